Source: an optimization exercise on an open RTL-to-GDS flow (aim: small area). Production flows keep margins and buffers that such runs may drop.
In this exercise RTL edits were held to simulation tests only and were not proved equivalent to the original.
Runs are listed by start time; runs that overlapped did not see each other's results, and the first one shown may already differ from the original design.
The series may have gaps, and a smaller design here may also do less where the tests do not look.
The clock cells of runs 4 to 14 come from the design's own scripts or RTL, not from TritonCTS.
No driver is modelled on the clock port, so clock power and skew are understated where the tree is cut down; a real chip needs a root buffer or a tree.

**design/flow/config.mk**
```make
export PLATFORM = sky130hd
export DESIGN_NAME = uart
export DESIGN_NICKNAME = uart
export VERILOG_FILES = /design/flow/design.v
export SDC_FILE = /design/flow/constraint.sdc
export NUM_CORES = 4
export LEC_CHECK = 0
export CAP_MARGIN = 20
export CORE_MARGIN = 2
export CORE_UTILIZATION = 40
export SLEW_MARGIN = 20
```
**design/flow/constraint.sdc**
```tcl
create_clock -name core_clock -period 10.0 [get_ports {clk}]
set_input_delay 2.0000 -clock core_clock [delete_from_list [all_inputs] [get_ports {clk}]]
set_output_delay 2.0000 -clock core_clock [all_outputs]
set_load 0.01 [all_outputs]
```
**design/flow/design.v**
```verilog
 `timescale 1ns/10ps
module rx #(
    parameter CLK_FRQ=100000000,  
    parameter BAUD_RATE=115200,   
    parameter BYTE=8
) (
    input logic clk,
    input logic areset,
    input logic data_in,
    output logic rx_open,
    output logic rx_valid,
    output logic [BYTE-1:0] rx_saved
);
    logic prev_data_in;
    logic data_in_val;
    always_ff @(posedge clk) begin
        prev_data_in <= data_in;
        data_in_val <= (!data_in && prev_data_in);
    end
    localparam int BAUD_DIV = CLK_FRQ / BAUD_RATE;
    logic baud_high; 
    int clk_counter;
    int half_counter;
    logic restart_baud;
    always_ff @(posedge clk or posedge areset) begin
        if (areset) begin
            clk_counter <= '0;
            baud_high <= 0;
        end else if (restart_baud) begin
            clk_counter <= '0;
            baud_high <= 1'b0;
        end else if (32'(clk_counter) == BAUD_DIV - 1) begin
            baud_high <= 1'b1;
            clk_counter <= '0;
        end else begin
            clk_counter <= clk_counter + 1;
            baud_high <= 1'b0;
        end
    end
    logic [1:0] state;
    logic [3:0] counter;
    localparam IDLE=2'd0, RECIEVING=2'd1, WAIT_HALF=2'd2, DONE=2'd3;
    localparam START_BIT=1'b0, STOP_BIT=1'b1;
    logic [BYTE-1:0] buffer;
    assign restart_baud = (state == WAIT_HALF) && (32'(half_counter) >= (BAUD_DIV >> 1));
    always_ff @(posedge clk or posedge areset) begin
        if (areset) begin
            counter <= 0;
            state <= IDLE;
            buffer <= '0; 
            rx_saved <= '0;
            half_counter <= 0;
            rx_open <= 1;
            rx_valid <= 0;
        end else begin
            case (state)
            IDLE : begin
                rx_open <= 1;
                rx_valid <= 0;
                if (data_in_val) begin
                    state <= WAIT_HALF;
                    counter <= 0;
                    half_counter <= 0;
                    buffer <= '0;
                end
            end
            WAIT_HALF : begin
                half_counter <= half_counter + 1;
                rx_open <= 1;
                rx_valid <= 0;
                if (32'(half_counter) >= (BAUD_DIV >> 1)) begin
                    half_counter <= 0;
                    state <= RECIEVING;
                end
            end
            RECIEVING : begin
                if (baud_high) begin
                    rx_open <= 0;
                    rx_valid <= 0;
                    if (counter == 8 && (data_in == STOP_BIT)) begin
                        counter <= 0;
                        state <= DONE;
                    end else if (counter >= 8 && (data_in != STOP_BIT)) begin
                        counter <= '0;
                        state <= IDLE;
                    end else begin
                        buffer[counter[2:0]] <= data_in;  
                        counter <= counter + 1;
                    end
                end
            end
            DONE : begin
                rx_saved <= buffer;
                rx_valid <= 1;
                rx_open <= 1;
                state <= IDLE;
            end
            default : begin
                state <= IDLE;
                counter <= '0;
                rx_open <= 1;
                buffer <= '0;
                rx_valid <= 0;
            end
            endcase
        end
    end
endmodule
 `timescale 1ns/10ps
module tx #(
    parameter CLK_FRQ=100000000,  
    parameter BAUD_RATE=115200,  
    parameter REG_WIDTH=10
) (
    input logic clk,
    input logic areset,
    input logic data_loaded,
    input logic [7:0] data_in,
    output logic data_out,
    output logic tx_done,
    output logic tx_busy
);
    logic prev_data_loaded;
    logic data_loaded_pos_edge;
    always_ff @(posedge clk) begin
        prev_data_loaded <= data_loaded;
        data_loaded_pos_edge <= (data_loaded && !prev_data_loaded);
    end
    logic load_pending;
    localparam int BAUD_DIV = CLK_FRQ / BAUD_RATE;
    logic baud_high; 
    logic [31:0] clk_counter; 
    always_ff @(posedge clk or posedge areset) begin
        if (areset) begin
            clk_counter <= '0;
            baud_high <= 0;
        end else if (32'(clk_counter) == 32'(BAUD_DIV - 1)) begin
            baud_high <= 1'b1;
            clk_counter <= '0;
        end else begin
            clk_counter <= clk_counter + 1;
            baud_high <= 1'b0;
        end
    end
    logic state;
    localparam START=1'd0, TRANSMIT=1'd1;
    localparam START_BIT=1'b0, STOP_BIT=1'b1;
    logic [REG_WIDTH-1:0] shift_reg;
    logic [$clog2(REG_WIDTH + 1) - 1:0] counter; 
    always_ff @(posedge clk or posedge areset) begin
        if (areset)
            load_pending <= 1'b0;
        else if (baud_high && state == START)
            load_pending <= 1'b0;
        else if (data_loaded_pos_edge)
            load_pending <= 1'b1;
    end
    always_ff @(posedge clk or posedge areset) begin
        if (areset) begin
            state <= START;
            tx_done <= 0;
            tx_busy <= 0;
            counter <= 0;
            data_out <= 1;
            shift_reg <= {REG_WIDTH{1'b0}};
        end else if (baud_high) begin
            case (state)
            START : begin
                tx_busy <= 0;
                if (load_pending || data_loaded_pos_edge) begin
                    tx_done <= 0;
                    shift_reg <= {STOP_BIT, data_in, START_BIT};
                    state <= TRANSMIT;
                end
            end
            TRANSMIT : begin
                if (counter == REG_WIDTH) begin
                    counter <= 0;
                    tx_done <= 1;
                    tx_busy <= 0;
                    state <= START;
                    data_out <= 1;
                end else begin
                    tx_busy <= 1;
                    data_out <= shift_reg[0];
                    shift_reg <= shift_reg >> 1;
                    counter <= counter + 1;
                end
            end
            default : begin
                tx_done <= 0;
                data_out <= 1;
                state <= START;
                tx_busy <= 0;
            end
            endcase
        end
    end
endmodule
 `timescale 1ns/10ps
module uart #(
    parameter BYTE=8,
    parameter CLK_FRQ=100000000,  
    parameter BAUD_RATE=115200    
) (
    input logic clk,
    input logic areset,
    input logic data_in_rx,
    output logic tx_done,
    output logic tx_busy, 
    output logic rx_open,
    output logic rx_valid,
    output logic [BYTE-1:0] rx_saved,
    output logic data_out
);
    tx #(.CLK_FRQ(CLK_FRQ), .BAUD_RATE(BAUD_RATE)) uart_tx(
        .clk(clk),
        .areset(areset),
        .data_loaded(rx_valid),
        .data_in(rx_saved),
        .data_out(data_out),
        .tx_done(tx_done),
        .tx_busy(tx_busy)
    );
    rx #(.CLK_FRQ(CLK_FRQ), .BAUD_RATE(BAUD_RATE), .BYTE(BYTE)) uart_rx (
        .clk(clk),
        .areset(areset),
        .data_in(data_in_rx),
        .rx_open(rx_open),
        .rx_valid(rx_valid),
        .rx_saved(rx_saved)
    );
endmodule
```
**design/flow/run.sh**
```bash
#!/bin/bash
# synth_recipe.tcl (not shown) runs the flow's synth.tcl, then flattens the netlist and writes it again
# the make line also repeats each setting of config.mk as NAME=value (left out here)
make -C /OpenROAD-flow-scripts/flow DESIGN_CONFIG=/design/flow/config.mk WORK_HOME=/design/flow/orfs CLKGATE_MAP_FILE= SYNTH_SCRIPT=/design/flow/synth_recipe.tcl finish
```
==> flow_summary.json, run 1 <==
{
  "drive_gt1_share_pct": 9.49,
  "die_y_um": 139,
  "rsz0062_at_grt": "no",
  "max_freq_mhz": 288,
  "fp.dieW_um": 139,
  "syn-num-nets": 741,
  "dpl.hpwl_mm": 9.39,
  "clkSlewWorstSetupHoldPaths_ns": 0.06,
  "cap_violations": 0,
  "yosysSeqAreaShare_pct": 49.7,
  "final_cell_mix": "139 x dfrtp_1, 87 x nor2_1, 61 x nand2_1",
  "ys_warn_count": 2,
  "synth-async-reset-ratio_pct": 97.2,
  "ios": 16,
  "cp.depth": 1,
  "vias": 5148,
  "root_buffer": "clkbuf_16",
  "startpoint": "uart_rx.rx_open$_DFFE_PP1P_",
  "fin_setup_tns_ns": 0,
  "ys_ff_latch": 145,
  "cts_max_level": 4,
  "dieArea_um2": 19300,
  "drc": 0,
  "fin_crit_ns": 3.47,
  "n_antenna_cell": 0,
  "ff2ff_setup_slack_ns": 7.25,
  "crit_path_start_kind": "flop",
  "synth_area_leaders": "dfrtp_1 48%, xnor2_1 6.0%, nor2_1 4.5%",
  "status": "timing/DRC/antenna clean",
  "ys.flop_type": "dfrtp_1",
  "worstPathArrival_ns": 1.47,
  "cp_top_family": "flip-flops",
  "clk_latency_ns": 0.42,
  "critical_path_class": "flop to output port",
  "grt_pass1_wl_mm": 23.9,
  "endpoint": "rx_open",
  "max_stage_delay_ns": 0.53,
  "postCtsResizedCells": 0,
  "first_iter_violations": 245,
  "tightest_slew_ns": 0.953,
  "grt-ovfl-total": 0,
  "cts.sinks": 145,
  "path_max_fanout": 2,
  "reg2regPathDepth": 6,
  "wire_per_inst_um": 14.3,
  "clock_path_buffers": 2,
  "syn_area_per_cell_um2": 10.0,
  "timing.final.crit_share_pct": 34.7,
  "io_buffers": 15,
  "synth_edf_count": 0,
  "cts_setup_buffers": 0,
  "synth_top_cell_by_area": "dfrtp_1",
  "slew_viol_final": 0,
  "grt_start_max_net_pins": 74,
  "num_rows": 49,
  "hp-class": "flop to flop",
  "synth_top_area_share_pct": 47.8,
  "worst-path-buf-inv": 1,
  "syn-cell-area_um2": 7270,
  "core-area_um2": 17900,
  "cts_tree": "yes",
  "setup_viol": 0,
  "grt_pass1_vias": 5079,
  "final_common_cell": "dfrtp_1",
  "cts_buffers": 17,
  "gp_congestion": 0.800,
  "routed_wl_mm": 13.9,
  "relSlewSlack_pct": 36.0,
  "crit_path_end_kind": "output port",
  "area_growth_pct": 12.3,
  "crit-reg2reg-launch": "uart_rx.state[0]$_DFFE_PP0P_",
  "holdBufCountCts": 0,
  "crit_chain": "clkdlybuf4s50_1",
  "vias_per_cell": 5.27,
  "track_usage_pct": 15.0,
  "ys_types": 59,
  "drt_pass1_iterations": 4,
  "r2r_end": "uart_rx.baud_high$_DFF_PP0_",
  "syn_inst": 726,
  "postRouteAntennaNets": 0,
  "antenna_found_initial": 0,
  "hold_viol": 0,
  "top_regs": "uart_rx.clk_counter x32, uart_rx.half_counter x32, uart_tx.clk_counter x32",
  "required_ns": 8.00,
  "layout.nets": 751,
  "start_util_pct": 40.6,
  "crit_path_top_delay_cell": "dfstp_2",
  "clock_skew_ns": 0.00823
}
-- cells by family after synthesis --
kind of cell,after synthesis,share of synthesized area (%)
simple gates,329,24.6
flops,145,49.7
compound gates,83,6.75
xor+xnor,82,9.88
buf+inv,48,3.15
mux,27,3.91
fa+ha+maj,12,2.07
-- cells in the mapped netlist, types with 16 or more instances --
library cell,count
a21oi_1,32
dfrtp_1,139
inv_1,21
mux2i_1,16
xnor2_1,50
nand3_1,34
nand2_1,61
nor2_1,87
nand4_1,33
xor2_1,32
nor4_1,20
o21ai_0,28
-- cell type report --
class | instances | area, µm²
multi-input combinational | 533 | 3440
clock inverter | 12 | 134
timing repair buffer | 17 | 165
inverter | 22 | 87.6
clock buffer | 19 | 443
fill | 1680 | 9740
tap | 229 | 287
sequential | 145 | 3610
-- through the flow --
stage	area [µm²]	hold WS, ns	std cells	setup WS, ns	util (%)
6_report	8160	0.377	977	6.53	45.6
5_1_grt	8160	0.401	977	6.32	45.6
4_1_cts	8160	0.383	977	6.51	45.6
3_5_place_dp	7580	0.379	946	6.07	42.3
3_3_place_gp	7580	0.371	946	6.12	42.3
2_1_floorplan	7270	0.367	726	4.22	-
-- per-layer routing --
layer	up-vias	GRT usage, %	share of wire [%]
met5	-	0	0
met4	0	5.74	1.7
met3	17	3.63	3.2
met2	77	24.5	47
met1	2499	19.3	48
li1	2555	-	-
-- worst min path at each step --
stage / start / to / slack (ns) / cells after the start
after floorplan: uart_tx.prev_data_loaded$_DFF_P_ / uart_tx.data_loaded_pos_edge$_DFF_P_ / 0.37 / 1
after global placement: uart_tx.prev_data_loaded$_DFF_P_ / uart_tx.data_loaded_pos_edge$_DFF_P_ / 0.37 / 1
final: uart_tx.prev_data_loaded$_DFF_P_ / uart_tx.data_loaded_pos_edge$_DFF_P_ / 0.38 / 1
after global routing: uart_tx.prev_data_loaded$_DFF_P_ / uart_tx.data_loaded_pos_edge$_DFF_P_ / 0.40 / 1
after CTS: uart_tx.prev_data_loaded$_DFF_P_ / uart_tx.data_loaded_pos_edge$_DFF_P_ / 0.38 / 1
after detailed placement: uart_tx.prev_data_loaded$_DFF_P_ / uart_tx.data_loaded_pos_edge$_DFF_P_ / 0.38 / 1
Power of run 1 is not shown: the default activity estimate is doubtful for this run.
==> inputs of run 2 (changes only) <==
==> design/flow/design.v (replaced) <==
 `timescale 1ns/10ps
module rx #(
    parameter CLK_FRQ=100000000,  
    parameter BAUD_RATE=115200,   
    parameter BYTE=8
) (
    input logic clk,
    input logic areset,
    input logic data_in,
    output logic rx_open,
    output logic rx_valid,
    output logic [BYTE-1:0] rx_saved
);
    logic prev_data_in;
    logic data_in_val;
    always_ff @(posedge clk) begin
        prev_data_in <= data_in;
        data_in_val <= (!data_in && prev_data_in);
    end
    logic [9:0] q;
    logic [9:0] q_step;
    assign q_step = {q[8], ~q[9],
                     q[6:5], ~(q[7] ^ q[6]),
                     q[3:0], ~(q[4] ^ q[2])};
    logic q_zero;
    assign q_zero = (q == 10'h000);
    logic b, o, v;
    logic [8:0] buf_q;
    logic armed, tick, full;
    assign armed = buf_q[8] | ~o;
    assign tick  = b & armed & q_zero;
    assign full  = buf_q[0];
    always_ff @(posedge clk) begin
        q <= b ? q_step : 10'h190;
        if (!b)
            buf_q <= {1'b0, buf_q[8:1]};
        else if (!armed)
            buf_q <= {q_zero, buf_q[8:1]};
        else if (tick && !full)
            buf_q <= {data_in, buf_q[8:1]};
    end
    always_ff @(posedge clk or posedge areset) begin
        if (areset) begin
            b <= 1'b0;
            o <= 1'b1;
            v <= 1'b0;
            rx_saved <= '0;
        end else begin
            if (!b) begin
                b <= data_in_val;
                o <= 1'b1;
                v <= 1'b0;
            end else begin
                b <= !(v || (tick && full && !data_in));
                o <= v || (o && !tick);
                v <= v || (tick && full && data_in);
            end
            if (b && v)
                rx_saved <= buf_q[8:1];
        end
    end
    assign rx_open  = o;
    assign rx_valid = v & ~b;
endmodule
 `timescale 1ns/10ps
module tx #(
    parameter CLK_FRQ=100000000,  
    parameter BAUD_RATE=115200  
) (
    input logic clk,
    input logic areset,
    input logic data_loaded,
    input logic [7:0] data_in,
    output logic data_out,
    output logic tx_done,
    output logic tx_busy
);
    logic [9:0] q;
    logic tick;
    assign tick = (q == 10'h000);
    always_ff @(posedge clk or posedge areset) begin
        if (areset)
            q <= '0;
        else
            q <= {q[8], ~q[9],
                  q[6:5], ~(q[7] ^ q[6]),
                  q[3:0], ~(q[4] ^ q[2])};
    end
    logic req;
    logic [8:0] sr;
    logic empty;
    assign empty = (sr == 9'd0);
    logic idle;
    assign idle = ~tx_busy & empty;
    always_ff @(posedge clk or posedge areset) begin
        if (areset) begin
            req <= 1'b0;
            sr <= '0;
            tx_busy <= 1'b0;
            tx_done <= 1'b0;
            data_out <= 1'b1;
        end else begin
            req <= data_loaded || (req && !(tick && idle));
            if (tick) begin
                tx_busy <= !empty;
                data_out <= empty || (tx_busy && sr[0]);
                if (idle && req) begin
                    sr <= {1'b1, data_in};
                    tx_done <= 1'b0;
                end else if (tx_busy && !empty) begin
                    sr <= {1'b0, sr[8:1]};
                end else if (tx_busy && empty) begin
                    tx_done <= 1'b1;
                end
            end
        end
    end
endmodule
 `timescale 1ns/10ps
module uart #(
    parameter BYTE=8,
    parameter CLK_FRQ=100000000,  
    parameter BAUD_RATE=115200    
) (
    input logic clk,
    input logic areset,
    input logic data_in_rx,
    output logic tx_done,
    output logic tx_busy, 
    output logic rx_open,
    output logic rx_valid,
    output logic [BYTE-1:0] rx_saved,
    output logic data_out
);
    tx #(.CLK_FRQ(CLK_FRQ), .BAUD_RATE(BAUD_RATE)) uart_tx(
        .clk(clk),
        .areset(areset),
        .data_loaded(rx_valid),
        .data_in(rx_saved),
        .data_out(data_out),
        .tx_done(tx_done),
        .tx_busy(tx_busy)
    );
    rx #(.CLK_FRQ(CLK_FRQ), .BAUD_RATE(BAUD_RATE), .BYTE(BYTE)) uart_rx (
        .clk(clk),
        .areset(areset),
        .data_in(data_in_rx),
        .rx_open(rx_open),
        .rx_valid(rx_valid),
        .rx_saved(rx_saved)
    );
endmodule
==> flow_summary.json, run 2 <==
{
  "holdBufCountCts": 0,
  "die_y_um": 75.6,
  "status": "timing/DRC/antenna clean",
  "first_iter_violations": 86,
  "synth_area_leaders": "dfrtp_1 39%, dfxtp_1 13%, edfxtp_1 12%",
  "ys_warn_count": 2,
  "top_regs": "uart_rx.q x10, uart_tx.q x10",
  "hold_start": "uart_tx.q[5]$_DFF_PP0_",
  "drt_pass1_iterations": 4,
  "whs_ns": 0.391,
  "fin_setup_tns_ns": 0,
  "ios": 16,
  "grt_pass1_vias": 1207,
  "startpoint": "uart_rx.b$_DFF_PP0_",
  "antenna_found_initial": 0,
  "path_max_fanout": 17,
  "num_rows": 26,
  "ys_types": 34,
  "synth-async-reset-ratio_pct": 61.8,
  "nFillCells": 453,
  "crit_path_top_delay_cell": "clkdlybuf4s50_1",
  "yosysSeqAreaShare_pct": 66.0,
  "vias": 1174,
  "crit_chain": "nor2b_1, clkdlybuf4s50_1",
  "clock_skew_ns": 0.00982,
  "dieArea_um2": 5720,
  "root_buffer": "clkbuf_8",
  "track_usage_pct": 13.0,
  "fin_crit_ns": 3.67,
  "crit_path_end_kind": "output port",
  "n_antenna_cell": 0,
  "final_common_cell": "dfrtp_1",
  "hp-class": "flop to flop",
  "wire_per_inst_um": 12.7,
  "syn_area_per_cell_um2": 12.7,
  "worst-path-buf-inv": 1,
  "io_buffers": 15,
  "required_ns": 8.00,
  "synth_edf_count": 8,
  "drive_gt1_share_pct": 11.5,
  "max_freq_mhz": 272,
  "critical_path_class": "flop to output port",
  "synth_top_area_share_pct": 39.0,
  "clk_latency_ns": 0.30,
  "area_growth_pct": 14.8,
  "setup_viol": 0,
  "ys_ff_latch": 55,
  "cts.sinks": 55,
  "synth_top_cell_by_area": "dfrtp_1",
  "ys.flop_type": "dfrtp_1",
  "grt_pass1_wl_mm": 5.54,
  "start_util_pct": 40.7,
  "stdcell_area_um2": 2350,
  "dpl.hpwl_mm": 2.32,
  "cts_tree": "yes",
  "core-area_um2": 5040,
  "hold_viol": 0,
  "synthMostInstantiatedCell": "dfrtp_1",
  "fp.dieW_um": 75.6,
  "place_area_um2": 2260,
  "worstPathArrival_ns": 1.67,
  "slew_viol_final": 0,
  "drc": 0,
  "cap_violations": 0,
  "yosys-top-cells-count": "32 x dfrtp_1, 19 x inv_1, 13 x dfxtp_1",
  "grt_start_max_net_pins": 35,
  "routed_wl_mm": 3.21,
  "timing.final.crit_share_pct": 36.7,
  "syn_inst": 162,
  "rsz0062_at_grt": "no",
  "cts_max_level": 2,
  "syn-num-nets": 167,
  "crit-reg2reg-launch": "uart_tx.sr[5]$_DFFE_PP0P_",
  "layout.nets": 186,
  "crit_path_start_kind": "flop",
  "postCtsResizedCells": 0,
  "clkSlewWorstSetupHoldPaths_ns": 0.09,
  "cts_buffers": 5,
  "grt-ovfl-total": 0,
  "final_cell_mix": "32 x dfrtp_1, 19 x inv_1, 15 x clkdlybuf4s50_1",
  "tightest_slew_ns": 0.786,
  "max_stage_delay_ns": 0.57,
  "syn-cell-area_um2": 2050,
  "ff2ff_setup_slack_ns": 8.02,
  "postRouteAntennaNets": 0,
  "vias_per_cell": 4.66,
  "cp_top_family": "buffers and inverters",
  "clock_path_buffers": 2,
  "cts_setup_buffers": 0,
  "relSlewSlack_pct": 47.4,
  "gp_congestion": 0.814
}
[run 2: changes by cell type after synthesis, sizes merged, moves of 17 or more]
cell,change
dfrtp,-107
nor2,-83
nand2,-56
xnor2,-48
nand3,-33
nand4,-33
xor2,-32
o21ai,-24
a21oi,-22
nor4,-20
nor3,-17
[run 2: logic make-up after synthesis]
family | synth area share, %
and+or+nand+nor | 11.8
adders and majority gates | 1.22
AOI/OAI and AO/OA | 6.83
xor gates and xnor gates | 0.854
muxes | 8.30
DFF | 66.0
buffers and inverters | 5.00
[run 2: metrics by stage]
step / instances / utilization (%) / setup WS, ns
2_1_floorplan: 162 / - / 7.26
3_3_place_gp: 244 / 44.9 / 6.67
3_5_place_dp: 244 / 44.9 / 6.62
4_1_cts: 252 / 46.7 / 6.28
5_1_grt: 252 / 46.7 / 6.19
6_report: 252 / 46.7 / 6.33
[run 2: layout make-up]
class	instances	area [µm²]	area share, %
clock buffers	5	68.8	2.92
clock inverters	3	20.0	0.851
inverters	19	71.3	3.03
multi-input cells	84	594	25.3
flip-flops and latches	55	1350	57.5
well taps	70	87.6	3.72
repair buffers	16	158	6.70
[run 2: final timing paths]
path | depth (start not counted) | end
setup reg to reg | 4 | uart_tx.sr[1]$_DFFE_PP0P_
max in group asynchronous | 3 | uart_rx.o$_DFF_PP1_
hold / removal | 0 | uart_tx.q[6]$_DFF_PP0_
setup / recovery | 2 | rx_valid
min in group asynchronous | 3 | uart_tx.sr[1]$_DFFE_PP0P_
hold reg to reg | 0 | uart_tx.q[6]$_DFF_PP0_
[run 2: per-layer routing]
metal | wire length, µm | track usage (%) | vias up
met4 | 55 | 6.63 | 0
met5 | 0 | 0 | -
li1 | - | - | 581
met3 | 98 | 2.78 | 5
met2 | 1540 | 19.5 | 17
met1 | 1510 | 17.7 | 571
Power of run 2 is not shown: the default activity estimate is doubtful for this run.
==> inputs of run 3 (changes only) <==
==> design/flow/flow/run.sh (new file) <==
#!/bin/bash
# The standard layout, with two changes: the port buffers are buf_1 cells (the
# smallest buffer) instead of the default, and CTS adds no dummy loads.
set -euo pipefail
export BUFFER_PORTS_ARGS="-buffer_cell sky130_fd_sc_hd__buf_1"
export CTS_ARGS="-sink_clustering_enable -repair_clock_nets -dont_use_dummy_load"
bash standard.sh > standard.log 2>&1
==> design/flow/standard.sh (new file) <==
#!/bin/bash
# synth_recipe.tcl (not shown) runs the flow's synth.tcl, then flattens the netlist and writes it again
# the make line also repeats each setting of config.mk as NAME=value (left out here)
make -C /OpenROAD-flow-scripts/flow DESIGN_CONFIG=/design/flow/config.mk WORK_HOME=/design/flow/orfs CLKGATE_MAP_FILE= SYNTH_SCRIPT=/design/flow/synth_recipe.tcl "${@:-finish}"
removed: design/flow/run.sh
==> flow_summary.json, run 3 <==
{
  "status": "timing/DRC/antenna clean",
  "rsz0062_at_grt": "no",
  "hp-class": "flop to flop",
  "nFillCells": 467,
  "hold_viol": 0,
  "dpl.hpwl_mm": 2.45,
  "cts_buffers": 5,
  "root_buffer": "clkbuf_8",
  "setup_viol": 0,
  "clock_skew_ns": 0.0193,
  "grt_start_max_net_pins": 35,
  "timing.final.crit_share_pct": 32.5,
  "clkSlewWorstSetupHoldPaths_ns": 0.09,
  "crit_path_top_delay_cell": "dfrtp_1",
  "final_common_cell": "dfrtp_1",
  "postCtsResizedCells": 0,
  "n_antenna_cell": 0,
  "clock_path_buffers": 2,
  "cp_top_family": "flip-flops",
  "track_usage_pct": 13.5,
  "postRouteAntennaNets": 0,
  "cts_setup_buffers": 0,
  "crit_path_end_kind": "output port",
  "yosys-top-cells-count": "32 x dfrtp_1, 19 x inv_1, 13 x dfxtp_1",
  "gp_congestion": 0.784,
  "final_cells": 249,
  "synth_area_leaders": "dfrtp_1 39%, dfxtp_1 13%, edfxtp_1 12%",
  "cts.sinks": 55,
  "worstPathArrival_ns": 1.25,
  "tightest_slew_ns": 0.745,
  "cap_violations": 0,
  "dieArea_um2": 5720,
  "critical_path_class": "flop to output port",
  "grt_pass1_wl_mm": 5.59,
  "io_buffers": 15,
  "syn_inst": 162,
  "ios": 16,
  "holdBufCountCts": 0,
  "yosysSeqAreaShare_pct": 66.0,
  "routed_wl_mm": 3.42,
  "slew_viol_final": 0,
  "relSlewSlack_pct": 50.1,
  "synth_edf_count": 8,
  "crit_path_start_kind": "flop",
  "vias": 1210,
  "antenna_found_initial": 0,
  "layout.nets": 186,
  "path_max_fanout": 17,
  "fin_crit_ns": 3.25,
  "fin_ws_ns": 6.75,
  "first_iter_violations": 68,
  "fin_setup_tns_ns": 0,
  "worst-path-buf-inv": 1,
  "required_ns": 8.00,
  "start_util_pct": 40.7,
  "die_y_um": 75.6,
  "drt_pass1_iterations": 4,
  "syn-cell-area_um2": 2050,
  "grt-ovfl-total": 0,
  "placed_cells": 244,
  "fp.dieW_um": 75.6,
  "max_stage_delay_ns": 0.55,
  "synth-async-reset-ratio_pct": 61.8,
  "wire_per_inst_um": 13.7,
  "ys_types": 34,
  "drc": 0,
  "cts_tree": "yes",
  "crit_chain": "nor2b_1, buf_1",
  "core-area_um2": 5040,
  "clk_latency_ns": 0.30,
  "syn_area_per_cell_um2": 12.7,
  "ys_warn_count": 2,
  "max_freq_mhz": 308,
  "syn-num-nets": 167,
  "ys.flop_type": "dfrtp_1",
  "grt_pass1_vias": 1184,
  "num_rows": 26,
  "synth_top_cell_by_area": "dfrtp_1",
  "drive_gt1_share_pct": 10.6,
  "vias_per_cell": 4.86,
  "synth_top_area_share_pct": 39.0,
  "ff2ff_setup_slack_ns": 7.91,
  "final_cell_mix": "32 x dfrtp_1, 19 x inv_1, 15 x buf_1",
  "area_growth_pct": 9.21,
  "synthMostInstantiatedCell": "dfrtp_1",
  "cts_max_level": 2,
  "top_regs": "uart_rx.q x10, uart_tx.q x10",
  "pre_cts_ws_ns": 7.05,
  "ys_ff_latch": 55
}
==> run 3: cell types whose count changed in the layout (fill, tap and decap cells not counted) <==
cell             previous run  this run
buf_1                       0        15
clkdlybuf4s50_1            15         0
clkinv_1                    1         0
clkinv_4                    1         0
clkinvlp_4                  1         0
==> run 3: cell type report <==
class	count	area, µm²	share of cell area [%]
sequential	55	1350	60.4
inverter	19	71.3	3.18
timing repair buffer	16	63.8	2.85
clock buffer	5	68.8	3.07
tap	70	87.6	3.91
multi-input combinational	84	594	26.5
==> run 3: stage by stage <==
stage | utilization (%) | instance area (µm²) | hold slack (ns)
finish | 44.4 | 2240 | 0.384
global route | 44.4 | 2240 | 0.405
CTS | 44.4 | 2240 | 0.386
detailed placement | 43.1 | 2170 | 0.366
global placement | 43.1 | 2170 | 0.363
floorplan | - | 2050 | 0.354
==> run 3: per-layer routing <==
| layer | vias up | wire, µm | global-route usage [%] |
|---|---|---|---|
| li1 | 583 | - | - |
| met1 | 597 | 1610 | 17.5 |
| met2 | 28 | 1630 | 20.8 |
| met3 | 2 | 154 | 5.16 |
| met4 | 0 | 22 | 4.68 |
| met5 | - | 0 | 0 |
==> run 3: final timing paths <==
path | startpoint | endpoint | cells after the start
min reg2reg | uart_tx.q[1]$_DFF_PP0_ | uart_tx.q[2]$_DFF_PP0_ | 0
min | uart_tx.q[1]$_DFF_PP0_ | uart_tx.q[2]$_DFF_PP0_ | 0
max reg2reg | uart_tx.sr[5]$_DFFE_PP0P_ | uart_tx.sr[5]$_DFFE_PP0P_ | 4
min in group asynchronous | areset | uart_tx.q[5]$_DFF_PP0_ | 3
max in group asynchronous | areset | uart_rx.o$_DFF_PP1_ | 3
max | uart_rx.b$_DFF_PP0_ | rx_valid | 2
==> run 3: worst reg2reg max path: cells and delay by family, from the launching register on <==
family             cells  cell delay, ns
DFF                    1            0.43
and+or+nand+nor        2            0.84
muxes                  1            0.27
AOI/OAI and AO/OA      1            0.47
==> run 3: cells by family after synthesis <==
group	Yosys count	synth area share, %
XOR/XNOR	2	0.854
AND/OR/NAND/NOR	40	11.8
buffers and inverters	23	5.00
multiplexers	16	8.30
AO/OA/AOI/OAI	24	6.83
flip-flops	55	66.0
adder cells (fa/ha/maj)	2	1.22
Power of run 3 is not shown: the default activity estimate is doubtful for this run.
==> inputs of run 4 (changes only) <==
==> design/flow/flow/run.sh (replaced) <==
#!/bin/bash
# The standard layout (standard.sh), with these changes:
#  - synthesis: the standard synthesis script, with abc given an area-oriented
#    script (abc.script) in place of ORFS's speed script; registers untouched;
#  - the port buffers are buf_1 cells (the smallest buffer);
#  - clock tree: cts.tcl drives the registers from three clkbuf_8 cells, each
#    at the centre of a third of the registers (split along x).
# Each step's full log is under orfs/logs; make's output is in standard.log.
set -euo pipefail
F=$PWD/flow
printf 'proc abc {args} {\n  set i [lsearch $args -script]\n  if {$i >= 0} { set args [lreplace $args [expr {$i+1}] [expr {$i+1}] %s] }\n  yosys abc {*}$args\n}\nsource %s\n' \
  "$F/abc.script" "$PWD/synth_recipe.tcl" > my_synth.tcl
sed "s#SYNTH_SCRIPT=[^ ]*#SYNTH_SCRIPT=$PWD/my_synth.tcl#" standard.sh > my_standard.sh
grep -q "SYNTH_SCRIPT=$PWD/my_synth.tcl" my_standard.sh
export BUFFER_PORTS_ARGS="-buffer_cell sky130_fd_sc_hd__buf_1"
export PRE_CTS_TCL=$F/cts.tcl
export ONE_CLK_BUF=sky130_fd_sc_hd__clkbuf_8 ONE_CLK_N=3 ONE_CLK_AXIS=0
bash my_standard.sh > standard.log 2>&1
==> design/flow/flow/abc.script (new file) <==
strash
rewrite
refactor
balance
rewrite -z
refactor -z
rewrite -z
balance
dch -f
map -a
==> design/flow/flow/cts.tcl (new file) <==
# Replace TritonCTS: split the registers into ONE_CLK_N groups by position
# (along x, then y) and drive each group from one clock buffer at its centre.
proc clock_tree_synthesis {args} {
  set block [ord::get_db_block]
  set dbu [$block getDbUnitsPerMicron]
  set net [$block findNet clk]
  set sinks {}
  foreach it [$net getITerms] {
    set bb [[$it getInst] getBBox]
    set x [expr {([$bb xMin] + [$bb xMax]) / 2.0 / $dbu}]
    set y [expr {([$bb yMin] + [$bb yMax]) / 2.0 / $dbu}]
    lappend sinks [list $x $y "[[$it getInst] getName]/[[$it getMTerm] getName]"]
  }
  set n [llength $sinks]
  set k $::env(ONE_CLK_N)
  if {$k == 4} {
    # 2 x 2: split by x, then each half by y
    set sx [lsort -real -index 0 $sinks]
    set h [expr {$n / 2}]
    set groups {}
    foreach half [list [lrange $sx 0 [expr {$h-1}]] [lrange $sx $h end]] {
      set sy [lsort -real -index 1 $half]
      set m [expr {[llength $sy] / 2}]
      lappend groups [lrange $sy 0 [expr {$m-1}]] [lrange $sy $m end]
    }
  } else {
    set sx [lsort -real -index $::env(ONE_CLK_AXIS) $sinks]
    set groups {}
    for {set g 0} {$g < $k} {incr g} {
      lappend groups [lrange $sx [expr {$g * $n / $k}] [expr {($g + 1) * $n / $k - 1}]]
    }
  }
  foreach grp $groups {
    set sx 0.0; set sy 0.0; set pins {}
    foreach s $grp {
      set sx [expr {$sx + [lindex $s 0]}]
      set sy [expr {$sy + [lindex $s 1]}]
      lappend pins [get_pins [lindex $s 2]]
    }
    set m [llength $grp]
    set r [insert_buffer -buffer_cell $::env(ONE_CLK_BUF) -net clk -load_pins $pins \
             -location [list [expr {$sx / $m}] [expr {$sy / $m}]] -buffer_name clkbuf_leaf -net_name clknet_leaf]
    set bi [$block findInst [get_full_name $r]]
    [[$bi findITerm X] getNet] setSigType CLOCK
    puts "clock buffer [$bi getName] drives $m sinks"
  }
  set_propagated_clock [all_clocks]
}
==> flow_summary.json, run 4 <==
{
  "max_freq_mhz": 340,
  "synth_top_area_share_pct": 41.3,
  "synth_area_leaders": "dfrtp_1 41%, dfxtp_1 13%, edfxtp_1 12%",
  "yosys-top-cells-count": "32 x dfrtp_1, 25 x clkinv_1, 24 x nor2_1",
  "hp-class": "flop to flop",
  "ys_warn_count": 2,
  "clkSlewWorstSetupHoldPaths_ns": 0.11,
  "timing.final.crit_share_pct": 29.4,
  "syn-num-nets": 178,
  "setup_viol": 0,
  "ios": 16,
  "area_growth_pct": 9.11,
  "drc": 0,
  "cts_setup_buffers": 0,
  "required_ns": 8.00,
  "first_iter_violations": 59,
  "ys_types": 19,
  "final_cell_mix": "32 x dfrtp_1, 25 x clkinv_1, 24 x nor2_1",
  "grt_pass1_vias": 1084,
  "top_regs": "uart_rx.q x10, uart_tx.q x10",
  "cap_violations": 0,
  "rsz0062_at_grt": "no",
  "critical_path_class": "flop to output port",
  "synth_top_cell_by_area": "dfrtp_1",
  "slew_viol_final": 0,
  "dpl.hpwl_mm": 2.14,
  "crit_path_end_kind": "output port",
  "status": "timing/DRC/antenna clean",
  "io_buffers": 15,
  "n_antenna_cell": 0,
  "grt_start_max_net_pins": 35,
  "track_usage_pct": 11.8,
  "grt_pass1_wl_mm": 5.22,
  "ys_ff_latch": 55,
  "num_rows": 25,
  "postRouteAntennaNets": 0,
  "fin_crit_ns": 2.94,
  "vias_per_cell": 4.89,
  "synth-async-reset-ratio_pct": 61.8,
  "die_y_um": 73.6,
  "syn-cell-area_um2": 1940,
  "holdBufCountCts": 0,
  "crit_path_top_delay_cell": "dfrtp_1",
  "yosysSeqAreaShare_pct": 69.9,
  "gp_congestion": 0.735,
  "synth_edf_count": 8,
  "drive_gt1_share_pct": 7.81,
  "syn_area_per_cell_um2": 11.2,
  "drt_pass1_iterations": 4,
  "dieArea_um2": 5410,
  "relSlewSlack_pct": 40.6,
  "clk_latency_ns": 0.16,
  "crit_chain": "nor2_1, buf_1",
  "final_common_cell": "dfrtp_1",
  "fin_setup_tns_ns": 0,
  "worstPathArrival_ns": 0.94,
  "crit_path_start_kind": "flop",
  "syn_inst": 173,
  "ys.flop_type": "dfrtp_1",
  "nFillCells": 435,
  "grt-ovfl-total": 0,
  "routed_wl_mm": 2.99,
  "postCtsResizedCells": 0,
  "antenna_found_initial": 0,
  "vias": 1202,
  "clock_skew_ns": 0.00609,
  "wire_per_inst_um": 12.1,
  "max_stage_delay_ns": 0.47,
  "tightest_slew_ns": 0.884,
  "path_max_fanout": 8,
  "synthMostInstantiatedCell": "dfrtp_1",
  "fp.dieW_um": 73.6,
  "start_util_pct": 41.3,
  "layout.nets": 199,
  "core-area_um2": 4690,
  "hold_viol": 0
}
-- run 4: cell types whose count changed in the layout (fill, tap and decap cells not counted), moves of 4 or more --
cell / before / now
a21oi_1: 10 / 21
and2_1: 6 / 0
clkinv_1: 0 / 25
inv_1: 19 / 0
mux2i_1: 8 / 0
nand2_1: 5 / 16
nand2b_1: 5 / 0
nor2_1: 6 / 24
nor2b_1: 4 / 0
-- run 4: critical path: cells and delay by family (launching register included) --
family | cells | cell delay, ns
DFF | 1 | 0.47
and+or+nand+nor | 1 | 0.15
buffers and inverters | 1 | 0.16
-- run 4: metrics by stage --
step           cell area (µm²)  hold slack, ns  setup WS [ns]  util [%]  instances
6_report                  2110           0.385           7.06      45.0        246
5_1_grt                   2110           0.407           6.96      45.0        246
4_1_cts                   2110           0.391           7.02      45.0        246
3_5_place_dp              2070           0.367           7.10      44.1        243
3_3_place_gp              2070           0.359           7.21      44.1        243
2_1_floorplan             1940           0.354           7.38         -        173
-- run 4: kinds of logic after synthesis --
logic type      Yosys count  synth area share, %
fa+ha+maj                 2                 1.29
simple gates             52                 11.3
compound gates           31                 8.14
flops                    55                 69.9
buf+inv                  25                 4.84
xor+xnor                  1                0.452
mux                       7                 4.07
-- run 4: final timing paths --
| check | slack [ns] | endpoint | startpoint | depth (start not counted) |
|---|---|---|---|---|
| max in group asynchronous | 7.78 | uart_rx.o$_DFF_PP1_ | areset | 3 |
| max | 7.06 | rx_valid | uart_rx.b$_DFF_PP0_ | 2 |
| min in group asynchronous | 1.88 | uart_tx.q[7]$_DFF_PP0_ | areset | 3 |
| max reg2reg | 7.35 | uart_tx.sr[0]$_DFFE_PP0P_ | uart_tx.sr[8]$_DFFE_PP0P_ | 7 |
| min | 0.38 | uart_tx.q[2]$_DFF_PP0_ | uart_tx.q[1]$_DFF_PP0_ | 0 |
| min reg2reg | 0.38 | uart_tx.q[2]$_DFF_PP0_ | uart_tx.q[1]$_DFF_PP0_ | 0 |
-- run 4: cell type report, clock buffers not listed --
class | instances | area, µm² | share of cell area, %
flip-flops and latches | 55 | 1350 | 64.1
well taps | 54 | 67.6 | 3.20
multi-input cells | 93 | 493 | 23.3
repair buffers | 16 | 63.8 | 3.02
inverters | 25 | 93.8 | 4.44
-- run 4: layer usage --
layer,share of wire (%),routed length (µm),global-route usage [%],vias to the layer above
met5,0,0,0,-
met4,1.0,31,1.21,0
met3,3.0,91,1.10,3
met2,45,1340,18.9,16
met1,51,1520,18.0,571
li1,-,-,-,612
Power of run 4 is not shown: the default activity estimate is doubtful for this run.
==> inputs of run 5 (changes only) <==
--- a/design/flow/design.v
+++ b/design/flow/design.v
@@ -17,8 +17,11 @@
         prev_data_in <= data_in;
         data_in_val <= (!data_in && prev_data_in);
     end
+    localparam logic [9:0] QPOL = 10'h0b5;
+    logic [9:0] qs;
     logic [9:0] q;
     logic [9:0] q_step;
+    assign q = qs ^ QPOL;
     assign q_step = {q[8], ~q[9],
                      q[6:5], ~(q[7] ^ q[6]),
                      q[3:0], ~(q[4] ^ q[2])};
@@ -31,7 +34,7 @@
     assign tick  = b & armed & q_zero;
     assign full  = buf_q[0];
     always_ff @(posedge clk) begin
-        q <= b ? q_step : 10'h190;
+        qs <= (b ? q_step : 10'h190) ^ QPOL;
         if (!b)
             buf_q <= {1'b0, buf_q[8:1]};
         else if (!armed)
@@ -75,45 +78,55 @@
     output logic tx_done,
     output logic tx_busy
 );
+    localparam logic [9:0] QPOL = 10'h0b5;
+    logic [9:0] qs;
     logic [9:0] q;
+    assign q = qs ^ QPOL;
     logic tick;
     assign tick = (q == 10'h000);
-    always_ff @(posedge clk or posedge areset) begin
+    always_ff @(posedge clk) begin
         if (areset)
-            q <= '0;
+            qs <= QPOL;
         else
-            q <= {q[8], ~q[9],
-                  q[6:5], ~(q[7] ^ q[6]),
-                  q[3:0], ~(q[4] ^ q[2])};
+            qs <= {q[8], ~q[9],
+                   q[6:5], ~(q[7] ^ q[6]),
+                   q[3:0], ~(q[4] ^ q[2])} ^ QPOL;
     end
     logic req;
+    logic       mk;          
+    logic [7:0] sd;          
     logic [8:0] sr;
+    assign sr = {mk, sd};
     logic empty;
     assign empty = (sr == 9'd0);
     logic idle;
-    assign idle = ~tx_busy & empty;
+    assign idle = ~tx_busy & ~sr[8];
     always_ff @(posedge clk or posedge areset) begin
         if (areset) begin
             req <= 1'b0;
-            sr <= '0;
+            mk <= 1'b0;
             tx_busy <= 1'b0;
             tx_done <= 1'b0;
             data_out <= 1'b1;
         end else begin
             req <= data_loaded || (req && !(tick && idle));
             if (tick) begin
-                tx_busy <= !empty;
-                data_out <= empty || (tx_busy && sr[0]);
+                tx_busy <= tx_busy ? !empty : sr[8];
+                data_out <= tx_busy ? (empty || sr[0]) : !sr[8];
                 if (idle && req) begin
-                    sr <= {1'b1, data_in};
+                    mk <= 1'b1;
                     tx_done <= 1'b0;
                 end else if (tx_busy && !empty) begin
-                    sr <= {1'b0, sr[8:1]};
+                    mk <= 1'b0;
                 end else if (tx_busy && empty) begin
                     tx_done <= 1'b1;
                 end
             end
         end
+    end
+    always_ff @(posedge clk) begin
+        if (tick && !(!tx_busy && mk))
+            sd <= sr[8:1] | ({8{req && idle}} & data_in);
     end
 endmodule
  `timescale 1ns/10ps
==> flow_summary.json, run 5 <==
{
  "yosys-top-cells-count": "28 x nor2_1, 25 x clkinv_1, 23 x dfxtp_1",
  "tightest_slew_ns": 0.957,
  "startpoint": "areset",
  "setup_viol": 0,
  "drc": 0,
  "required_ns": 10.09,
  "final_cell_mix": "28 x nor2_1, 25 x clkinv_1, 23 x dfxtp_1",
  "critical_path_class": "input port to flop",
  "final_common_cell": "nor2_1",
  "postRouteAntennaNets": 0,
  "whs_ns": 0.393,
  "first_iter_violations": 72,
  "grt_pass1_wl_mm": 5.38,
  "syn-num-nets": 181,
  "postCtsResizedCells": 0,
  "crit-reg2reg-launch": "uart_tx.qs[6]$_SDFF_PP0_",
  "synth_top_area_share_pct": 25.2,
  "wire_per_inst_um": 12.1,
  "max_freq_mhz": 335,
  "ys.flop_type": "dfxtp_1",
  "gp_congestion": 0.705,
  "synth_area_leaders": "edfxtp_1 25%, dfxtp_1 24%, dfrtp_1 18%",
  "rsz0062_at_grt": "no",
  "fin_crit_ns": 2.99,
  "clkSlewWorstSetupHoldPaths_ns": 0.11,
  "grtUsageMet2_pct": 20.4,
  "cts_setup_buffers": 0,
  "utilization_pct": 44.5,
  "vias": 1202,
  "grt-ovfl-total": 0,
  "routed_wl_mm": 3.01,
  "vias_per_cell": 4.85,
  "num_rows": 25,
  "dieArea_um2": 5340,
  "fin_setup_tns_ns": 0,
  "clock_skew_ns": 0.0107,
  "ys_types": 20,
  "synth_top_cell_by_area": "edfxtp_1",
  "drt_pass1_iterations": 4,
  "holdBufCountCts": 0,
  "layout.nets": 201,
  "core-area_um2": 4660,
  "crit_path_start_kind": "input port",
  "grt_start_max_net_pins": 21,
  "syn_area_per_cell_um2": 10.8,
  "slew_viol_final": 0,
  "path_max_fanout": 20,
  "relSlewSlack_pct": 36.2,
  "antenna_found_initial": 0,
  "track_usage_pct": 12.4,
  "ios": 16,
  "synthMostInstantiatedCell": "nor2_1",
  "hold_start": "uart_tx.qs[3]$_SDFF_PP0_",
  "syn_inst": 176,
  "clk_latency_ns": 0.16,
  "timing.final.crit_share_pct": 29.9,
  "hold_viol": 0,
  "grt_pass1_vias": 1115,
  "hp-class": "flop to flop",
  "area_growth_pct": 8.66,
  "io_buffers": 15,
  "worstPathArrival_ns": 3.08,
  "grtUsageMet3_pct": 1.24,
  "ys_ff_latch": 55,
  "drive_gt1_share_pct": 4.64,
  "fp.dieW_um": 73.1,
  "yosysSeqAreaShare_pct": 70.4,
  "n_antenna_cell": 0,
  "ys_warn_count": 2,
  "crit_path_end_kind": "flop",
  "synth_edf_count": 16,
  "dpl.hpwl_mm": 2.19,
  "grtUsageMet1_pct": 18.4,
  "synth-async-reset-ratio_pct": 29.1,
  "grt-busiest-layer": "met2",
  "top_regs": "uart_rx.qs x10, uart_tx.qs x10, uart_rx.buf_q x9",
  "syn-cell-area_um2": 1910,
  "cap_violations": 0,
  "die_y_um": 73.1,
  "start_util_pct": 40.9,
  "status": "timing/DRC/antenna clean"
}
==> run 5: changes by cell type after synthesis, moves of 6 or more <==
cell,change
edfxtp_1,+8
dfrtp_1,-18
a21oi_1,-10
dfxtp_1,+10
mux2_2,-7
o21bai_1,+6
==> run 5: worst max-delay path, stage by stage <==
cell and delay [ns]:
buf_1 0.22, clkinv_1 0.62, o21ai_0 0.23
==> run 5: final cells by class, clock buffers not listed <==
class	count	area [µm²]
multi-input cells	96	470
inverters	25	93.8
repair buffers	15	56.3
fillers	440	2590
flip-flops and latches	55	1340
well taps	54	67.6
==> run 5: final timing paths <==
path,to,slack (ns),cells after the start
max in group asynchronous,uart_rx.o$_DFF_PP1_,7.71,2
setup reg to reg,uart_tx.sd[5]$_DFFE_PP_,8.00,6
hold / removal,uart_tx.qs[4]$_SDFF_PP1_,0.39,1
min in group asynchronous,uart_tx.tx_busy$_DFFE_PP0P_,1.93,2
setup / recovery,uart_tx.qs[0]$_SDFF_PP1_,7.01,3
hold reg to reg,uart_tx.qs[4]$_SDFF_PP1_,0.39,1
==> run 5: cells by family (layout without fill, tap and decap cells) <==
group	count (synthesis)	in the layout	synth area share, %
AND/OR/NAND/NOR	61	61	13.2
flip-flops	55	55	70.4
AO/OA/AOI/OAI	33	33	10.2
buffers and inverters	25	43	4.92
adder cells (fa/ha/maj)	2	2	1.31
==> run 5: metal layers <==
layer / wire length (µm) / vias up
met5: 0 / -
met4: 31 / 0
met3: 143 / 3
met2: 1360 / 21
met1: 1480 / 558
li1: - / 620
==> run 5: stage by stage <==
step,instances,instance area [µm²],setup WS (ns)
4_1_cts,248,2070,6.93
3_3_place_gp,245,2030,6.82
3_5_place_dp,245,2030,6.75
5_1_grt,248,2070,6.78
2_1_floorplan,176,1910,7.34
6_report,248,2070,7.01
Power of run 5 is not shown: the default activity estimate is doubtful for this run.
==> inputs of run 6 (changes only) <==
--- a/design/flow/design.v
+++ b/design/flow/design.v
@@ -42,19 +42,24 @@
         else if (tick && !full)
             buf_q <= {data_in, buf_q[8:1]};
     end
+    always_ff @(posedge clk) begin
+        if (areset)
+            b <= 1'b0;
+        else if (!b)
+            b <= data_in_val;
+        else
+            b <= !(v || (tick && full && !data_in));
+    end
     always_ff @(posedge clk or posedge areset) begin
         if (areset) begin
-            b <= 1'b0;
             o <= 1'b1;
             v <= 1'b0;
             rx_saved <= '0;
         end else begin
             if (!b) begin
-                b <= data_in_val;
                 o <= 1'b1;
                 v <= 1'b0;
             end else begin
-                b <= !(v || (tick && full && !data_in));
                 o <= v || (o && !tick);
                 v <= v || (tick && full && data_in);
             end
@@ -101,23 +106,31 @@
     assign empty = (sr == 9'd0);
     logic idle;
     assign idle = ~tx_busy & ~sr[8];
-    always_ff @(posedge clk or posedge areset) begin
+    always_ff @(posedge clk) begin
         if (areset) begin
             req <= 1'b0;
             mk <= 1'b0;
+        end else begin
+            req <= data_loaded || (req && !(tick && idle));
+            if (tick) begin
+                if (idle && req)
+                    mk <= 1'b1;
+                else if (tx_busy && !empty)
+                    mk <= 1'b0;
+            end
+        end
+    end
+    always_ff @(posedge clk or posedge areset) begin
+        if (areset) begin
             tx_busy <= 1'b0;
             tx_done <= 1'b0;
             data_out <= 1'b1;
         end else begin
-            req <= data_loaded || (req && !(tick && idle));
             if (tick) begin
                 tx_busy <= tx_busy ? !empty : sr[8];
                 data_out <= tx_busy ? (empty || sr[0]) : !sr[8];
                 if (idle && req) begin
-                    mk <= 1'b1;
                     tx_done <= 1'b0;
-                end else if (tx_busy && !empty) begin
-                    mk <= 1'b0;
                 end else if (tx_busy && empty) begin
                     tx_done <= 1'b1;
                 end
==> design/flow/flow/run.sh (replaced) <==
#!/bin/bash
# The standard layout (standard.sh), with these changes:
#  - synthesis: the standard synthesis script, but abc maps the logic with
#    each of the area-oriented scripts abc_*.script and keeps the smallest
#    result (synth_wrap.tcl); registers are untouched;
#  - the port buffers are buf_1 cells (the smallest buffer);
#  - clock tree: cts.tcl drives the registers from three clkbuf_8 cells, each
#    at the centre of a third of the registers (split along x).
# Each step's full log is under orfs/logs; make's output is in standard.log.
set -euo pipefail
F=$PWD/flow
mkdir -p abc_stats
export ABC_STAT_DIR=$PWD/abc_stats
export ABC_SCRIPTS="$(ls $F/abc_*.script | tr '\n' ' ')"
printf 'source %s\nsource %s\n' "$F/synth_wrap.tcl" "$PWD/synth_recipe.tcl" > my_synth.tcl
sed "s#SYNTH_SCRIPT=[^ ]*#SYNTH_SCRIPT=$PWD/my_synth.tcl#" standard.sh > my_standard.sh
grep -q "SYNTH_SCRIPT=$PWD/my_synth.tcl" my_standard.sh
export BUFFER_PORTS_ARGS="-buffer_cell sky130_fd_sc_hd__buf_1"
export PRE_CTS_TCL=$F/cts.tcl
export ONE_CLK_BUF=sky130_fd_sc_hd__clkbuf_8 ONE_CLK_N=3 ONE_CLK_AXIS=0
bash my_standard.sh > standard.log 2>&1
==> design/flow/flow/abc_a1.script (new file) <==
strash
dch -f
map -a
==> design/flow/flow/abc_a8.script (new file) <==
strash
rewrite
refactor
balance
rewrite -z
refactor -z
rewrite -z
balance
dch -f
map -a
==> design/flow/flow/abc_b1.script (new file) <==
strash
dch -f
map -a
strash
dch -f
map -a
strash
dch -f
map -a
strash
dch -f
map -a
==> design/flow/flow/abc_b2.script (new file) <==
strash
&get -n
&deepsyn -T 20
&put
dch -f
map -a
==> design/flow/flow/abc_c2.script (new file) <==
strash
&get -n
&st
&dch -f
&nf -R 1000
&put
==> design/flow/flow/abc_c3.script (new file) <==
strash
&get -n
&deepsyn -T 30
&put
strash
rewrite
refactor
balance
rewrite -z
refactor -z
rewrite -z
balance
dch -f
map -a
==> design/flow/flow/synth_wrap.tcl (new file) <==
# Sourced by my_synth.tcl (written by run.sh) before the standard
# synthesis script. It replaces abc's script: abc maps the combinational logic
# once per script in ABC_SCRIPTS and keeps the smallest result (standard-cell
# area by yosys stat). Registers are mapped before abc and are not touched.
proc abc {args} {
  set i [lsearch $args -script]
  set j [lsearch $args -liberty]
  set lib [lindex $args [expr {$j + 1}]]
  yosys design -save pre_abc
  set best -1
  set k 0
  foreach s $::env(ABC_SCRIPTS) {
    yosys design -load pre_abc
    set a [lreplace $args [expr {$i + 1}] [expr {$i + 1}] $s]
    yosys abc {*}$a
    set f $::env(ABC_STAT_DIR)/abc_area_$k.txt
    yosys tee -q -o $f stat -liberty $lib
    set area -1
    set fh [open $f]
    foreach line [split [read $fh] "\n"] {
      if {[regexp {Chip area[^:]*:\s*([0-9.eE+-]+)} $line -> x]} { set area $x }
    }
    close $fh
    puts "abc script $s: area $area"
    if {$area >= 0 && ($best < 0 || $area < $best)} {
      set best $area
      yosys design -save best_abc
      puts "abc: best so far"
    }
    incr k
  }
  yosys design -load best_abc
}
removed: design/flow/flow/abc.script
==> flow_summary.json, run 6 <==
{
  "status": "timing/DRC/antenna clean",
  "worst-path-buf-inv": 3,
  "start_util_pct": 40.9,
  "ios": 16,
  "crit_path_start_kind": "flop",
  "synth_adder_area_share_pct": 1.32,
  "hp-class": "flop to flop",
  "syn_area_per_cell_um2": 10.6,
  "cpMostUsedCell": "clkinv_1",
  "slew_viol_final": 0,
  "synth_top_family_by_area": "simple AND/OR/NAND/NOR gates",
  "max_stage_delay_ns": 0.43,
  "timing.final.crit_share_pct": 32.8,
  "synth_top_area_share_pct": 27.5,
  "synth-async-reset-ratio_pct": 23.6,
  "cp_top_family": "buffers and inverters",
  "synth_compound_area_share_pct": 9.11,
  "synth-xor-area-share_pct": 0,
  "holdPathStages": 1,
  "synthMostInstantiatedCell": "nor2_1",
  "final_common_cell": "nor2_1",
  "grt_pass1_wl_mm": 4.81,
  "critical_path_class": "flop to output port",
  "drc": 0,
  "synthSimpleGateAreaFrac_pct": 14.9,
  "postCtsResizedCells": 0,
  "die_y_um": 72.8,
  "track_usage_pct": 10.9,
  "worstPathArrival_ns": 1.28,
  "ys.flop_type": "dfxtp_1",
  "gp_congestion": 0.803,
  "r2r_end": "uart_rx.buf_q[4]$_DFFE_PP_",
  "area_growth_pct": 8.72,
  "fin_crit_ns": 3.28,
  "fp.dieW_um": 72.8,
  "yosysSeqAreaShare_pct": 70.1,
  "wire_per_inst_um": 11.4,
  "crit-reg2reg-launch": "uart_rx.b$_SDFF_PP0_",
  "vias_per_cell": 4.71,
  "syn-num-nets": 184,
  "hold_viol": 0,
  "path_max_fanout": 12,
  "syn_inst": 179,
  "fin_setup_tns_ns": 0,
  "cts_setup_buffers": 0,
  "place_area_um2": 2020,
  "core-area_um2": 4630,
  "dpl.hpwl_mm": 2.11,
  "grt-ovfl-total": 0,
  "utilization_pct": 44.5,
  "max_freq_mhz": 305,
  "n_antenna_cell": 0,
  "synth_mux_area_share_pct": 0,
  "synth_edf_count": 16,
  "setup_viol": 0,
  "holdBufCountCts": 0,
  "layout.nets": 204,
  "clkSlewWorstSetupHoldPaths_ns": 0.10,
  "syn-cell-area_um2": 1890,
  "vias": 1183,
  "crit_path_end_kind": "output port",
  "nFillCells": 442,
  "synth_top_cell_by_area": "dfxtp_1",
  "top_regs": "uart_rx.qs x10, uart_tx.qs x10, uart_rx.buf_q x9",
  "postRouteAntennaNets": 0,
  "dieArea_um2": 5300,
  "stdcell_area_um2": 2060,
  "final_cell_mix": "28 x nor2_1, 26 x nand2_1, 26 x dfxtp_1",
  "first_iter_violations": 25,
  "grt_pass1_vias": 1043,
  "rsz0062_at_grt": "no",
  "clk_latency_ns": 0.16,
  "ys_ff_latch": 55,
  "yosys-top-cells-count": "28 x nor2_1, 26 x dfxtp_1, 26 x nand2_1",
  "clock_skew_ns": 0.00545,
  "grt_start_max_net_pins": 20,
  "drt_pass1_iterations": 4,
  "hold_start": "uart_tx.qs[6]$_SDFF_PP0_",
  "reg2regPathDepth": 4,
  "cap_violations": 0,
  "drive_gt1_share_pct": 4.06,
  "ys_types": 18,
  "synth_area_leaders": "dfxtp_1 27%, edfxtp_1 25%, dfrtp_1 15%",
  "crit_path_top_delay_cell": "dfxtp_1",
  "min_to": "uart_tx.qs[7]$_SDFF_PP1_",
  "num_rows": 25,
  "routed_wl_mm": 2.87,
  "crit_chain": "clkinv_1, nand2_1, clkinv_1, buf_1",
  "ff2ff_setup_slack_ns": 7.74,
  "tightest_slew_ns": 1.01,
  "io_buffers": 15,
  "relSlewSlack_pct": 32.2,
  "required_ns": 8.00,
  "ys_warn_count": 2,
  "antenna_found_initial": 0
}
## run 6: cell count changes after synthesis, sizes merged, moves of 2 or more
cell / change
clkinv: -2
dfrtp: -3
dfxtp: +3
nand2: +6
nand3: -2
## run 6: kinds of logic (layout without fill, tap and decap cells)
family                   count (synthesis)  in the layout
AO/OA/AOI/OAI                           31             31
AND/OR/NAND/NOR                         68             68
buffers and inverters                   23             41
adder cells (fa/ha/maj)                  2              2
flip-flops                              55             55
## run 6: per-stage QoR
stage,instances,hold slack [ns],setup WS [ns]
6_report,251,0.397,6.72
3_3_place_gp,248,0.371,6.78
5_1_grt,251,0.414,6.58
4_1_cts,251,0.401,6.70
2_1_floorplan,179,0.366,7.17
3_5_place_dp,248,0.376,6.69
## run 6: per-layer routing
metal	track usage (%)	wire, µm
met1	16.8	1530
met2	17.2	1200
met3	1.24	97
met4	1.23	37
met5	0	0
## run 6: area by class of cell, clock buffers not listed
cell class / instances / area [µm²] / share of cell area [%]
repair buffers: 15 / 56.3 / 2.73
inverters: 23 / 86.3 / 4.19
well taps: 54 / 67.6 / 3.28
flip-flops and latches: 55 / 1330 / 64.5
multi-input cells: 101 / 479 / 23.3
## run 6: worst max path at each step
| stage | end | cells past startpoint | start |
|---|---|---|---|
| floorplan | rx_valid | 3 | uart_rx.b$_SDFF_PP0_ |
| CTS | rx_valid | 4 | uart_rx.b$_SDFF_PP0_ |
| global placement | uart_tx.qs[0]$_SDFF_PP1_ | 3 | areset |
| detailed placement | uart_tx.qs[0]$_SDFF_PP1_ | 3 | areset |
| global route | rx_valid | 4 | uart_rx.b$_SDFF_PP0_ |
| finish | rx_valid | 4 | uart_rx.b$_SDFF_PP0_ |
## run 6: worst register-to-register path, stage by stage, from the launching register on
cell and delay, ns:
dfxtp_1 0.43, clkinv_1 0.32, nor2_1 0.22, nand2_1 0.10, o21ai_0 0.81
Power of run 6 is not shown: the default activity estimate is doubtful for this run.
==> inputs of run 7 (changes only) <==
--- a/design/flow/design.v
+++ b/design/flow/design.v
@@ -17,7 +17,7 @@
         prev_data_in <= data_in;
         data_in_val <= (!data_in && prev_data_in);
     end
-    localparam logic [9:0] QPOL = 10'h0b5;
+    localparam logic [9:0] QPOL = 10'h04a;
     logic [9:0] qs;
     logic [9:0] q;
     logic [9:0] q_step;
==> flow_summary.json, run 7 <==
{
  "vias": 1184,
  "grt-ovfl-total": 0,
  "grt_pass1_wl_mm": 5.69,
  "yosys-top-cells-count": "32 x nand2_1, 26 x dfxtp_1, 23 x clkinv_1, 23 x nor2_1, 16 x edfxtp_1",
  "cap_violations": 0,
  "final_cell_mix": "32 x nand2_1, 26 x dfxtp_1, 23 x clkinv_1, 23 x nor2_1, 16 x edfxtp_1",
  "top_regs": "uart_rx.qs x10, uart_tx.qs x10, uart_rx.buf_q x9",
  "io_buffers": 15,
  "routed_wl_mm": 3.07,
  "ios": 16,
  "antenna_found_initial": 0,
  "first_iter_violations": 81,
  "area_growth_pct": 8.62,
  "ys_types": 23,
  "hp-class": "flop to flop",
  "crit_path_start_kind": "input port",
  "holdBufCountCts": 0,
  "dpl.hpwl_mm": 2.37,
  "ys_warn_count": 2,
  "fin_ws_ns": 6.88,
  "synthMostInstantiatedCell": "nand2_1",
  "fp.dieW_um": 72.7,
  "path_max_fanout": 18,
  "clk_latency_ns": 0.16,
  "crit_chain": "buf_1, clkinv_1, o211ai_1, a21oi_1",
  "synth_top_cell_by_area": "dfxtp_1",
  "cp_top_family": "buffers and inverters",
  "num_rows": 24,
  "drt_pass1_iterations": 4,
  "syn_area_per_cell_um2": 11.0,
  "synth_edf_count": 16,
  "grt_start_max_net_pins": 20,
  "cts_setup_buffers": 0,
  "yosysSeqAreaShare_pct": 70.4,
  "worstPathArrival_ns": 3.17,
  "utilization_pct": 46.1,
  "setup_viol": 0,
  "syn_inst": 172,
  "gp_congestion": 0.769,
  "die_y_um": 72.7,
  "grt_pass1_vias": 1222,
  "synth_top_area_share_pct": 27.6,
  "multi_input_area_um2": 472,
  "core-area_um2": 4440,
  "final_common_cell": "nand2_1",
  "slew_viol_final": 0,
  "wire_per_inst_um": 12.7,
  "critical_path_class": "input port to flop",
  "postRouteAntennaNets": 0,
  "hold_viol": 0,
  "n_antenna_cell": 0,
  "max_freq_mhz": 321,
  "ys.flop_type": "dfxtp_1",
  "timing.final.crit_share_pct": 31.2,
  "synth_area_leaders": "dfxtp_1 28%, edfxtp_1 25%, dfrtp_1 15%",
  "postCtsResizedCells": 0,
  "layout.area.seq_um2": 1330,
  "crit_path_top_delay_cell": "clkinv_1",
  "syn-num-nets": 177,
  "max_stage_delay_ns": 0.58,
  "pre_cts_ws_ns": 6.66,
  "required_ns": 10.05,
  "ys_ff_latch": 55,
  "worst-path-buf-inv": 2,
  "relSlewSlack_pct": 60.4,
  "start_util_pct": 42.5,
  "synth-async-reset-ratio_pct": 23.6,
  "dieArea_um2": 5280,
  "fin_crit_ns": 3.12,
  "clkSlewWorstSetupHoldPaths_ns": 0.10,
  "nFillCells": 422,
  "crit_path_end_kind": "flop",
  "vias_per_cell": 4.89,
  "layout.nets": 197,
  "status": "timing/DRC/antenna clean",
  "track_usage_pct": 12.9,
  "fin_setup_tns_ns": 0,
  "clock_skew_ns": 0.00614,
  "tightest_slew_ns": 0.591,
  "drc": 0,
  "drive_gt1_share_pct": 6.84,
  "rsz0062_at_grt": "no",
  "syn-cell-area_um2": 1890
}
run 7: cell types whose count changed after synthesis, moves of 2 or more:
| cell | before | now |
|---|---|---|
| nand3_1 | 5 | 3 |
| a21oi_1 | 13 | 8 |
| o21bai_1 | 6 | 3 |
| mux2_2 | 0 | 4 |
| nor2_1 | 28 | 23 |
| a21o_2 | 0 | 2 |
| o21ai_0 | 11 | 4 |
| nand2_1 | 26 | 32 |
run 7: final timing paths:
path / from / to / slack [ns] / cells after the start
max in group asynchronous: areset / uart_rx.o$_DFF_PP1_ / 7.72 / 2
min in group asynchronous: areset / uart_tx.tx_done$_DFFE_PP0P_ / 1.94 / 2
worst min-delay path: uart_tx.qs[6]$_SDFF_PP0_ / uart_tx.qs[7]$_SDFF_PP1_ / 0.40 / 1
worst min register to register: uart_tx.qs[6]$_SDFF_PP0_ / uart_tx.qs[7]$_SDFF_PP1_ / 0.40 / 1
worst max-delay path: areset / uart_rx.b$_SDFF_PP0_ / 6.88 / 4
worst max register to register: uart_tx.qs[6]$_SDFF_PP0_ / uart_tx.sd[4]$_DFFE_PP_ / 8.21 / 10
run 7: through the flow:
step / area (µm²) / cells / hold slack (ns)
2_1_floorplan: 1890 / 172 / 0.366
3_5_place_dp: 2010 / 239 / 0.376
5_1_grt: 2050 / 242 / 0.412
3_3_place_gp: 2010 / 239 / 0.369
6_report: 2050 / 242 / 0.396
4_1_cts: 2050 / 242 / 0.401
run 7: worst reg2reg max path: cells and delay by family (launching register included):
family                     cells  cell delay [ns]
adders and majority gates      1             0.19
DFF                            1             0.34
buffers and inverters          3             0.43
and+or+nand+nor                6             0.53
run 7: layout make-up, clock buffers not listed:
cell class                      count  area share, %
Multi-Input combinational cell     94           23.0
Inverter                           23           4.21
Tap cell                           52           3.17
Timing Repair Buffer               15           2.75
Sequential cell                    55           64.8
run 7: cell families after synthesis:
family                   synth area share (%)
buffers and inverters                    4.58
adder cells (fa/ha/maj)                  1.33
flip-flops                               70.4
multiplexers                             2.39
AO/OA/AOI/OAI                            6.37
AND/OR/NAND/NOR                          14.9
run 7: metal layers:
metal	global-route usage (%)	vias to the layer above	part of all wire, %
li1	-	596	-
met5	0	-	0
met3	0.967	4	3.2
met1	18.2	564	48
met2	22.6	20	47
met4	1.65	0	1.3
Power of run 7 is not shown: the default activity estimate is doubtful for this run.
==> inputs of run 8 (changes only) <==
--- a/design/flow/flow/run.sh
+++ b/design/flow/flow/run.sh
@@ -4,8 +4,9 @@
 #    each of the area-oriented scripts abc_*.script and keeps the smallest
 #    result (synth_wrap.tcl); registers are untouched;
 #  - the port buffers are buf_1 cells (the smallest buffer);
-#  - clock tree: cts.tcl drives the registers from three clkbuf_8 cells, each
-#    at the centre of a third of the registers (split along x).
+#  - clock tree: cts.tcl drives the registers from three inv_6 cells, each at
+#    the centre of a third of the registers (split along x), fed by one inv_2
+#    root inverter on clk, so each register sees clk through two inverters.
 # Each step's full log is under orfs/logs; make's output is in standard.log.
 set -euo pipefail
 F=$PWD/flow
@@ -17,5 +18,5 @@
 grep -q "SYNTH_SCRIPT=$PWD/my_synth.tcl" my_standard.sh
 export BUFFER_PORTS_ARGS="-buffer_cell sky130_fd_sc_hd__buf_1"
 export PRE_CTS_TCL=$F/cts.tcl
-export ONE_CLK_BUF=sky130_fd_sc_hd__clkbuf_8 ONE_CLK_N=3 ONE_CLK_AXIS=0
+export ROOT_INV=sky130_fd_sc_hd__inv_2 LEAF_INV=sky130_fd_sc_hd__inv_6 ONE_CLK_N=3
 bash my_standard.sh > standard.log 2>&1
==> design/flow/flow/cts.tcl (replaced) <==
# Replace TritonCTS: clk -> one root inverter -> ONE_CLK_N leaf inverters,
# each driving the registers of one group (split along x), so every register
# sees clk through two inversions.
proc mk_inst {block master name x y} {
  set m [[ord::get_db] findMaster $master]
  set inst [odb::dbInst_create $block $m $name]
  set dbu [$block getDbUnitsPerMicron]
  $inst setLocation [expr {int($x * $dbu)}] [expr {int($y * $dbu)}]
  $inst setPlacementStatus PLACED
  return $inst
}
proc clock_tree_synthesis {args} {
  set block [ord::get_db_block]
  set dbu [$block getDbUnitsPerMicron]
  set net [$block findNet clk]
  set sinks {}
  set ax 0.0; set ay 0.0
  foreach it [$net getITerms] {
    set bb [[$it getInst] getBBox]
    set x [expr {([$bb xMin] + [$bb xMax]) / 2.0 / $dbu}]
    set y [expr {([$bb yMin] + [$bb yMax]) / 2.0 / $dbu}]
    set ax [expr {$ax + $x}]; set ay [expr {$ay + $y}]
    lappend sinks [list $x $y $it]
  }
  set n [llength $sinks]
  set k $::env(ONE_CLK_N)
  set root [mk_inst $block $::env(ROOT_INV) clkinv_root [expr {$ax / $n}] [expr {$ay / $n}]]
  set rnet [odb::dbNet_create $block clknet_root]
  $rnet setSigType CLOCK
  [$root findITerm A] connect $net
  [$root findITerm Y] connect $rnet
  set sx [lsort -real -index 0 $sinks]
  for {set g 0} {$g < $k} {incr g} {
    set grp [lrange $sx [expr {$g * $n / $k}] [expr {($g + 1) * $n / $k - 1}]]
    set gx 0.0; set gy 0.0
    foreach s $grp { set gx [expr {$gx + [lindex $s 0]}]; set gy [expr {$gy + [lindex $s 1]}] }
    set m [llength $grp]
    set leaf [mk_inst $block $::env(LEAF_INV) clkinv_leaf_$g [expr {$gx / $m}] [expr {$gy / $m}]]
    set lnet [odb::dbNet_create $block clknet_leaf_$g]
    $lnet setSigType CLOCK
    [$leaf findITerm A] connect $rnet
    [$leaf findITerm Y] connect $lnet
    foreach s $grp {
      set it [lindex $s 2]
      $it disconnect
      $it connect $lnet
    }
    puts "clock inverter clkinv_leaf_$g drives $m sinks"
  }
  set_propagated_clock [all_clocks]
}
==> flow_summary.json, run 8 <==
{
  "tightest_slew_ns": 0.591,
  "grt_start_max_net_pins": 20,
  "io_buffers": 15,
  "postRouteAntennaNets": 0,
  "dpl.hpwl_mm": 2.37,
  "die_y_um": 72.7,
  "max_freq_mhz": 327,
  "synth_edf_count": 16,
  "synth_top_area_share_pct": 27.6,
  "fp.dieW_um": 72.7,
  "hold_viol": 0,
  "grt_pass1_wl_mm": 5.73,
  "final_common_cell": "nand2_1",
  "ios": 16,
  "syn_inst": 172,
  "drc": 0,
  "fin_crit_ns": 3.06,
  "track_usage_pct": 13.1,
  "clock_skew_ns": 0.00946,
  "clk_latency_ns": 0.22,
  "path_max_fanout": 18,
  "drive_gt1_share_pct": 7.33,
  "top_regs": "uart_rx.qs x10, uart_tx.qs x10, uart_rx.buf_q x9",
  "clkSlewWorstSetupHoldPaths_ns": 0.11,
  "ys_warn_count": 2,
  "num_rows": 24,
  "syn-cell-area_um2": 1890,
  "worstPathArrival_ns": 3.17,
  "ff2ff_setup_slack_ns": 8.21,
  "grt_pass1_vias": 1228,
  "syn_area_per_cell_um2": 11.0,
  "synth-async-reset-ratio_pct": 23.6,
  "crit_path_start_kind": "input port",
  "cap_violations": 0,
  "hp-class": "flop to flop",
  "ys_types": 23,
  "cp_top_family": "buffers and inverters",
  "crit-reg2reg-launch": "uart_tx.qs[6]$_SDFF_PP0_",
  "ys_ff_latch": 55,
  "gp_congestion": 0.769,
  "wire_per_inst_um": 12.7,
  "ys.flop_type": "dfxtp_1",
  "vias": 1179,
  "setup_viol": 0,
  "synthMostInstantiatedCell": "nand2_1",
  "final_cell_mix": "32 x nand2_1, 26 x dfxtp_1, 23 x clkinv_1, 23 x nor2_1, 16 x edfxtp_1",
  "drt_pass1_iterations": 6,
  "layout.nets": 198,
  "vias_per_cell": 4.85,
  "fin_setup_tns_ns": 0,
  "holdBufCountCts": 0,
  "area_growth_pct": 8.02,
  "worst-path-buf-inv": 2,
  "required_ns": 10.10,
  "start_util_pct": 42.5,
  "holdPathStages": 1,
  "yosysSeqAreaShare_pct": 70.4,
  "nFillCells": 425,
  "n_antenna_cell": 0,
  "relSlewSlack_pct": 60.4,
  "min_to": "uart_tx.qs[7]$_SDFF_PP1_",
  "core-area_um2": 4440,
  "crit_path_top_delay_cell": "clkinv_1",
  "max_stage_delay_ns": 0.58,
  "cts_setup_buffers": 0,
  "syn-num-nets": 177,
  "reg2regPathDepth": 10,
  "synth_top_cell_by_area": "dfxtp_1",
  "timing.final.crit_share_pct": 30.6,
  "yosys-top-cells-count": "32 x nand2_1, 26 x dfxtp_1, 23 x clkinv_1, 23 x nor2_1, 16 x edfxtp_1",
  "grt-ovfl-total": 0,
  "routed_wl_mm": 3.08,
  "status": "timing/DRC/antenna clean",
  "crit_chain": "buf_1, clkinv_1, o211ai_1, a21oi_1",
  "first_iter_violations": 80,
  "slew_viol_final": 0,
  "postCtsResizedCells": 0,
  "r2r_end": "uart_tx.sd[0]$_DFFE_PP_",
  "rsz0062_at_grt": "no",
  "critical_path_class": "input port to flop",
  "crit_path_end_kind": "flop",
  "synth_area_leaders": "dfxtp_1 28%, edfxtp_1 25%, dfrtp_1 15%",
  "antenna_found_initial": 0,
  "hold_start": "uart_tx.qs[6]$_SDFF_PP0_",
  "dieArea_um2": 5280
}
==> run 8: worst register-to-register path: stages, from the launching register on <==
cell,delay (ns)
dfxtp_1,0.35
clkinv_1,0.07
ha_1,0.19
nand2_1,0.06
nor2_1,0.04
nand3_1,0.14
clkinv_1,0.11
nand2_1,0.11
nand2_1,0.08
nand2_1,0.09
clkinv_1,0.25
==> run 8: how the worst max path moves through the flow <==
stage | start | cells past startpoint | slack [ns] | endpoint
2_1_floorplan | areset | 3 | 7.28 | uart_rx.b$_SDFF_PP0_
3_3_place_gp | areset | 4 | 6.72 | uart_rx.b$_SDFF_PP0_
3_5_place_dp | areset | 4 | 6.66 | uart_rx.b$_SDFF_PP0_
6_report | areset | 4 | 6.94 | uart_rx.b$_SDFF_PP0_
4_1_cts | areset | 4 | 6.90 | uart_rx.b$_SDFF_PP0_
5_1_grt | areset | 4 | 6.77 | uart_rx.b$_SDFF_PP0_
==> run 8: logic make-up (layout without fill, tap and decap cells) <==
group	Yosys count	count (layout)	synth area share (%)
compound gates	20	20	6.37
fa+ha+maj	2	2	1.33
mux	4	4	2.39
buf+inv	23	42	4.58
flops	55	55	70.4
simple gates	68	68	14.9
==> run 8: layout make-up <==
class,instances,area (µm²),share of cell area [%]
inverters,27,116,5.71
well taps,52,65.1,3.19
flip-flops and latches,55,1330,65.2
multi-input cells,94,472,23.1
repair buffers,15,56.3,2.76
==> run 8: per-layer routing <==
metal / global-route usage, % / wire length, µm / vias up
li1: - / - / 600
met1: 18.2 / 1470 / 557
met2: 22.8 / 1460 / 18
met3: 1.38 / 106 / 4
met4: 1.65 / 39 / 0
met5: 0 / 0 / -
==> run 8: through the flow <==
stage               setup WS (ns)  hold WS, ns  instances  area [µm²]  util, %
floorplan                    7.28        0.366        172        1890        -
global placement             6.72        0.369        239        2010     45.2
CTS                          6.90        0.403        243        2040     45.9
finish                       6.94        0.396        243        2040     45.9
global route                 6.77        0.414        243        2040     45.9
detailed placement           6.66        0.376        239        2010     45.2
Power of run 8 is not shown: the default activity estimate is doubtful for this run.
==> inputs of run 9 (changes only) <==
--- a/design/flow/design.v
+++ b/design/flow/design.v
@@ -29,18 +29,14 @@
     assign q_zero = (q == 10'h000);
     logic b, o, v;
     logic [8:0] buf_q;
-    logic armed, tick, full;
-    assign armed = buf_q[8] | ~o;
-    assign tick  = b & armed & q_zero;
-    assign full  = buf_q[0];
+    logic a, tick, full;
+    assign a    = b & (buf_q[8] | ~o);
+    assign tick = a & q_zero;
+    assign full = buf_q[0];
     always_ff @(posedge clk) begin
         qs <= (b ? q_step : 10'h190) ^ QPOL;
-        if (!b)
-            buf_q <= {1'b0, buf_q[8:1]};
-        else if (!armed)
-            buf_q <= {q_zero, buf_q[8:1]};
-        else if (tick && !full)
-            buf_q <= {data_in, buf_q[8:1]};
+        if (!a || (q_zero && !full))
+            buf_q <= {a ? data_in : q_zero, buf_q[8:1]};
     end
     always_ff @(posedge clk) begin
         if (areset)
==> flow_summary.json, run 9 <==
{
  "holdPathStages": 1,
  "n_antenna_cell": 0,
  "antenna_found_initial": 0,
  "hp-class": "flop to flop",
  "syn_inst": 168,
  "drc": 0,
  "worst-path-buf-inv": 2,
  "dpl.hpwl_mm": 2.23,
  "cts_setup_buffers": 0,
  "yosysSeqAreaShare_pct": 71.7,
  "grt-busiest-layer": "met2",
  "vias_per_cell": 5.00,
  "fin_setup_tns_ns": 0,
  "setup_viol": 0,
  "grtUsageMet3_pct": 1.39,
  "ys_warn_count": 2,
  "pre_cts_ws_ns": 6.58,
  "vias": 1199,
  "cp_top_family": "buffers and inverters",
  "crit-reg2reg-launch": "uart_tx.qs[6]$_SDFF_PP0_",
  "final_common_cell": "nor2_1",
  "ys_types": 19,
  "drt_pass1_iterations": 4,
  "layout.nets": 195,
  "num_rows": 24,
  "io_buffers": 15,
  "grtUsageMet2_pct": 21.5,
  "clkSlewWorstSetupHoldPaths_ns": 0.12,
  "ys.flop_type": "dfxtp_1",
  "yosys-top-cells-count": "28 x nor2_1, 25 x dfxtp_1, 20 x clkinv_1, 20 x nand2_1, 17 x edfxtp_1",
  "gp_congestion": 0.811,
  "fp.dieW_um": 72.3,
  "critical_path_class": "input port to flop",
  "max_stage_delay_ns": 0.59,
  "relSlewSlack_pct": 46.3,
  "syn-num-nets": 173,
  "drive_gt1_share_pct": 5.32,
  "area_growth_pct": 8.51,
  "crit_path_start_kind": "input port",
  "routed_wl_mm": 3.02,
  "final_cell_mix": "28 x nor2_1, 25 x dfxtp_1, 20 x clkinv_1, 20 x nand2_1, 17 x edfxtp_1",
  "grt_start_max_net_pins": 20,
  "start_util_pct": 42.3,
  "cap_violations": 0,
  "hold_start": "uart_tx.qs[3]$_SDFF_PP0_",
  "required_ns": 10.12,
  "synth_area_leaders": "edfxtp_1 27%, dfxtp_1 27%, dfrtp_1 15%",
  "synth_top_area_share_pct": 27.3,
  "wire_per_inst_um": 12.6,
  "grt_pass1_wl_mm": 5.16,
  "syn_area_per_cell_um2": 11.1,
  "path_max_fanout": 18,
  "startpoint": "areset",
  "status": "timing/DRC/antenna clean",
  "ys_ff_latch": 55,
  "holdBufCountCts": 0,
  "tightest_slew_ns": 0.805,
  "worstPathArrival_ns": 3.21,
  "first_iter_violations": 35,
  "postCtsResizedCells": 0,
  "clk_latency_ns": 0.22,
  "clock_skew_ns": 0.00737,
  "ios": 16,
  "synthMostInstantiatedCell": "nor2_1",
  "synth-async-reset-ratio_pct": 23.6,
  "synth_top_cell_by_area": "edfxtp_1",
  "syn-cell-area_um2": 1870,
  "cp.depth": 4,
  "reg2regPathDepth": 6,
  "grtUsageMet1_pct": 15.7,
  "die_y_um": 72.3,
  "nFillCells": 410,
  "max_freq_mhz": 323,
  "grt_pass1_vias": 1199,
  "crit_path_end_kind": "flop",
  "crit_chain": "buf_1, clkinv_1, o211ai_1, nor2_1",
  "dieArea_um2": 5230,
  "fin_crit_ns": 3.10,
  "timing.final.crit_share_pct": 31.0,
  "postRouteAntennaNets": 0,
  "fin_ws_ns": 6.90,
  "grt-ovfl-total": 0,
  "hold_viol": 0,
  "slew_viol_final": 0,
  "rsz0062_at_grt": "no",
  "core-area_um2": 4410,
  "track_usage_pct": 11.8,
  "top_regs": "uart_rx.qs x10, uart_tx.qs x10, uart_rx.buf_q x9",
  "crit_path_top_delay_cell": "clkinv_1",
  "synth_edf_count": 17
}
[run 9: cell count changes after synthesis, moves of 3 or more]
cell and delta:
a21oi_1 +7, nand2_1 -12, mux2_2 -4, o21bai_1 +4, clkinv_1 -3, nor2_1 +5
[run 9: layout make-up]
| cell class | count | area (µm²) | area share [%] |
|---|---|---|---|
| Sequential cell | 55 | 1340 | 66.0 |
| Inverter | 24 | 105 | 5.19 |
| Multi-Input combinational cell | 93 | 454 | 22.4 |
| Timing Repair Buffer | 16 | 63.8 | 3.15 |
| Tap cell | 52 | 65.1 | 3.21 |
[run 9: per-stage QoR]
| stage | instance area (µm²) | instances | util [%] | hold WS [ns] |
|---|---|---|---|---|
| 4_1_cts | 2030 | 240 | 45.9 | 0.400 |
| 3_3_place_gp | 2000 | 236 | 45.2 | 0.369 |
| 5_1_grt | 2030 | 240 | 45.9 | 0.426 |
| 3_5_place_dp | 2000 | 236 | 45.2 | 0.378 |
| 6_report | 2030 | 240 | 45.9 | 0.397 |
| 2_1_floorplan | 1870 | 168 | - | 0.358 |
[run 9: logic make-up (layout without fill, tap and decap cells)]
| logic type | count (synthesis) | count (layout) | share of synthesized area [%] |
|---|---|---|---|
| compound gates | 30 | 30 | 9.31 |
| fa+ha+maj | 2 | 2 | 1.34 |
| simple gates | 61 | 61 | 13.7 |
| buf+inv | 20 | 40 | 4.02 |
| flops | 55 | 55 | 71.7 |
[run 9: path summary, 6_finish.rpt]
check | endpoint | slack, ns
setup / recovery | uart_rx.b$_SDFF_PP0_ | 6.90
hold / removal | uart_tx.qs[4]$_SDFF_PP1_ | 0.40
setup reg to reg | uart_tx.sd[7]$_DFFE_PP_ | 8.05
hold reg to reg | uart_tx.qs[4]$_SDFF_PP1_ | 0.40
max in group asynchronous | uart_rx.o$_DFF_PP1_ | 7.77
min in group asynchronous | uart_tx.tx_done$_DFFE_PP0P_ | 1.89
[run 9: routing by layer]
layer | up-vias | routed length, µm
met5 | - | 0
met4 | 0 | 12
met2 | 21 | 1450
met1 | 577 | 1430
met3 | 2 | 125
li1 | 599 | -
Power of run 9 is not shown: the default activity estimate is doubtful for this run.
==> inputs of run 10 (changes only) <==
--- a/design/flow/design.v
+++ b/design/flow/design.v
@@ -108,12 +108,8 @@
             mk <= 1'b0;
         end else begin
             req <= data_loaded || (req && !(tick && idle));
-            if (tick) begin
-                if (idle && req)
-                    mk <= 1'b1;
-                else if (tx_busy && !empty)
-                    mk <= 1'b0;
-            end
+            if (tick)
+                mk <= !tx_busy && (mk || req);
         end
     end
     always_ff @(posedge clk or posedge areset) begin
@@ -121,21 +117,18 @@
             tx_busy <= 1'b0;
             tx_done <= 1'b0;
             data_out <= 1'b1;
-        end else begin
-            if (tick) begin
-                tx_busy <= tx_busy ? !empty : sr[8];
-                data_out <= tx_busy ? (empty || sr[0]) : !sr[8];
-                if (idle && req) begin
-                    tx_done <= 1'b0;
-                end else if (tx_busy && empty) begin
-                    tx_done <= 1'b1;
-                end
-            end
+        end else if (tick) begin
+            tx_busy <= tx_busy ? !empty : mk;
+            data_out <= tx_busy ? (empty || sd[0]) : !mk;
+            if (tx_busy && empty)
+                tx_done <= 1'b1;
+            else if (idle && req)
+                tx_done <= 1'b0;
         end
     end
     always_ff @(posedge clk) begin
-        if (tick && !(!tx_busy && mk))
-            sd <= sr[8:1] | ({8{req && idle}} & data_in);
+        if (tick && (tx_busy || !mk))
+            sd <= sr[8:1] | ({8{req && !tx_busy}} & data_in);
     end
 endmodule
  `timescale 1ns/10ps
==> flow_summary.json, run 10 <==
{
  "grt_pass1_vias": 1033,
  "syn-num-nets": 176,
  "start_util_pct": 42.1,
  "cts_setup_buffers": 0,
  "clkSlewWorstSetupHoldPaths_ns": 0.11,
  "crit_path_start_kind": "input port",
  "dieArea_um2": 5240,
  "gp_congestion": 0.789,
  "cap_violations": 0,
  "clk_latency_ns": 0.22,
  "ios": 16,
  "top_regs": "uart_rx.qs x10, uart_tx.qs x10, uart_rx.buf_q x9",
  "rsz0062_at_grt": "no",
  "drc": 0,
  "hp-class": "flop to flop",
  "clock_skew_ns": 0.00643,
  "worstPathArrival_ns": 3.14,
  "antenna_found_initial": 0,
  "holdBufCountCts": 0,
  "vias_per_cell": 4.76,
  "ys_ff_latch": 55,
  "io_buffers": 15,
  "area_growth_pct": 8.09,
  "critical_path_class": "input port to flop",
  "dpl.hpwl_mm": 2.17,
  "ys_warn_count": 2,
  "final_common_cell": "nor2_1",
  "die_y_um": 72.4,
  "required_ns": 10.11,
  "routed_wl_mm": 2.88,
  "timing.final.crit_share_pct": 30.3,
  "slew_viol_final": 0,
  "syn_area_per_cell_um2": 10.9,
  "ys.flop_type": "dfxtp_1",
  "tightest_slew_ns": 0.745,
  "relSlewSlack_pct": 50.0,
  "postRouteAntennaNets": 0,
  "hold_viol": 0,
  "syn_inst": 171,
  "num_rows": 24,
  "postCtsResizedCells": 0,
  "core-area_um2": 4440,
  "setup_viol": 0,
  "synth_top_area_share_pct": 27.3,
  "synth-async-reset-ratio_pct": 23.6,
  "syn-cell-area_um2": 1870,
  "wire_per_inst_um": 11.9,
  "crit_path_end_kind": "flop",
  "yosys-top-cells-count": "28 x nor2_1, 25 x dfxtp_1, 24 x clkinv_1",
  "synth_area_leaders": "edfxtp_1 27%, dfxtp_1 27%, dfrtp_1 15%",
  "track_usage_pct": 11.1,
  "fin_crit_ns": 3.03,
  "grt_pass1_wl_mm": 4.76,
  "vias": 1153,
  "final_cell_mix": "28 x nor2_1, 25 x dfxtp_1, 24 x clkinv_1",
  "path_max_fanout": 18,
  "grt-ovfl-total": 0,
  "ys_types": 19,
  "max_freq_mhz": 330,
  "layout.nets": 197,
  "status": "timing/DRC/antenna clean",
  "n_antenna_cell": 0,
  "fp.dieW_um": 72.4,
  "grt_start_max_net_pins": 20,
  "yosysSeqAreaShare_pct": 71.5,
  "first_iter_violations": 92,
  "drt_pass1_iterations": 4,
  "fin_setup_tns_ns": 0,
  "nFillCells": 411,
  "drive_gt1_share_pct": 4.74,
  "synth_top_cell_by_area": "edfxtp_1",
  "synth_edf_count": 17,
  "synthMostInstantiatedCell": "nor2_1"
}
## run 10: cell types whose count changed after synthesis
cell      previous run  this run
a21oi_1             15        14
nand3_1              3         4
a31o_2               1         0
nand2_1             20        22
clkinv_1            20        24
a21o_2               0         1
nor4_1               3         2
o21bai_1             7         6
nor3_1               3         2
## run 10: worst max-delay path: stages
cell,delay (ns)
buf_1,0.26
clkinv_1,0.56
o211ai_1,0.25
nor2_1,0.07
## run 10: path summary, 6_finish.rpt
| check | from | end | slack, ns | depth (start not counted) |
|---|---|---|---|---|
| worst max-delay path | areset | uart_rx.b$_SDFF_PP0_ | 6.97 | 4 |
| worst min-delay path | uart_tx.qs[3]$_SDFF_PP0_ | uart_tx.qs[4]$_SDFF_PP1_ | 0.40 | 1 |
| worst max register to register | uart_tx.qs[6]$_SDFF_PP0_ | uart_tx.tx_done$_DFFE_PP0P_ | 7.89 | 12 |
| worst min register to register | uart_tx.qs[3]$_SDFF_PP0_ | uart_tx.qs[4]$_SDFF_PP1_ | 0.40 | 1 |
| max in group asynchronous | areset | uart_tx.data_out$_DFFE_PP1P_ | 7.81 | 2 |
| min in group asynchronous | areset | uart_tx.tx_busy$_DFFE_PP0P_ | 1.87 | 2 |
## run 10: metrics by stage
stage	util (%)	instance area (µm²)	worst slack, ns	hold WS [ns]	cells
4_1_cts	45.5	2020	6.91	0.402	242
3_5_place_dp	44.8	1990	6.64	0.374	238
3_3_place_gp	44.8	1990	6.71	0.366	238
2_1_floorplan	-	1870	7.27	0.358	171
5_1_grt	45.5	2020	6.74	0.406	242
6_report	45.5	2020	6.97	0.399	242
## run 10: layout make-up
type | instances | area [µm²] | share of cell area [%]
Inverter | 28 | 120 | 5.94
Multi-Input combinational cell | 92 | 443 | 21.9
Sequential cell | 55 | 1340 | 66.2
Tap cell | 52 | 65.1 | 3.22
Timing Repair Buffer | 15 | 56.3 | 2.78
## run 10: kinds of logic after synthesis
logic type	synth area share, %
AND/OR/NAND/NOR	13.7
flip-flops	71.5
AO/OA/AOI/OAI	8.62
buffers and inverters	4.81
adder cells (fa/ha/maj)	1.34
## run 10: routing by layer
metal / global-route usage [%] / routed length [µm] / share of wire [%]
met5: 0 / 0 / 0
met2: 18.9 / 1320 / 46
met1: 15.6 / 1420 / 49
met3: 1.53 / 115 / 4.0
met4: 1.44 / 21 / 0.73
Power of run 10 is not shown: the default activity estimate is doubtful for this run.
==> inputs of run 11 (changes only) <==
--- a/design/flow/design.v
+++ b/design/flow/design.v
@@ -96,6 +96,9 @@
     logic req;
     logic       mk;          
     logic [7:0] sd;          
+    localparam logic [7:0] DPOL = 8'haa;
+    logic [7:0] sds;
+    assign sd = sds ^ DPOL;
     logic [8:0] sr;
     assign sr = {mk, sd};
     logic empty;
@@ -128,7 +131,7 @@
     end
     always_ff @(posedge clk) begin
         if (tick && (tx_busy || !mk))
-            sd <= sr[8:1] | ({8{req && !tx_busy}} & data_in);
+            sds <= (sr[8:1] | ({8{req && !tx_busy}} & data_in)) ^ DPOL;
     end
 endmodule
  `timescale 1ns/10ps
==> flow_summary.json, run 11 <==
{
  "area_growth_pct": 8.18,
  "critical_path_class": "input port to flop",
  "num_rows": 24,
  "hp-class": "flop to flop",
  "timing.final.crit_share_pct": 30.5,
  "relSlewSlack_pct": 51.2,
  "hold_viol": 0,
  "syn_inst": 164,
  "fin_setup_tns_ns": 0,
  "first_iter_violations": 42,
  "slew_viol_final": 0,
  "wire_per_inst_um": 13.0,
  "tightest_slew_ns": 0.727,
  "setup_viol": 0,
  "n_antenna_cell": 0,
  "clk_latency_ns": 0.22,
  "io_buffers": 15,
  "utilization_pct": 45.4,
  "cap_violations": 0,
  "clock_skew_ns": 0.0132,
  "die_y_um": 72.0,
  "path_max_fanout": 18,
  "drt_pass1_iterations": 4,
  "ys.flop_type": "dfxtp_1",
  "postRouteAntennaNets": 0,
  "synth_edf_count": 17,
  "rsz0062_at_grt": "no",
  "holdBufCountCts": 0,
  "fp.dieW_um": 72.0,
  "final_cell_mix": "25 x nor2_1, 25 x dfxtp_1, 21 x clkinv_1, 21 x nand2_1, 17 x edfxtp_1",
  "synth_top_cell_by_area": "edfxtp_1",
  "drc": 0,
  "worstPathArrival_ns": 3.17,
  "required_ns": 10.11,
  "track_usage_pct": 12.1,
  "synth-async-reset-ratio_pct": 23.6,
  "core-area_um2": 4410,
  "syn_area_per_cell_um2": 11.3,
  "vias_per_cell": 4.85,
  "grt-ovfl-total": 0,
  "layout.nets": 190,
  "max_stage_delay_ns": 0.57,
  "drive_gt1_share_pct": 6.56,
  "synth_top_area_share_pct": 27.6,
  "dieArea_um2": 5190,
  "synth_area_leaders": "edfxtp_1 28%, dfxtp_1 27%, dfrtp_1 15%",
  "crit_path_top_delay_cell": "clkinv_1",
  "cts_setup_buffers": 0,
  "crit_path_start_kind": "input port",
  "ys_ff_latch": 55,
  "grt_pass1_wl_mm": 5.24,
  "ys_warn_count": 2,
  "gp_congestion": 0.782,
  "fin_crit_ns": 3.05,
  "grt_pass1_vias": 1113,
  "crit_path_end_kind": "flop",
  "ios": 16,
  "syn-cell-area_um2": 1850,
  "max_freq_mhz": 327,
  "vias": 1139,
  "top_regs": "uart_rx.qs x10, uart_tx.qs x10, uart_rx.buf_q x9",
  "clkSlewWorstSetupHoldPaths_ns": 0.10,
  "ys_types": 20,
  "postCtsResizedCells": 0,
  "crit_chain": "buf_1, clkinv_1, o211ai_1, nor2_1",
  "antenna_found_initial": 0,
  "whs_ns": 0.395,
  "grt_start_max_net_pins": 20,
  "start_util_pct": 42.0,
  "status": "timing/DRC/antenna clean",
  "dpl.hpwl_mm": 2.32,
  "yosysSeqAreaShare_pct": 72.3,
  "routed_wl_mm": 3.05,
  "yosys-top-cells-count": "25 x dfxtp_1, 25 x nor2_1, 21 x clkinv_1, 21 x nand2_1, 17 x edfxtp_1",
  "syn-num-nets": 169
}
[run 11: changes by cell type after synthesis, sizes merged]
cell    previous run  this run
o21ai              6         9
o21bai             6         0
mux2               0         3
nor2              28        25
clkinv            24        21
nor4b              0         1
nand2             22        21
nor4               2         1
a21oi             14        15
nand3              4         3
[run 11: path summary, 6_finish.rpt]
path / startpoint / endpoint / slack [ns] / depth (start not counted)
worst max-delay path: areset / uart_rx.b$_SDFF_PP0_ / 6.95 / 4
worst min-delay path: uart_rx.qs[3]$_DFF_P_ / uart_rx.qs[4]$_SDFF_PN1_ / 0.39 / 1
worst max register to register: uart_tx.qs[6]$_SDFF_PP0_ / uart_tx.req$_SDFF_PP0_ / 7.88 / 13
worst min register to register: uart_rx.qs[3]$_DFF_P_ / uart_rx.qs[4]$_SDFF_PN1_ / 0.39 / 1
max in group asynchronous: areset / uart_rx.o$_DFF_PP1_ / 7.79 / 2
min in group asynchronous: areset / uart_tx.tx_done$_DFFE_PP0P_ / 1.87 / 2
[run 11: critical path, delay by kind of cell]
family	cells	cell delay, ns
buffers and inverters	2	0.83
AOI/OAI and AO/OA	1	0.26
and+or+nand+nor	1	0.07
[run 11: per-layer routing]
metal	up-vias	part of all wire [%]	global-route usage, %	wire length, µm
met5	-	0	0	0
met1	537	48	17.5	1460
li1	580	-	-	-
met2	18	47	20.5	1440
met4	0	0.92	1.26	28
met3	4	4.1	1.67	126
[run 11: per-stage QoR]
stage / instance area, µm² / std cells / setup slack (ns)
finish: 2000 / 235 / 6.95
global route: 2000 / 235 / 6.76
detailed placement: 1970 / 231 / 6.67
CTS: 2000 / 235 / 6.92
global placement: 1970 / 231 / 6.73
floorplan: 1850 / 164 / 7.27
[run 11: area by class of cell]
type / count / area (µm²)
multi-input cells: 88 / 434
flip-flops and latches: 55 / 1340
fillers: 425 / 2410
inverters: 25 / 109
well taps: 52 / 65.1
repair buffers: 15 / 56.3
[run 11: cell families (layout without fill, tap and decap cells)]
| kind of cell | Yosys count | after routing | synth area share [%] |
|---|---|---|---|
| buffers and inverters | 21 | 40 | 4.26 |
| adder cells (fa/ha/maj) | 2 | 2 | 1.35 |
| AO/OA/AOI/OAI | 26 | 26 | 7.36 |
| multiplexers | 3 | 3 | 1.82 |
| AND/OR/NAND/NOR | 57 | 57 | 12.9 |
| flip-flops | 55 | 55 | 72.3 |
Power of run 11 is not shown: the default activity estimate is doubtful for this run.
==> inputs of run 12 (changes only) <==
--- a/design/flow/design.v
+++ b/design/flow/design.v
@@ -86,12 +86,9 @@
     logic tick;
     assign tick = (q == 10'h000);
     always_ff @(posedge clk) begin
-        if (areset)
-            qs <= QPOL;
-        else
-            qs <= {q[8], ~q[9],
-                   q[6:5], ~(q[7] ^ q[6]),
-                   q[3:0], ~(q[4] ^ q[2])} ^ QPOL;
+        qs <= {q[8], ~q[9] & ~areset,
+               q[6:5], ~(q[7] ^ q[6]) & ~areset,
+               q[3], q[2] & ~areset, q[1:0], ~(q[4] ^ q[2]) & ~areset} ^ QPOL;
     end
     logic req;
     logic       mk;          
--- a/design/flow/flow/run.sh
+++ b/design/flow/flow/run.sh
@@ -6,7 +6,9 @@
 #  - the port buffers are buf_1 cells (the smallest buffer);
 #  - clock tree: cts.tcl drives the registers from three inv_6 cells, each at
 #    the centre of a third of the registers (split along x), fed by one inv_2
-#    root inverter on clk, so each register sees clk through two inverters.
+#    root inverter on clk, so each register sees clk through two inverters;
+#    a leaf whose registers' clock slew (placement estimate) is over 115 ps
+#    is upsized to inv_8.
 # Each step's full log is under orfs/logs; make's output is in standard.log.
 set -euo pipefail
 F=$PWD/flow
@@ -19,4 +21,5 @@
 export BUFFER_PORTS_ARGS="-buffer_cell sky130_fd_sc_hd__buf_1"
 export PRE_CTS_TCL=$F/cts.tcl
 export ROOT_INV=sky130_fd_sc_hd__inv_2 LEAF_INV=sky130_fd_sc_hd__inv_6 ONE_CLK_N=3
+export LEAF_SLEW_LIMIT=0.115 LEAF_INV_BIG=sky130_fd_sc_hd__inv_8
 bash my_standard.sh > standard.log 2>&1
--- a/design/flow/flow/cts.tcl
+++ b/design/flow/flow/cts.tcl
@@ -48,4 +48,23 @@
     puts "clock inverter clkinv_leaf_$g drives $m sinks"
   }
   set_propagated_clock [all_clocks]
+  estimate_parasitics -placement
+  for {set g 0} {$g < $k} {incr g} {
+    set leaf [$block findInst clkinv_leaf_$g]
+    set worst 0.0
+    foreach it [[[$leaf findITerm Y] getNet] getITerms] {
+      if {[$it isInputSignal]} {
+        set p [get_pins "[[$it getInst] getName]/[[$it getMTerm] getName]"]
+        foreach key {slew_max_rise slew_max_fall} {
+          set s [get_property $p $key]
+          if {$s > $worst} { set worst $s }
+        }
+      }
+    }
+    puts "clkinv_leaf_$g worst clock-pin slew (placement estimate) $worst"
+    if {$worst > $::env(LEAF_SLEW_LIMIT)} {
+      replace_cell [get_cells clkinv_leaf_$g] $::env(LEAF_INV_BIG)
+      puts "clkinv_leaf_$g upsized to $::env(LEAF_INV_BIG)"
+    }
+  }
 }
--- a/design/flow/config.mk
+++ b/design/flow/config.mk
@@ -7,5 +7,5 @@
 export LEC_CHECK = 0
 export CAP_MARGIN = 20
 export CORE_MARGIN = 2
-export CORE_UTILIZATION = 40
+export CORE_UTILIZATION = 55
 export SLEW_MARGIN = 20
==> flow_summary.json, run 12 <==
{
  "ys_warn_count": 2,
  "routed_wl_mm": 2.72,
  "ys_ff_latch": 55,
  "rsz0062_at_grt": "no",
  "yosys-top-cells-count": "25 x dfxtp_1, 22 x clkinv_1, 20 x nand2_1",
  "vias": 1105,
  "synth_top_cell_by_area": "edfxtp_1",
  "wl_met3_um": 85,
  "status": "timing/DRC/antenna clean",
  "synth_top_family_by_area": "simple AND/OR/NAND/NOR gates",
  "dpl.hpwl_mm": 2.03,
  "final_cell_mix": "25 x dfxtp_1, 22 x clkinv_1, 20 x nand2_1",
  "cap_violations": 0,
  "die_y_um": 61.8,
  "syn_area_per_cell_um2": 11.8,
  "worstPathArrival_ns": 1.02,
  "synth_compound_area_share_pct": 6.95,
  "fp.dieW_um": 61.8,
  "required_ns": 8.00,
  "synth-xor-area-share_pct": 0,
  "n_antenna_cell": 0,
  "max_stage_delay_ns": 0.53,
  "top_regs": "uart_rx.qs x10, uart_tx.qs x10, uart_rx.buf_q x9",
  "ys_types": 19,
  "relSlewSlack_pct": 34.3,
  "grt_pass1_vias": 1056,
  "core-area_um2": 3100,
  "grt_pass1_wl_mm": 4.56,
  "crit_path_start_kind": "flop",
  "synth_adder_area_share_pct": 1.36,
  "clock_skew_ns": 0.0149,
  "timing.final.crit_share_pct": 30.2,
  "crit_path_end_kind": "output port",
  "setup_viol": 0,
  "yosysSeqAreaShare_pct": 72.9,
  "synth_top_area_share_pct": 27.8,
  "synthMostInstantiatedCell": "dfxtp_1",
  "clkSlewWorstSetupHoldPaths_ns": 0.11,
  "vias_per_cell": 5.02,
  "dieArea_um2": 3820,
  "fin_setup_tns_ns": 0,
  "layout.nets": 183,
  "num_rows": 20,
  "grt_start_max_net_pins": 20,
  "syn_inst": 156,
  "crit_path_top_delay_cell": "dfxtp_1",
  "grt-ovfl-total": 0,
  "track_usage_pct": 15.5,
  "tightest_slew_ns": 0.986,
  "hp-class": "flop to flop",
  "ios": 16,
  "highest_layer": "met4",
  "synthSimpleGateAreaFrac_pct": 11.2,
  "worst-path-buf-inv": 1,
  "nFillCells": 281,
  "syn-num-nets": 161,
  "synth_edf_count": 17,
  "io_buffers": 15,
  "syn-cell-area_um2": 1840,
  "postRouteAntennaNets": 0,
  "wl_met2_mm": 1.31,
  "start_util_pct": 59.2,
  "synth_mux_area_share_pct": 3.07,
  "synth-async-reset-ratio_pct": 23.6,
  "first_iter_violations": 58,
  "path_max_fanout": 10,
  "hold_viol": 0,
  "gp_congestion": 0.781,
  "drive_gt1_share_pct": 8.52,
  "critical_path_class": "flop to output port",
  "ys.flop_type": "dfxtp_1",
  "crit_chain": "nor2_1, buf_1",
  "slew_viol_final": 0,
  "fin_crit_ns": 3.02,
  "area_growth_pct": 8.24,
  "wire_per_inst_um": 12.3,
  "wl_met1_mm": 1.30,
  "holdBufCountCts": 0,
  "postCtsResizedCells": 0,
  "drt_pass1_iterations": 4,
  "antenna_found_initial": 0,
  "cts_setup_buffers": 0,
  "synth_area_leaders": "edfxtp_1 28%, dfxtp_1 27%, dfrtp_1 15%",
  "clk_latency_ns": 0.23,
  "final_common_cell": "dfxtp_1",
  "cp_top_family": "flip-flops",
  "max_freq_mhz": 331,
  "drc": 0
}
[run 12: cell families (layout without fill, tap and decap cells)]
logic type	after synthesis	in the layout
AO/OA/AOI/OAI	25	25
adder cells (fa/ha/maj)	2	2
buffers and inverters	22	42
flip-flops	55	55
multiplexers	5	5
AND/OR/NAND/NOR	47	47
[run 12: path summary, 6_finish.rpt]
check | cells past startpoint | slack (ns) | endpoint | from
worst max-delay path | 2 | 6.98 | rx_valid | uart_rx.b$_SDFF_PP0_
worst min-delay path | 0 | 0.37 | uart_tx.qs[9]$_DFF_P_ | uart_tx.qs[8]$_DFF_P_
worst max register to register | 7 | 7.83 | uart_tx.req$_SDFF_PP0_ | uart_tx.qs[5]$_DFF_P_
worst min register to register | 0 | 0.37 | uart_tx.qs[9]$_DFF_P_ | uart_tx.qs[8]$_DFF_P_
max in group asynchronous | 2 | 7.89 | uart_tx.data_out$_DFFE_PP1P_ | areset
min in group asynchronous | 2 | 1.79 | uart_rx.v$_DFF_PP0_ | areset
[run 12: cell type report]
class,count,area [µm²],area share [%]
Sequential cell,55,1340,67.3
Multi-Input combinational cell,79,415,20.9
Inverter,26,115,5.79
Timing Repair Buffer,16,63.8,3.21
Tap cell,44,55.1,2.77
[run 12: worst register-to-register path: stages, from the launching register on]
cell and delay [ns]:
dfxtp_1 0.32, clkinv_1 0.07, nor4_1 0.23, nand4_1 0.24, a21oi_1 0.83, nand2_1 0.18, a21oi_1 0.17, nor2_1 0.05
[run 12: routing by layer]
layer	GRT usage (%)	vias up
met5	0	-
met4	1.82	0
met3	2.07	2
met2	27.7	13
met1	20.9	527
li1	-	563
[run 12: per-stage QoR]
stage / util [%] / cells / area [µm²] / hold slack, ns / setup slack (ns)
4_1_cts: 64.1 / 220 / 1990 / 0.379 / 6.94
3_3_place_gp: 63.0 / 216 / 1960 / 0.339 / 6.93
2_1_floorplan: - / 156 / 1840 / 0.332 / 7.33
3_5_place_dp: 63.0 / 216 / 1960 / 0.359 / 6.86
5_1_grt: 64.1 / 220 / 1990 / 0.382 / 6.88
6_report: 64.1 / 220 / 1990 / 0.367 / 6.98
Power of run 12 is not shown: the default activity estimate is doubtful for this run.
==> inputs of run 13 (changes only) <==
--- a/design/flow/flow/run.sh
+++ b/design/flow/flow/run.sh
@@ -4,6 +4,9 @@
 #    each of the area-oriented scripts abc_*.script and keeps the smallest
 #    result (synth_wrap.tcl); registers are untouched;
 #  - the port buffers are buf_1 cells (the smallest buffer);
+#  - the resizer may swap cells of other footprints (MATCH_CELL_FOOTPRINT=0)
+#    and recovers power (RECOVER_POWER=100), which downsizes gates that the
+#    timing does not need;
 #  - clock tree: cts.tcl drives the registers from three inv_6 cells, each at
 #    the centre of a third of the registers (split along x), fed by one inv_2
 #    root inverter on clk, so each register sees clk through two inverters;
@@ -16,7 +19,7 @@
 export ABC_STAT_DIR=$PWD/abc_stats
 export ABC_SCRIPTS="$(ls $F/abc_*.script | tr '\n' ' ')"
 printf 'source %s\nsource %s\n' "$F/synth_wrap.tcl" "$PWD/synth_recipe.tcl" > my_synth.tcl
-sed "s#SYNTH_SCRIPT=[^ ]*#SYNTH_SCRIPT=$PWD/my_synth.tcl#" standard.sh > my_standard.sh
+sed -e "s#SYNTH_SCRIPT=[^ ]*#SYNTH_SCRIPT=$PWD/my_synth.tcl MATCH_CELL_FOOTPRINT=0 RECOVER_POWER=100#" standard.sh > my_standard.sh
 grep -q "SYNTH_SCRIPT=$PWD/my_synth.tcl" my_standard.sh
 export BUFFER_PORTS_ARGS="-buffer_cell sky130_fd_sc_hd__buf_1"
 export PRE_CTS_TCL=$F/cts.tcl
==> flow_summary.json, run 13 <==
{
  "drc": 0,
  "reg2regPathDepth": 7,
  "area_growth_pct": 8.04,
  "cts_setup_buffers": 0,
  "vias_per_cell": 5.05,
  "yosys-top-cells-count": "25 x dfxtp_1, 22 x clkinv_1, 20 x nand2_1",
  "first_iter_violations": 58,
  "grt_pass1_vias": 1056,
  "max_freq_mhz": 331,
  "core-area_um2": 3100,
  "dpl.hpwl_mm": 2.03,
  "setup_viol": 0,
  "crit_path_start_kind": "flop",
  "ff2ff_setup_slack_ns": 7.83,
  "clk_latency_ns": 0.23,
  "top_regs": "uart_rx.qs x10, uart_tx.qs x10, uart_rx.buf_q x9",
  "clkSlewWorstSetupHoldPaths_ns": 0.11,
  "crit-reg2reg-launch": "uart_tx.qs[5]$_DFF_P_",
  "layout.area.seq_um2": 1340,
  "grt_pass1_wl_mm": 4.56,
  "fin_setup_tns_ns": 0,
  "antenna_found_initial": 0,
  "rsz0062_at_grt": "no",
  "io_buffers": 15,
  "relSlewSlack_pct": 34.3,
  "fin_crit_ns": 3.02,
  "r2r_end": "uart_tx.req$_SDFF_PP0_",
  "ys_ff_latch": 55,
  "ys_warn_count": 2,
  "endpoint": "rx_valid",
  "synth_top_area_share_pct": 27.8,
  "postCtsResizedCells": 0,
  "ys.flop_type": "dfxtp_1",
  "synth-async-reset-ratio_pct": 23.6,
  "synth_area_leaders": "edfxtp_1 28%, dfxtp_1 27%, dfrtp_1 15%",
  "holdPathStages": 0,
  "grt-ovfl-total": 0,
  "start_util_pct": 59.2,
  "layout.nets": 183,
  "syn_inst": 156,
  "slew_viol_final": 0,
  "track_usage_pct": 15.5,
  "crit_path_end_kind": "output port",
  "clock_skew_ns": 0.0148,
  "hp-class": "flop to flop",
  "routed_wl_mm": 2.71,
  "drt_pass1_iterations": 4,
  "multi_input_area_um2": 415,
  "status": "timing/DRC/antenna clean",
  "synth_edf_count": 17,
  "dieArea_um2": 3820,
  "ios": 16,
  "num_rows": 20,
  "required_ns": 8.00,
  "yosysSeqAreaShare_pct": 72.9,
  "die_y_um": 61.8,
  "hold_viol": 0,
  "path_max_fanout": 10,
  "cap_violations": 0,
  "drive_gt1_share_pct": 6.82,
  "gp_congestion": 0.781,
  "critical_path_class": "flop to output port",
  "syn_area_per_cell_um2": 11.8,
  "worstPathArrival_ns": 1.02,
  "timing.final.crit_share_pct": 30.2,
  "synthMostInstantiatedCell": "dfxtp_1",
  "syn-cell-area_um2": 1840,
  "holdBufCountCts": 0,
  "startpoint": "uart_rx.b$_SDFF_PP0_",
  "wire_per_inst_um": 12.3,
  "final_common_cell": "dfxtp_1",
  "final_cell_mix": "25 x dfxtp_1, 22 x clkinv_1, 20 x nand2_1",
  "fp.dieW_um": 61.8,
  "vias": 1111,
  "ys_types": 19,
  "syn-num-nets": 161,
  "tightest_slew_ns": 0.986,
  "postRouteAntennaNets": 0,
  "grt_start_max_net_pins": 20,
  "n_antenna_cell": 0,
  "nFillCells": 282,
  "synth_top_cell_by_area": "edfxtp_1"
}
run 13: cell counts after synthesis:
Identical to the previous run, type by type.
run 13: routing by layer:
layer	wire length, µm	GRT usage (%)	part of all wire [%]	vias to the layer above
met5	0	0	0	-
met4	19	1.82	0.70	0
met3	88	2.07	3.2	2
met2	1310	27.7	48	15
met1	1290	20.9	48	532
li1	-	-	-	562
run 13: layout make-up:
cell class,count,area share (%)
tap,44,2.77
inverter,26,5.80
timing repair buffer,16,3.03
multi-input combinational,79,20.9
sequential,55,67.5
run 13: worst min path at each step:
| stage | from | end | slack, ns |
|---|---|---|---|
| floorplan | uart_tx.qs[8]$_DFF_P_ | uart_tx.qs[9]$_DFF_P_ | 0.33 |
| global placement | uart_tx.qs[8]$_DFF_P_ | uart_tx.qs[9]$_DFF_P_ | 0.34 |
| detailed placement | uart_tx.qs[3]$_DFF_P_ | uart_tx.qs[4]$_DFF_P_ | 0.36 |
| CTS | uart_tx.qs[8]$_DFF_P_ | uart_tx.qs[9]$_DFF_P_ | 0.38 |
| global route | uart_tx.qs[8]$_DFF_P_ | uart_tx.qs[9]$_DFF_P_ | 0.38 |
| finish | uart_tx.qs[8]$_DFF_P_ | uart_tx.qs[9]$_DFF_P_ | 0.37 |
run 13: cells by family after synthesis:
group,Yosys count,share of synthesized area [%]
buf+inv,22,4.50
fa+ha+maj,2,1.36
simple gates,47,11.2
mux,5,3.07
compound gates,25,6.95
flops,55,72.9
run 13: worst max-delay path: stages, from the launching register on:
cell,delay (ns)
dfxtp_1,0.53
nor2_1,0.12
buf_1,0.14
run 13: metrics by stage:
stage	hold slack [ns]	worst slack (ns)	util, %	area (µm²)	instances
2_1_floorplan	0.332	7.33	-	1840	156
3_3_place_gp	0.339	6.93	63.0	1960	216
3_5_place_dp	0.359	6.86	63.0	1960	216
4_1_cts	0.379	6.94	64.1	1990	220
5_1_grt	0.382	6.88	64.0	1980	220
6_report	0.367	6.98	64.0	1980	220
Power of run 13 is not shown: the default activity estimate is doubtful for this run.
==> inputs of run 14 (changes only) <==
--- a/design/flow/design.v
+++ b/design/flow/design.v
@@ -17,24 +17,27 @@
         prev_data_in <= data_in;
         data_in_val <= (!data_in && prev_data_in);
     end
-    localparam logic [9:0] QPOL = 10'h04a;
+    localparam logic [9:0] QPOL = 10'h073;
+    localparam logic [9:0] Q_TICK = 10'h221;
     logic [9:0] qs;
     logic [9:0] q;
     logic [9:0] q_step;
+    logic ld;
     assign q = qs ^ QPOL;
-    assign q_step = {q[8], ~q[9],
-                     q[6:5], ~(q[7] ^ q[6]),
-                     q[3:0], ~(q[4] ^ q[2])};
-    logic q_zero;
-    assign q_zero = (q == 10'h000);
+    assign q_step = {q[8], ~q[9] & ~ld,
+                     q[6] & ~ld, q[5], ~(q[7] ^ q[6]) & ~ld,
+                     q[3] & ~ld, q[2], q[1] & ~ld, q[0], ~(q[4] ^ q[2]) & ~ld};
+    logic q_zero;            
+    assign q_zero = (q == Q_TICK);
     logic b, o, v;
     logic [8:0] buf_q;
     logic a, tick, full;
     assign a    = b & (buf_q[8] | ~o);
     assign tick = a & q_zero;
     assign full = buf_q[0];
+    assign ld = ~b | v | (tick & full);
     always_ff @(posedge clk) begin
-        qs <= (b ? q_step : 10'h190) ^ QPOL;
+        qs <= q_step ^ QPOL;
         if (!a || (q_zero && !full))
             buf_q <= {a ? data_in : q_zero, buf_q[8:1]};
     end
@@ -79,7 +82,7 @@
     output logic tx_done,
     output logic tx_busy
 );
-    localparam logic [9:0] QPOL = 10'h0b5;
+    localparam logic [9:0] QPOL = 10'h018;
     logic [9:0] qs;
     logic [9:0] q;
     assign q = qs ^ QPOL;
==> flow_summary.json, run 14 <==
{
  "final_cells": 215,
  "synth_edf_count": 17,
  "crit_path_end_kind": "output port",
  "grt_pass1_vias": 1017,
  "fin_ws_ns": 7.03,
  "ys.flop_type": "dfxtp_1",
  "rsz0062_at_grt": "no",
  "clkSlewWorstSetupHoldPaths_ns": 0.09,
  "worstPathArrival_ns": 0.97,
  "grt_pass1_wl_mm": 4.57,
  "cts_setup_buffers": 0,
  "place_area_um2": 1930,
  "timing.final.crit_share_pct": 29.7,
  "yosys-top-cells-count": "25 x dfxtp_1, 21 x clkinv_1, 18 x nor2_1",
  "holdBufCountCts": 0,
  "dieArea_um2": 3790,
  "vias_per_cell": 4.93,
  "dpl.hpwl_mm": 1.98,
  "ys_warn_count": 2,
  "area_growth_pct": 8.18,
  "placed_cells": 211,
  "synthMostInstantiatedCell": "dfxtp_1",
  "routed_wl_mm": 2.65,
  "multi_input_area_um2": 403,
  "cap_violations": 0,
  "final_common_cell": "dfxtp_1",
  "synth_top_cell_by_area": "edfxtp_1",
  "hp-class": "flop to flop",
  "layout.nets": 178,
  "max_freq_mhz": 336,
  "syn-cell-area_um2": 1820,
  "gp_congestion": 0.815,
  "syn_area_per_cell_um2": 12.0,
  "slew_viol_final": 0,
  "vias": 1060,
  "io_buffers": 15,
  "nFillCells": 268,
  "synth_top_area_share_pct": 28.0,
  "yosysSeqAreaShare_pct": 73.5,
  "antenna_found_initial": 0,
  "stdcell_area_um2": 1970,
  "synth_area_leaders": "edfxtp_1 28%, dfxtp_1 27%, dfrtp_1 15%",
  "setup_viol": 0,
  "ys_ff_latch": 55,
  "drt_pass1_iterations": 4,
  "grt-ovfl-total": 0,
  "status": "timing/DRC/antenna clean",
  "wire_per_inst_um": 12.3,
  "hold_viol": 0,
  "fp.dieW_um": 61.5,
  "grt_start_max_net_pins": 20,
  "syn_inst": 152,
  "fin_setup_tns_ns": 0,
  "fin_crit_ns": 2.97,
  "pre_cts_ws_ns": 6.97,
  "n_antenna_cell": 0,
  "path_max_fanout": 4,
  "required_ns": 8.00,
  "clk_latency_ns": 0.23,
  "drc": 0,
  "tightest_slew_ns": 1.12,
  "relSlewSlack_pct": 24.5,
  "syn-num-nets": 157,
  "core-area_um2": 3100,
  "critical_path_class": "flop to output port",
  "layout.area.seq_um2": 1340,
  "drive_gt1_share_pct": 6.43,
  "ys_types": 19,
  "clock_skew_ns": 0.00530,
  "die_y_um": 61.5,
  "num_rows": 20,
  "start_util_pct": 58.7,
  "synth-async-reset-ratio_pct": 23.6,
  "crit_path_start_kind": "flop",
  "postCtsResizedCells": 0,
  "ios": 16,
  "top_regs": "uart_rx.qs x10, uart_tx.qs x10, uart_rx.buf_q x9",
  "track_usage_pct": 15.5,
  "final_cell_mix": "25 x dfxtp_1, 21 x clkinv_1, 18 x nor2_1",
  "postRouteAntennaNets": 0,
  "first_iter_violations": 54
}
[run 14: changes by cell type in the layout (fill, tap and decap cells not counted), moves of 2 or more]
cell     change
nand2_1      -4
inv_6        -2
o21ai_0      +4
nor2_1       +2
and2_2       -2
a21oi_1      -4
inv_8        +2
[run 14: cells by family (layout without fill, tap and decap cells)]
logic type	after synthesis	count (layout)	synth area share [%]
AND/OR/NAND/NOR	42	42	9.83
buffers and inverters	21	40	4.33
flip-flops	55	55	73.5
AO/OA/AOI/OAI	27	27	7.84
adder cells (fa/ha/maj)	2	2	1.37
multiplexers	5	5	3.09
[run 14: worst paths after layout]
| check | from | end | slack (ns) | cells past startpoint |
|---|---|---|---|---|
| max | uart_rx.b$_SDFF_PP0_ | rx_valid | 7.03 | 4 |
| min | uart_rx.qs[0]$_DFF_P_ | uart_rx.qs[1]$_DFF_P_ | 0.36 | 0 |
| min in group asynchronous | areset | uart_tx.tx_busy$_DFFE_PP0P_ | 1.83 | 2 |
| min reg2reg | uart_rx.qs[0]$_DFF_P_ | uart_rx.qs[1]$_DFF_P_ | 0.36 | 0 |
| max in group asynchronous | areset | uart_tx.data_out$_DFFE_PP1P_ | 7.88 | 2 |
| max reg2reg | uart_rx.qs[0]$_DFF_P_ | uart_rx.buf_q[8]$_DFFE_PP_ | 7.82 | 3 |
[run 14: metrics by stage]
step           hold WS, ns  util [%]
2_1_floorplan        0.331         -
3_3_place_gp         0.338      62.3
3_5_place_dp         0.341      62.3
4_1_cts              0.361      63.5
5_1_grt              0.365      63.5
6_report             0.356      63.5
[run 14: cell type report]
type | count | area share, %
well taps | 44 | 2.80
repair buffers | 15 | 2.86
inverters | 25 | 5.91
multi-input cells | 76 | 20.5
flip-flops and latches | 55 | 68.0
[run 14: worst max-delay path: stages (launching register included)]
cell	delay [ns]
dfxtp_1	0.34
clkinv_1	0.11
nand2_1	0.11
clkinv_1	0.06
buf_1	0.12
[run 14: layer usage]
metal,global-route usage [%],part of all wire [%]
met1,22.9,51
met5,0,0
met3,1.89,3.5
met4,0.912,0.60
met2,26.2,45
Power of run 14 is not shown: the default activity estimate is doubtful for this run.

static timing again, ports no longer ideal:
In the flow no input, the clock included, has a driving cell. The finished layouts below were timed again as built, in two steps.
Step 1 sets driving cells, clkbuf_16 on the clock port and buf_2 on the other inputs (assumed; they add their load-dependent delay and slew).
Step 2 times the ports against the registers' clock, not the clock port: input delays grow and output delays shrink by t, the midpoint of the rising clock arrivals with the driver on.
a / b / c = ideal / step 1 / step 2; a / b = the first two.
run	shift t [ns]	slack for setup (ns)	hold slack, ns	clock arrival spread, ns	worst register clock-pin slew, ns
run 1	0.456	6.532 / 6.489 / 6.206	0.377 / 0.377 / 0.377	0.011 / 0.010	0.06 / 0.06
run 2	0.326	6.327 / 6.301 / 6.627	0.391 / 0.391 / 0.391	0.010 / 0.010	0.10 / 0.10
run 3	0.314	6.750 / 6.724 / 7.038	0.384 / 0.384 / 0.384	0.020 / 0.021	0.09 / 0.09
run 4	0.203	7.059 / 7.014 / 7.216	0.385 / 0.385 / 0.385	0.007 / 0.007	0.11 / 0.11
run 5	0.205	7.013 / 7.007 / 6.832	0.393 / 0.393 / 0.393	0.011 / 0.011	0.11 / 0.11
run 6	0.204	6.723 / 6.678 / 6.753	0.397 / 0.397 / 0.397	0.006 / 0.005	0.10 / 0.10
run 7	0.200	6.883 / 6.900 / 6.700	0.396 / 0.396 / 0.396	0.006 / 0.006	0.10 / 0.10
run 8	0.238	6.938 / 6.934 / 6.702	0.396 / 0.396 / 0.396	0.009 / 0.010	0.12 / 0.12
run 9	0.242	6.903 / 6.903 / 6.661	0.397 / 0.397 / 0.397	0.007 / 0.008	0.12 / 0.12
run 10	0.239	6.969 / 6.964 / 6.732	0.399 / 0.399 / 0.399	0.007 / 0.008	0.11 / 0.11
run 11	0.240	6.946 / 6.939 / 6.705	0.395 / 0.395 / 0.395	0.015 / 0.014	0.12 / 0.12
run 12	0.246	6.981 / 6.953 / 6.927	0.367 / 0.367 / 0.367	0.015 / 0.015	0.11 / 0.11
run 13	0.246	6.981 / 6.953 / 6.925	0.367 / 0.367 / 0.367	0.015 / 0.016	0.11 / 0.11
run 14	0.252	7.028 / 7.001 / 7.030	0.356 / 0.356 / 0.356	0.007 / 0.006	0.09 / 0.09
After both steps setup and hold are still met in every run listed. For run 1, which loses most, drivers alone change the setup slack by -0.043 ns; drivers and shift together by -0.326 ns. Setup slack includes reset recovery checks.
